What follows belongs to an exercise in optimizing a design on an open flow for small area; a production flow would make more cautious choices. In this exercise RTL edits were held to simulation tests only and were not proved equivalent to the original. Order is by start time. A run may have started before the one above it ended, and the first run may already hold edits. The series may have gaps, and a smaller design here may also do less where the tests do not look. No activity file was given, so power comes from the tool's default toggle rates.

==> design/flow/design.v <==
`timescale 1ns / 1ps
module ALU_16(A, B, 	C, Opcode, Flags);
	input [15:0] A, B;	 
	input [7:0] Opcode;	 
	output reg [15:0]	C;		 
	output reg [4:0] Flags;  
	parameter ADD = 8'b00000101;
	parameter ADDI = 8'b01010000;
	parameter ADDU = 8'b00000110;
	parameter ADDUI = 8'b01100000;
	parameter ADDC = 8'b00000111;
	parameter ADDCU = 8'b00001110;   
	parameter ADDCUI = 8'b11100000; 
	parameter ADDCI = 8'b01110000;
	parameter SUB = 8'b00001001;
	parameter SUBI = 8'b10010000;
	parameter CMP = 8'b00001011;
	parameter CMPI = 8'b10110000;
	parameter CMPU = 8'b00001101;     
	parameter AND = 8'b00000001;
	parameter OR = 8'b00000010;
	parameter XOR = 8'b00000011;
	parameter NOT = 8'b00100000;	 	 
	parameter LSH = 8'b10000100;
	parameter LSHI = 8'b10000000;
	parameter RSH = 8'b00001010;      
	parameter RSHI = 8'b1010000;
	parameter ALSH = 8'b10000110;		 
	parameter ARSH = 8'b10000010;
	parameter WAIT = 8'b00000000;
	always @* 
	begin
			C = 16'b0;
			Flags = 5'b0;
			case(Opcode)
			ADD, ADDI:
				begin
					{Flags[4],C} = A + B;
					if (C	== 0) 
						Flags[1] = 1'b1;
					else 
						Flags[1] = 1'b0;
					if( (~A[15] & ~B[15] & 	C[15]) | (A[15] & B[15] & ~C[15]) )
						Flags[2] = 1'b1;
					else 
						Flags[2] = 1'b0;
					Flags[3] = 0; Flags[0] = 1'b0;
				end
			ADDU, ADDUI:
				begin
					{Flags[4], 	C} = A + B;
					if (C	== 0) 
						Flags[1] = 1'b1;
					else 
						Flags[1] = 1'b0;
					Flags[3:2] = 2'b00; Flags[0] = 1'b0;
				end
			ADDC	:
				begin
					{Flags[4], 	C} = (A + Flags[4]) + B;
					if (C == 0) 
						Flags[1] = 1'b1;
					else 
						Flags[1] = 1'b0;
					if( (~A[15] & ~B[15] & 	C[15]) | (A[15] & B[15] & ~C[15]) )
						Flags[4] = 1'b1;
					else 
						Flags[4] = 1'b0;
					Flags[3:2] = 2'b00; Flags[0] = 1'b0;
				end
			ADDCU, ADDCUI:
				begin
					{Flags[4], 	C} = (A + Flags[4]) + B;
					if (C	 == 0) 
						Flags[1] = 1'b1;
					else 
						Flags[1] = 1'b0;
					Flags[3:2] = 2'b00; Flags[0] = 1'b0;
				end
			SUB, SUBI:
				begin
					C	= A - B;
					if (C	 == 0)
						Flags[1] = 1'b1;
					else 
						Flags[1] = 1'b0;
					if( (~A[15] & B[15] & 	C[15]) | (A[15] & ~B[15] & ~C[15]) )
						Flags[2] = 1'b1;  
					else 
						Flags[2] = 1'b0;
					Flags[3:2] = 2'b00; Flags[0] = 1'b0;
				end
				CMP, 	CMPI:
				begin
					if (A == B)
						Flags[1] = 1'b1;  
					else
						Flags[1] = 1'b0;
					if( $signed(A) < $signed(B) )
						Flags[0] = 1'b1;  
					else 
						Flags[0] = 1'b0;
					if(A < B)
						Flags[3] = 1'b1;  
					else
						Flags[3] = 1'b0;
					Flags[4] = 1'b0; Flags[2] = 1'b0; 
					C	= 0;
				end
				CMPU:
				begin
					if (A == B)
						Flags[1] = 1'b1;  
						else
						Flags[1] = 1'b0;
					if(A < B)
						Flags[3] = 1'b1;  
						else
						Flags[3] = 1'b0;
					Flags[4] = 1'b0; Flags[2] = 1'b0; Flags[0] = 1'b0;  
					C	= 0;
				end
			LSH, LSHI:
				begin
				C	= A << B;
				Flags[4:0] = 5'b0000;
				end
			RSH, RSHI:
				begin
				C	= A >> B;
				Flags[4:0] = 5'b0000;
				end
			ALSH:
				begin
				C	= A <<< B;
				Flags[4:0] = 5'b0000;
				end
			ARSH:
				begin
				C	= A >>> B;
				Flags[4:0] = 5'b0000;
				end
			AND:
				begin
				C	= A & B;
				Flags[4:0] = 5'b0000;
				end
			OR:
				begin
				C	= A | B;
				Flags[4:0] = 5'b0000;
				end
			XOR:
				begin
				C	= A ^ B;
				Flags[4:0] = 5'b0000;
				end
			NOT:
				begin
				C	= ~A;
				Flags[4:0] = 5'b0000;
				end
			WAIT:
				begin
					C	= 4'b0000;
					Flags = 5'b00010;
				end
			default: 
				begin
				end
				endcase
	end
endmodule
`timescale 1ns / 1ps
module mux(imm, Rin, ctrl, enable, out);
	input [15:0] imm, Rin;
	input ctrl, enable;
	output reg [15:0] out;
	always@(imm, Rin, ctrl, enable)
	begin
		if(ctrl)
			out <= Rin;
		else
			out <= imm;
	end
endmodule
`timescale 1ns / 1ps
module register(clk, write, EnableWrite, read, rst);
	input [15:0] write;
	input clk, rst, EnableWrite;
	output wire [15:0] read;
	reg [15:0] register;
	assign read = register;
	always @(posedge clk, posedge rst)
	begin
		if(rst)
			register <= 0;
		else if(EnableWrite)
			register <= write;
	end
endmodule
`timescale 1ns / 1ps
module regfile(Rdest, Rsrc, EnableWrite, A, B, write, rst, clk);
	input [3:0] Rdest, Rsrc;
	input [15:0] write;
	input EnableWrite, rst, clk;
	wire[15:0] readReg [0:15];
	wire [15:0] writeEnable;
	output wire[15:0] A, B;
	assign A = readReg[Rdest];
	assign B = readReg[Rsrc];
	assign writeEnable[15:0] = (EnableWrite << Rdest);
		register R0(.clk(clk), .write(write), .EnableWrite(writeEnable[0]), .read(readReg[0]), .rst(rst));
		register R1(.clk(clk), .write(write), .EnableWrite(writeEnable[1]), .read(readReg[1]), .rst(rst));
		register R2(.clk(clk), .write(write), .EnableWrite(writeEnable[2]), .read(readReg[2]), .rst(rst));
		register R3(.clk(clk), .write(write), .EnableWrite(writeEnable[3]), .read(readReg[3]), .rst(rst));
		register R4(.clk(clk), .write(write), .EnableWrite(writeEnable[4]), .read(readReg[4]), .rst(rst));
		register R5(.clk(clk), .write(write), .EnableWrite(writeEnable[5]), .read(readReg[5]), .rst(rst));
		register R6(.clk(clk), .write(write), .EnableWrite(writeEnable[6]), .read(readReg[6]), .rst(rst));
		register R7(.clk(clk), .write(write), .EnableWrite(writeEnable[7]), .read(readReg[7]), .rst(rst));
		register R8(.clk(clk), .write(write), .EnableWrite(writeEnable[8]), .read(readReg[8]), .rst(rst));
		register R9(.clk(clk), .write(write), .EnableWrite(writeEnable[9]), .read(readReg[9]), .rst(rst));
		register R10(.clk(clk), .write(write), .EnableWrite(writeEnable[10]), .read(readReg[10]), .rst(rst));
		register R11(.clk(clk), .write(write), .EnableWrite(writeEnable[11]), .read(readReg[11]), .rst(rst));
		register R12(.clk(clk), .write(write), .EnableWrite(writeEnable[12]), .read(readReg[12]), .rst(rst));
		register R13(.clk(clk), .write(write), .EnableWrite(writeEnable[13]), .read(readReg[13]), .rst(rst));
		register R14(.clk(clk), .write(write), .EnableWrite(writeEnable[14]), .read(readReg[14]), .rst(rst));
		register R15(.clk(clk), .write(write), .EnableWrite(writeEnable[15]), .read(readReg[15]), .rst(rst));
endmodule
`timescale 1ns / 1ps
module CPU(clk, nextInstruction, rst, Flags, OUT, aluOutput, mem_rdata, mem_wdata, mem_we, REGA, REGB, ADDRA, FULLOP);
	reg [15:0] data_a, imm, NextIns, WRITEBACK, FullOp;
	reg [9:0] addr_a, ProgramCounter;
	output[9:0] nextInstruction;
	reg we_a, WriteReg;
	input clk, rst;
	wire [15:0] q_a;
	output [15:0] OUT, aluOutput;
	output wire [4:0] Flags;
	reg [3:0] Rsrc, Rdest;
	wire [15:0] MuxBout, regfileA, regfileB;
	reg ctrlMuxB;
	reg[1:0] TriCount;
	reg[4:0] JcondFlags;
	input [15:0] mem_rdata;
	output [15:0] mem_wdata;
	output mem_we;
	output [15:0] REGA, REGB, FULLOP;
	output [9:0] ADDRA;
	parameter ADD = 8'b00000101;
	parameter ADDI = 8'b01010000;
	parameter ADDU = 8'b00000110;
	parameter ADDUI = 8'b01100000;
	parameter ADDC = 8'b00000111;
	parameter ADDCU = 8'b00001110;   
	parameter ADDCUI = 8'b11100000; 
	parameter ADDCI = 8'b01110000;
	parameter SUB = 8'b00001001;
	parameter SUBI = 8'b10010000;
	parameter CMP = 8'b00001011;
	parameter CMPI = 8'b10110000;
	parameter CMPU = 8'b00001101;     
	parameter AND = 8'b00000001;
	parameter OR = 8'b00000010;
	parameter XOR = 8'b00000011;
	parameter NOT = 8'b00100000;	 	 
	parameter LSH = 8'b10000100;
	parameter LSHI = 8'b1000000x;
	parameter RSH = 8'b00001010;      
	parameter RSHI = 8'b1010000;
	parameter ALSH = 8'b10000110;		 
	parameter ARSH = 8'b10000010;
	parameter WAIT = 8'b00000000;
	parameter LOAD = 8'b01000000;
	parameter STORE = 8'b01000100;
	parameter JAL = 8'b01001000;
	parameter JCOND = 8'b01001100;
assign q_a = mem_rdata;
assign mem_wdata = data_a;
assign mem_we = we_a;
    ALU_16 ALU(
				  .A(regfileA), 
				  .B(MuxBout), 
				  .C(aluOutput),
				  .Opcode({FullOp[15:12], FullOp[7:4]}), 
				  .Flags(Flags)
				  );
	regfile RegFile(
						.Rdest(Rdest),
						.Rsrc(Rsrc),
						.EnableWrite(WriteReg),
						.A(regfileA),
						.B(regfileB),
						.write(WRITEBACK),
						.rst(rst),
						.clk(clk)
						);
	mux muxB(
		  .imm(imm), 
		  .Rin(regfileB), 
		  .ctrl(ctrlMuxB),
		  .enable(1'b1),
		  .out(MuxBout)
		  );
assign nextInstruction = ProgramCounter;
assign OUT = WRITEBACK;
assign ADDRA = addr_a;
assign REGA = regfileA;
assign REGB = MuxBout;
assign FULLOP = FullOp;
reg [15:0] imm_n;
reg [15:0] FullOp_n;
reg [9:0] addr_a_n;
reg [15:0] data_a_n;
reg  we_a_n;
reg [9:0] ProgramCounter_n;
reg  WriteReg_n;
reg [3:0] Rsrc_n;
reg [3:0] Rdest_n;
reg  ctrlMuxB_n;
reg [1:0] TriCount_n;
reg [15:0] NextIns_n;
reg [15:0] WRITEBACK_n;
reg [4:0] JcondFlags_n;
always@(posedge clk, posedge rst)
		begin
		if(rst) begin
		imm <= 0;
		FullOp <= 16'b0;
	   addr_a <= 10'b0;
		we_a <= 0;
		ProgramCounter <= -1;
		WriteReg <= 0;
	   Rsrc <= 4'b0;
		Rdest <= 4'b0;
	   ctrlMuxB <= 1;
	   TriCount <= -1;
		NextIns <= 16'b0;
		WRITEBACK <= 16'b0;
		JcondFlags <= 5'b0;
		end
		else begin
		imm_n = imm;
		FullOp_n = FullOp;
		addr_a_n = addr_a;
		data_a_n = data_a;
		we_a_n = we_a;
		ProgramCounter_n = ProgramCounter;
		WriteReg_n = WriteReg;
		Rsrc_n = Rsrc;
		Rdest_n = Rdest;
		ctrlMuxB_n = ctrlMuxB;
		TriCount_n = TriCount;
		NextIns_n = NextIns;
		WRITEBACK_n = WRITEBACK;
		JcondFlags_n = JcondFlags;
		TriCount_n = TriCount_n + 1;
			case(TriCount_n)
			0: begin  
			WriteReg_n = 0;
			FullOp_n = NextIns_n;
			Rdest_n = FullOp_n[11:8];
			Rsrc_n  = FullOp_n[3:0];
			case(FullOp_n[7:4])
			4'b0: begin
				imm_n = FullOp_n[3:0];
				ctrlMuxB_n = 0;
			end
			default: begin
				ctrlMuxB_n = 1;
			end
			endcase
			case({FullOp_n[15:12],FullOp_n[7:4]})
			JAL: begin
				addr_a_n = regfileB;
				we_a_n = 0;
			end
			JCOND: begin
				case(JcondFlags_n[3])
				0: begin
					addr_a_n = regfileB;
					we_a_n = 0;
				end
				1: begin
					ProgramCounter_n = ProgramCounter_n + 1;
					addr_a_n = ProgramCounter_n;
					we_a_n = 0;
				end
				endcase
			end
			default: begin
			ProgramCounter_n = ProgramCounter_n + 1;
			addr_a_n = ProgramCounter_n;
			we_a_n = 0;
			end
			endcase
			end
			1: begin
			case({FullOp_n[15:12],FullOp_n[7:4]})
				CMP, CMPI, CMPU: begin
					JcondFlags_n = Flags;
				end
				LOAD: begin
					addr_a_n = regfileB;
					we_a_n = 0;
				end
				JAL, JCOND: begin
					we_a_n = 0;
				end
				default: begin
			end
			endcase
			NextIns_n = q_a;
			end
			2: begin
			case({FullOp_n[15:12],FullOp_n[7:4]})
			STORE:
			begin
				data_a_n = regfileB;
				addr_a_n = regfileA;
		   	we_a_n = 1;
				WriteReg_n = 0;
				WRITEBACK_n = regfileB;
			end
			CMP, CMPI, CMPU, WAIT:
			begin
				WriteReg_n = 0;
				WRITEBACK_n = 0;
			end
			LOAD: begin
				WRITEBACK_n = q_a;
				WriteReg_n = 1;
				TriCount_n = TriCount_n - 1;
			end
			JAL: begin
				WRITEBACK_n = ProgramCounter_n;
				WriteReg_n = 1;
				ProgramCounter_n = regfileB;
			end
			JCOND: begin
				WRITEBACK_n = ProgramCounter_n;
				WriteReg_n = 0;
				ProgramCounter_n = regfileB;
			end
			default:
			begin
				WRITEBACK_n = aluOutput;
				WriteReg_n = 1;
			end
			endcase
			TriCount_n = -1;
			end
			default: begin
			end
			endcase
				imm <= imm_n;
		FullOp <= FullOp_n;
		addr_a <= addr_a_n;
		data_a <= data_a_n;
		we_a <= we_a_n;
		ProgramCounter <= ProgramCounter_n;
		WriteReg <= WriteReg_n;
		Rsrc <= Rsrc_n;
		Rdest <= Rdest_n;
		ctrlMuxB <= ctrlMuxB_n;
		TriCount <= TriCount_n;
		NextIns <= NextIns_n;
		WRITEBACK <= WRITEBACK_n;
		JcondFlags <= JcondFlags_n;
		end
	end
endmodule 
==> design/flow/run.sh <==
#!/bin/bash
# synth_recipe.tcl (not shown) runs the flow's synth.tcl, then flattens the netlist and writes it again
# the make line also repeats each setting of config.mk as NAME=value (left out here)
make -C /OpenROAD-flow-scripts/flow DESIGN_CONFIG=/design/flow/config.mk WORK_HOME=/design/flow/orfs CLKGATE_MAP_FILE= SYNTH_SCRIPT=/design/flow/synth_recipe.tcl finish
==> design/flow/config.mk <==
export PLATFORM = sky130hd
export DESIGN_NAME = CPU
export DESIGN_NICKNAME = CPU
export VERILOG_FILES = /design/flow/design.v
export SDC_FILE = /design/flow/constraint.sdc
export NUM_CORES = 4
export LEC_CHECK = 0
export ABC_AREA = 1
export CAP_MARGIN = 20
export CORE_MARGIN = 2
export CORE_UTILIZATION = 40
export PLACE_DENSITY = 0.6
export SLEW_MARGIN = 20
==> design/flow/constraint.sdc <==
create_clock -name core_clock -period 12.0 [get_ports {clk}]
set_input_delay 2.4000 -clock core_clock [delete_from_list [all_inputs] [get_ports {clk}]]
set_output_delay 2.4000 -clock core_clock [all_outputs]
set_load 0.01 [all_outputs]
==> notes.md, run 1 <==
- Register area share after synthesis: 40.3%
- Fmax: 0.104 GHz
- Power, Total: 0.00329 W
- Status: no timing/DRC/antenna violations
- Iteration-0 DRC Markers: 2,944
- Synth-to-Final Area Change: 16.8%
- Critical Path Source: FullOp[3]
- Setup repair bufs after CTS: 0
- Reg-to-reg critical path endpoint: WRITEBACK[11]
- Synth Area in Adders: 3.26%
- Hold-fix buffers, CTS: 0
- Slew @ Worst Pin: 1160 ps
- Met3 Wirelength: 11,500 microns
- Yosys warnings: 5
- CP delay by family, top: buffers and inverters
- Die Wd: 238 microns
- Routed WL: 108,000 microns
- P per Cell Area: 128 nW/um^2
- CP bufs+invs: 5
- Core ar.: 54,100 sq um
- Most common cell after layout, fill and taps aside: nand2_1
- Unique cell type count in the Yosys netlist: 56
- Final Max Tran Viols: 0
- CP Capture Type: output pin
- CTS max path bufs: 3
- Sw Pwr: 0.00104 W
- CTS tree: yes
- Setup slack at placement: 3100 ps
- Clk sinks: 350
- Leakage: 12.1 nW
- R2R Path Start: FullOp[3]
- Router iterations before antenna repair: 6
- Share of cells above drive strength 1: 6.39%
- Comb pwr share: 18.3%
- PortBufs: 139
- Row count: 85
- Synth Cell Area: 22,000 sq um
- IO Pins: 140
- Crit path required time: 9600 ps
- Crit Path Class: flop to output pin
- CP Launch Type: flop
- Worst setup path end: aluOutput[11]
- WHS: 478 ps
- Rel. slew slack: 22.2%
- Final period util: 80.3%
- Share of power burned in the clock network: 41.0%
- Vias in the first global route: 22,300
- Clock root buffer: clkbuf_16
- Peak supply drop: 0.135 mV
- Count of final hold-check violations: 0
- Syn_nets: 3,258
- Gr usage total: 37.6%
- FF+latch count, synth: 350
- Vias/cell: 5.93
- Total number of vias: 23,800
- Ys async rst share: 95.4%
- Fin Setup TNS: 0 ps
- R2r worst-path depth: 30
- Flop2flop setup slack: 5410 ps
- Clock slew seen by the registers of the worst setup and hold paths: 60 ps
- WP depth: 29
- DR DRC count: 0
- Most common cell on crit path: nand2_1
- Post-synthesis mux area share: 0%
- Top sig layer: met4
- Post-route cell area: 25,700 sq um
- Fillcell total: 5,556
- CTS buffer count: 42
- Final setup margin: 2360 ps
- MaxCap Viol Count: 0
- Largest family of logic cells by synthesized area: simple AND/OR/NAND/NOR gates
- Compound-gate portion of the synthesized area: 16.4%
- Sw Ratio: 31.5%
- Simple-gate share of the synthesized area: 30.8%
- GRT overflow: 0
- Max stage delay cell, worst path: o21ai_0
- Final Critical Period: 9640 ps
- First-pass GRT wire length: 156,000 microns
- Gpl congestion: 1.01
- Crit path max fanout: 39
- Placed Area: 24,300 sq um
- Worst hold path class: flop to flop
- Routed length on met2: 45,000 microns
- Cell Int Power: 0.00225 W
- Synth Area in XOR/XNOR: 1.20%
- Flop pwr share: 40.6%
- DIE AREA: 56,900 sq um
- Most used DFF post-synth: dfrtp_1
- Die Span Y: 238 microns
- Most frequent cells in the layout: nand2_1, o21ai_0, dfrtp_1
- Cells after synthesis: 3,184
- Setup violators final: 0
- DRT met1 WL: 46,200 microns
- Largest net degree at the start of global routing: 74
- ANT nets after route: 0
- DR WL/cell: 26.9 microns
- Number of synthesized flops with an enable pin: 16
- Starting Density: 40.6%
- Post_cts resized: 0
- Nets@finish: 3,364
- RSZ-0062 raised after global routing: no
- DPL Wire Length: 76,900 microns
- Slowest stage delay, CP: 660 ps
- Htree depth: 2
- CP arrival: 7240 ps
- Clock skew: 15.6 ps
- Initial antenna violation count: 3
- Syn_area_per_cell: 6.91 sq um
- Latest clock arrival within the worst-skew pair: 580 ps
cell type report:
type,instances,area (sq um),share of cell area [%]
diodes,1,2.50,0.00974
clock buffers,54,1170,4.55
clock inverters,20,250,0.974
inverters,303,1140,4.46
multi-input cells,2372,11400,44.3
flip-flops and latches,350,8850,34.5
well taps,696,871,3.39
repair buffers,221,2010,7.81
tightest hold or removal path, delay by kind of cell (launching register included):
family	cells	cell delay, ps
and+or+nand+nor	2	100
DFF	1	350
per-stage QoR:
stage	instances	utilization, %
6_report	4017	47.4
3_3_place_gp	3942	44.8
3_5_place_dp	3942	44.8
4_1_cts	4016	47.4
5_1_grt	4016	47.4
2_1_floorplan	3184	-
worst min path at each step:
stage,startpoint,end,slack [ps],cells after the start
final,NextIns[11],NextIns[11],480,2
after global routing,NextIns[9],NextIns[9],500,2
after CTS,NextIns[9],NextIns[9],480,2
after detailed placement,NextIns[9],NextIns[9],460,2
after global placement,NextIns[9],NextIns[9],460,2
after floorplan,NextIns[10],NextIns[10],440,2
power groups by stage:
stage	clock (W)	sequential [W]	combinational, W
after detailed placement	0	0.00135	0.000586
after CTS	0.00136	0.00133	0.000589
final	0.00135	0.00134	0.000601
after floorplan	0	0.00134	0.000328
after global placement	0	0.00135	0.000588
after global routing	0.00141	0.00134	0.000648
state kept, by name (all words and copies together), names as in the netlist, 16 cells and up:
name and cells:
FullOp 16, NextIns 16, RegFile.R0.register 16, RegFile.R1.register 16
RegFile.R10.register 16, RegFile.R11.register 16, RegFile.R12.register 16, RegFile.R13.register 16
RegFile.R14.register 16, RegFile.R15.register 16, RegFile.R2.register 16, RegFile.R3.register 16
RegFile.R4.register 16, RegFile.R5.register 16, RegFile.R6.register 16, RegFile.R7.register 16
RegFile.R8.register 16, RegFile.R9.register 16, WRITEBACK 16, data_a 16
cell usage after synthesis, types with 14 or more instances:
library cell     n  area [sq um]
a211oi_1        14           105
a21oi_1         98           490
a221oi_1        27           236
buf_2           27           135
clkbuf_1       126           473
dfrtp_1        321          8030
edfxtp_1        16           480
ha_1            54           676
inv_1          280          1050
inv_2           14          52.6
nand2_1       1088          4080
nand3_1        235          1180
nand4_1         37           231
nor2_1         231           867
nor3_1          18          90.1
nor4_1          14          87.6
o21ai_0        365          1830
o22ai_1         33           206
xor2_1          27           236
per-layer routing:
metal | up-vias | GRT usage, %
met2 | 1411 | 54.8
met4 | 0 | 16.7
met1 | 11500 | 53.3
met3 | 257 | 8.35
met5 | - | 0
li1 | 10600 | -
logic make-up after synthesis:
kind of cell,Yosys count
DFF,350
buffers and inverters,462
adders and majority gates,56
AOI/OAI and AO/OA,631
xor gates and xnor gates,30
and+or+nand+nor,1655
==> inputs of run 2 (changes only) <==
==> design/flow/design.v (replaced) <==
`timescale 1ns / 1ps
module ALU_16(A, B, C, Opcode, Flags);
	input [15:0] A, B;
	input [7:0] Opcode;
	output [15:0] C;
	output [4:0] Flags;    
	wire oADD  = (Opcode == 8'h05) | (Opcode == 8'h50);
	wire oADDC = (Opcode == 8'h07);
	wire oADDU = (Opcode == 8'h06) | (Opcode == 8'h60) | (Opcode == 8'h0E) | (Opcode == 8'hE0);
	wire oSUB  = (Opcode == 8'h09) | (Opcode == 8'h90);
	wire oCMPS = (Opcode == 8'h0B) | (Opcode == 8'hB0);
	wire oCMPU = (Opcode == 8'h0D);
	wire oSHL  = (Opcode == 8'h84) | (Opcode == 8'h80) | (Opcode == 8'h86);
	wire oSHR  = (Opcode == 8'h0A) | (Opcode == 8'h82);
	wire oAND  = (Opcode == 8'h01);
	wire oOR   = (Opcode == 8'h02);
	wire oXOR  = (Opcode == 8'h03);
	wire oNOT  = (Opcode == 8'h20);
	wire oWAIT = (Opcode == 8'h00);
	wire oCMP = oCMPS | oCMPU;
	wire sub = oSUB | oCMP;
	wire oSUM = oADD | oADDC | oADDU | oSUB;
	wire [15:0] b = B ^ {16{sub}};
	wire [16:0] c;
	wire [15:0] s;
	assign c[0] = sub;
	genvar i;
	generate
		for (i = 0; i < 16; i = i + 1) begin : add
			assign s[i] = A[i] ^ b[i] ^ c[i];
			assign c[i+1] = (A[i] & b[i]) | (A[i] & c[i]) | (b[i] & c[i]);
		end
	endgenerate
	wire ovf = c[15] ^ c[16];
	wire zero = (s == 16'b0);
	wire [15:0] x, xr, y, yr;
	generate
		for (i = 0; i < 16; i = i + 1) begin : rev
			assign xr[i] = A[15-i];
			assign yr[i] = y[15-i];
		end
	endgenerate
	assign x = oSHR ? xr : A;
	assign y = (B[15:4] != 12'b0) ? 16'b0 : (x << B[3:0]);
	wire [15:0] sh = oSHR ? yr : y;
	assign C = ({16{oSUM}} & s)
		| ({16{oSHL | oSHR}} & sh)
		| ({16{oAND}} & (A & B))
		| ({16{oOR}} & (A | B))
		| ({16{oXOR}} & (A ^ B))
		| ({16{oNOT}} & ~A);
	assign Flags[4] = ((oADD | oADDU) & c[16]) | (oADDC & ovf);
	assign Flags[3] = oCMP & ~c[16];
	assign Flags[2] = oADD & ovf;
	assign Flags[1] = ((oSUM | oCMP) & zero) | oWAIT;
	assign Flags[0] = oCMPS & (s[15] ^ ovf);
endmodule
`timescale 1ns / 1ps
module regfile(clk, rst, Rdest, Rsrc, EnableWrite, write, A, B);
	input clk, rst, EnableWrite;
	input [3:0] Rdest, Rsrc;
	input [15:0] write;
	output reg [15:0] A, B;
	reg [15:0] R [0:15];
	reg [15:0] valid;
	wire [15:0] decA = 16'b1 << Rdest;
	wire [15:0] decB = 16'b1 << Rsrc;
	wire [15:0] we = decA & {16{EnableWrite}};
	integer i;
	always @* begin
		A = 16'b0;
		B = 16'b0;
		for (i = 0; i < 16; i = i + 1) begin
			A = A | ({16{decA[i] & valid[i]}} & R[i]);
			B = B | ({16{decB[i] & valid[i]}} & R[i]);
		end
	end
	always @(posedge clk, posedge rst) begin
		if (rst)
			valid <= 16'b0;
		else
			valid <= valid | we;
	end
	genvar g;
	generate
		for (g = 0; g < 16; g = g + 1) begin : regs
			always @(posedge clk)
				if (we[g])
					R[g] <= write;
		end
	endgenerate
endmodule
`timescale 1ns / 1ps
module CPU(clk, nextInstruction, rst, Flags, OUT, aluOutput, mem_rdata, mem_wdata, mem_we, REGA, REGB, ADDRA, FULLOP);
	input clk, rst;
	input [15:0] mem_rdata;
	output [9:0] nextInstruction, ADDRA;
	output [4:0] Flags;
	output [15:0] OUT, aluOutput, mem_wdata, REGA, REGB, FULLOP;
	output mem_we;
	reg [15:0] FullOp, NextIns, WB;
	reg [9:0] PC, addr;
	reg s0, s1;      
	reg L;           
	wire sD = ~s0 & ~s1;     
	wire [7:0] op  = {FullOp[15:12], FullOp[7:4]};
	wire [7:0] nop = {NextIns[15:12], NextIns[7:4]};
	wire extz = (FullOp[7:4] == 4'b0);
	wire isSTORE = (op == 8'h44);
	wire isLOAD  = (op == 8'h40);
	wire isJ     = (op == 8'h48) | (op == 8'h4C);
	wire isCMP   = (op == 8'h0B) | (op == 8'hB0) | (op == 8'h0D);
	wire noWrite = isSTORE | isCMP | (op == 8'h00) | (op == 8'h4C);
	wire WriteReg = sD & ~noWrite;
	wire [15:0] ra, rb;
	wire [15:0] bop = extz ? {12'b0, FullOp[3:0]} : rb;
	regfile RegFile(.clk(clk), .rst(rst), .Rdest(FullOp[11:8]), .Rsrc(FullOp[3:0]),
		.EnableWrite(WriteReg), .write(WB), .A(ra), .B(rb));
	ALU_16 ALU(.A(ra), .B(bop), .C(aluOutput), .Opcode(op), .Flags(Flags));
	assign nextInstruction = PC;
	assign ADDRA = addr;
	assign OUT = WB;
	assign mem_wdata = WB;
	assign mem_we = sD & isSTORE;
	assign REGA = ra;
	assign REGB = bop;
	assign FULLOP = FullOp;
	wire njump = (nop == 8'h48) | ((nop == 8'h4C) & ~L);
	wire [9:0] pc1 = PC + 10'd1;
	always @(posedge clk, posedge rst) begin
		if (rst) begin
			s0 <= 1'b0;
			s1 <= 1'b0;
			FullOp <= 16'b0;
			NextIns <= 16'b0;
			WB <= 16'b0;
			PC <= 10'h3FF;
			addr <= 10'b0;
			L <= 1'b0;
		end else begin
			s0 <= sD;
			s1 <= s0;
			if (sD) begin
				FullOp <= NextIns;
				if (njump)
					addr <= rb[9:0];
				else begin
					PC <= pc1;
					addr <= pc1;
				end
			end
			if (s0) begin
				NextIns <= mem_rdata;
				if (isCMP)
					L <= Flags[3];
				if (isLOAD)
					addr <= rb[9:0];
			end
			if (s1) begin
				if (isSTORE) begin
					addr <= ra[9:0];
					WB <= rb;
				end else if (isLOAD)
					WB <= mem_rdata;
				else if (isJ) begin
					WB <= {6'b0, PC};
					PC <= rb[9:0];
				end else
					WB <= aluOutput;
			end
		end
	end
endmodule
==> notes.md, run 2 <==
- Inserted Diodes: 0 (-1)
- Largest net degree at the start of global routing: 73 (-1.4%)
- Most used DFF post-synth: edfxtp_1
- Yosys warnings: 3 (-2)
- Post-synth top area share: 38.5% (+1.9 points)
- Peak supply drop: 0.112 mV (-17%)
- Iteration-0 DRC Markers: 2,875 (-2.3%)
- Most numerous cell in the Yosys netlist: nand2_1
- Inst Count DP: 3,415 (-13%)
- Starting Density: 40.6% (about the same)
- Flop pwr share: 41.9% (+1.3 points)
- Vias in the first global route: 19,500 (-12%)
- Slew @ Worst Pin: 1230 ps (+66.0 ps)
- Rel. slew slack: 17.7% (-4.5 points)
- Fmax: 0.0856 GHz (-18%)
- Comb pwr share: 21.2% (+2.9 points)
- Router iterations before antenna repair: 8 (+2)
- PortBufs: 139 (unchanged)
- DPL Wire Length: 75,900 microns (-1.4%)
- Max reg flops: 256
- Synth cell count leaders: nand2_1, edfxtp_1, nor2_1
- Vias/cell: 5.85 (-1.4%)
- Latest clock arrival within the worst-skew pair: 590 ps (about the same)
- Slowest stage delay, CP: 450 ps (-210 ps)
- Clk sinks: 343 (-2.0%)
- Flop2flop setup slack: 3140 ps (-2270 ps)
- CTS tree: yes
- Crit path max fanout: 6 (-85%)
- Most common cell on crit path: fa_2
- Row count: 81 (-4.7%)
- CTS buffer count: 40 (-4.8%)
- CP Launch Type: flop
- Clock root buffer: clkbuf_16
- RSZ-0062 raised after global routing: no
- Routed WL: 103,000 microns (-4.8%)
- Setup violators final: 0 (unchanged)
- Synth Cell Area: 20,000 sq um (-9.1%)
- FF+latch count, synth: 343 (-2.0%)
- Cell Int Power: 0.00228 W (+1.2%)
- CP arrival: 9280 ps (+2040 ps)
- DR DRC count: 0 (unchanged)
- Post-synth top area cell: edfxtp_1
- Final period util: 97.4% (+17 points)
- Fin cells: 3,492 (-13%)
- Hold-fix buffers, CTS: 0 (unchanged)
- Leakage: 11.6 nW (-4.3%)
- CTS max path bufs: 3 (unchanged)
- Crit Path Class: flop to output pin
- Final Max Tran Viols: 0 (unchanged)
- Clock slew seen by the registers of the worst setup and hold paths: 50 ps (about the same)
- Htree depth: 2 (unchanged)
- Fin Setup TNS: 0 ps (unchanged)
- Die Span Y: 227 microns (-4.6%)
- Placed Area: 23,700 sq um (-2.5%)
- First-pass GRT wire length: 143,000 microns (-8.3%)
- Most common cell after layout, fill and taps aside: nand2_1
- Fillcell total: 4,733 (-15%)
- Nets@finish: 2,863 (-15%)
- DIE AREA: 51,700 sq um (-9.0%)
- CP delay by family, top: adder cells
- Initial antenna violation count: 3 (unchanged)
- Sw Ratio: 31.5% (about the same)
- DR WL/cell: 29.5 microns (+9.5%)
- Crit path required time: 9600 ps (about the same)
- Unique cell type count in the Yosys netlist: 50 (-11%)
- GRT overflow: 0 (unchanged)
- ANT nets after route: 0 (unchanged)
- CP Capture Type: output pin
- Register area share after synthesis: 49.4% (+9.2 points)
- Post-route cell area: 25,100 sq um (-2.2%)
- Count of final hold-check violations: 0 (unchanged)
- Clock skew: 33.4 ps (+17.8 ps)
- Sw Pwr: 0.00105 W (+1.2%)
- Final Critical Period: 11,680 ps (+2050 ps)
- Core ar.: 49,200 sq um (-9.2%)
- Share of cells above drive strength 1: 16.6% (+10 points)
- Most frequent cells in the layout: nand2_1, buf_4, edfxtp_1
- Syn_area_per_cell: 8.10 sq um (+17%)
- Gpl congestion: 1.08 (+7.3%)
- Die Wd: 227 microns (-4.6%)
- MaxCap Viol Count: 0 (unchanged)
- Max stage delay cell, worst path: dfrtp_2
- Syn_nets: 2,532 (-22%)
- Gr usage total: 39.7% (+2.1 points)
- Finished Core Util: 51.1% (+3.6 points)
- Synth-to-Final Area Change: 25.7%
- Total number of vias: 20,400 (-14%)
- Largest Register: RegFile.R
- CP bufs+invs: 7 (+2)
- IO Pins: 140 (unchanged)
- P per Cell Area: 132 nW/um^2 (+3.5%)
- Area contributors post-synth: edfxtp_1, nand2_1, dfrtp_1, nand3_1, nor2_1
- Share of power burned in the clock network: 36.9% (-4.1 points)
- Number of synthesized flops with an enable pin: 256 (+240)
- WHS: 483 ps (+5.27 ps)
- Ys async rst share: 25.4% (-70 points)
- Status: no timing/DRC/antenna violations
- Worst hold path class: flop to flop
- Cells after synthesis: 2,465 (-23%)
-- run 2: final timing paths --
kind / startpoint / end / cells past startpoint
setup / recovery: FullOp[0] / aluOutput[15] / 34
hold / removal: NextIns[11] / NextIns[11] / 2
setup reg to reg: FullOp[0] / WB[15] / 36
hold reg to reg: NextIns[11] / NextIns[11] / 2
max in group asynchronous: rst / FullOp[11] / 3
min in group asynchronous: rst / RegFile.valid[1] / 2
-- run 2: cell families after synthesis --
kind of cell             synth area share (%)
AND/OR/NAND/NOR                          32.8
flip-flops                               49.4
buffers and inverters                    6.86
AO/OA/AOI/OAI                            6.42
adder cells (fa/ha/maj)                  3.67
XOR/XNOR                                0.833
-- run 2: worst min-delay path, delay by kind of cell (launching register included) --
kind / cells / cell delay, ps
AND/OR/NAND/NOR: 2 / 110
flip-flops: 1 / 350
-- run 2: power by group through the flow --
stage	Sequential [W]	Clock, W	Combinational [W]
after floorplan	0.00141	0	0.000305
after global placement	0.00141	0	0.000671
after detailed placement	0.00141	0	0.000670
after CTS	0.00139	0.00123	0.000679
after global routing	0.00140	0.00128	0.000741
final	0.00139	0.00123	0.000704
-- run 2: through the flow --
step / power [W] / worst slack [ps]
floorplan: 0.00171 / 17.2
global placement: 0.00208 / -282
detailed placement: 0.00208 / -436
CTS: 0.00330 / 61.1
global route: 0.00342 / 50.9
finish: 0.00332 / 317
-- run 2: per-layer routing --
layer	vias up	GRT usage (%)	routed length (microns)
met4	4	20.1	5860
met1	9880	53.3	41000
met2	1335	57.7	43100
li1	8914	-	-
met3	288	12.6	12800
met5	-	0	27
-- run 2: area by class of cell --
cell class                 count  area [sq um]  share of cell area (%)
sequential                   343          9880                    39.4
multi-input combinational   1815          8930                    35.6
timing repair buffer         412          3470                    13.8
clock buffer                  47          1060                    4.22
tap                          664           831                    3.31
inverter                     184           693                    2.76
clock inverter                27           243                   0.967
-- run 2: timing repair --
item / in CTS / in global routing
endpoints found under the setup margin: 8 / 7
pin swaps: 3 / 10
resized for setup: 31 / 10
setup buffers: 1 / 2
==> inputs of run 3 (changes only) <==
==> design/flow/flow/run.sh (new file) <==
#!/bin/bash
# Own layout flow: the standard layout with three changes.
#  1. synthesis maps the logic with an area-oriented abc script (my_synth.tcl);
#     the registers are those of the standard synthesis.
#  2. port buffers are buf_1 cells instead of the default.
#  3. CTS uses clkbuf_8 buffers and no dummy loads.
# Each tool's output goes to a log file in this folder.
set -euo pipefail
W=$PWD
F=$W/flow
make -C "$FLOW_HOME" DESIGN_CONFIG=$W/config.mk WORK_HOME=$W/orfs CLKGATE_MAP_FILE= \
  SYNTH_SCRIPT=$F/my_synth.tcl MY_ABC_SCRIPT=$F/area.abc synth > $W/synth.log 2>&1
export BUFFER_PORTS_ARGS="-buffer_cell sky130_fd_sc_hd__buf_1"
export CTS_ARGS="-sink_clustering_enable -repair_clock_nets -buf_list sky130_fd_sc_hd__clkbuf_8 -dont_use_dummy_load"
bash $W/standard.sh > $W/layout.log 2>&1
==> design/flow/flow/area.abc (new file) <==
strash
&get -n
&st
&syn2
&dch -f
&nf -a -R 1000
&put
topo
==> design/flow/flow/my_synth.tcl (new file) <==
# The standard synthesis (synth_recipe.tcl: ORFS synth.tcl, then flatten and
# rename) with one change: abc maps the logic with flow/area.abc, an
# area-oriented script, instead of ORFS's abc_area.script.
proc synth {args} { yosys synth -nofsm -noshare {*}$args }
set f [open $::env(SCRIPTS_DIR)/synth.tcl]; set t [read $f]; close $f
set old {log_cmd abc {*}$abc_args}
if { [string first $old $t] < 0 } { error "abc call not found in synth.tcl" }
set t [string map [list $old {log_cmd abc {*}[lreplace $abc_args 1 1 $::env(MY_ABC_SCRIPT)]}] $t]
set p $::env(OBJECTS_DIR)/synth_patched.tcl
set f [open $p w]; puts -nonewline $f $t; close $f
source $p
# left out here: clear keep_hierarchy, flatten, clean up, hide names made inside functions, write 1_2_yosys.v
==> design/flow/standard.sh (new file) <==
#!/bin/bash
# synth_recipe.tcl (not shown) runs the flow's synth.tcl, then flattens the netlist and writes it again
# the make line also repeats each setting of config.mk as NAME=value (left out here)
make -C /OpenROAD-flow-scripts/flow DESIGN_CONFIG=/design/flow/config.mk WORK_HOME=/design/flow/orfs CLKGATE_MAP_FILE= SYNTH_SCRIPT=/design/flow/synth_recipe.tcl "${@:-finish}"
removed: design/flow/run.sh
==> notes.md, run 3 <==
- Status: no timing/DRC/antenna violations
- Most common cell after layout, fill and taps aside: edfxtp_1
- Synth Cell Area: 17,000 sq um (-15%)
- Finished Core Util: 48.2% (-2.8 points)
- Gpl congestion: 0.947 (-12%)
- Router iterations before antenna repair: 10 (+2)
- Latest clock arrival within the worst-skew pair: 670 ps (+80 ps)
- Final Critical Period: 11,710 ps (+28.6 ps)
- RSZ-0062 raised after global routing: no
- Most frequent cells in the layout: edfxtp_1, nand2_1, buf_4
- Row count: 75 (-7.4%)
- Clk sinks: 343 (unchanged)
- Vias in the first global route: 14,700 (-25%)
- Leakage: 7.45 nW (-36%)
- MaxCap Viol Count: 0 (unchanged)
- Core ar.: 41,900 sq um (-15%)
- Most common cell on crit path: fa_2
- Fin cells: 2,275 (-35%)
- Die Span Y: 210 microns (-7.6%)
- P per Cell Area: 132 nW/um^2 (-0.17%)
- Largest net degree at the start of global routing: 72 (-1.4%)
- CP bufs+invs: 3 (-4)
- Starting Density: 40.5% (-0.14 points)
- Final period util: 97.6% (+0.24 points)
- Slowest stage delay, CP: 440 ps (about the same)
- GRT overflow: 0 (unchanged)
- Iteration-0 DRC Markers: 2,678 (-6.9%)
- Htree depth: 2 (unchanged)
- Slew @ Worst Pin: 1110 ps (-123 ps)
- CTS tree: yes
- ANT nets after route: 0 (unchanged)
- Cells after synthesis: 1,407 (-43%)
- Largest Register: RegFile.R
- Rel. slew slack: 25.2% (+7.5 points)
- Peak supply drop: 0.0704 mV (-37%)
- Yosys warnings: 3 (unchanged)
- Nets@finish: 1,804 (-37%)
- Post-synth top area share: 45.3% (+6.8 points)
- CP Capture Type: output pin
- Die Wd: 210 microns (-7.6%)
- First-pass GRT wire length: 102,000 microns (-28%)
- Register area share after synthesis: 58.1% (+8.7 points)
- Worst hold path class: flop to flop
- DIE AREA: 44,100 sq um (-15%)
- Gr usage total: 32.0% (-7.7 points)
- Number of synthesized flops with an enable pin: 256 (unchanged)
- Crit path max fanout: 5 (-1)
- Share of cells above drive strength 1: 15.7% (-0.94 points)
- Initial antenna violation count: 2 (-1)
- Clock root buffer: clkbuf_8
- Max reg flops: 256 (unchanged)
- Vias/cell: 6.72 (+15%)
- Routed WL: 72,100 microns (-30%)
- Final Max Tran Viols: 0 (unchanged)
- Max stage delay cell, worst path: dfrtp_2
- CP Launch Type: flop
- Setup violators final: 0 (unchanged)
- IO Pins: 140 (unchanged)
- Hold-fix buffers, CTS: 0 (unchanged)
- Count of final hold-check violations: 0 (unchanged)
- Crit path required time: 9600 ps (about the same)
- Fillcell total: 3,808 (-20%)
- Fmax: 0.0854 GHz (-0.24%)
- Synth cell count leaders: edfxtp_1, nand2_1, nor2_1
- PortBufs: 139 (unchanged)
- Unique cell type count in the Yosys netlist: 50 (unchanged)
- Power, Total: 0.00268 W (-20%)
- Most used DFF post-synth: edfxtp_1
- Setup slack at placement: -326 ps (+110 ps)
- Inst Count DP: 2,213 (-35%)
- Post-synth top area cell: edfxtp_1
- Syn_nets: 1,474 (-42%)
- CTS max path bufs: 3 (unchanged)
- Clock slew seen by the registers of the worst setup and hold paths: 50 ps (about the same)
- Total number of vias: 15,300 (-25%)
- DR DRC count: 0 (unchanged)
- CP arrival: 9310 ps (+30 ps)
- Ys async rst share: 25.4% (unchanged)
- CP delay by family, top: adder cells
- Most numerous cell in the Yosys netlist: edfxtp_1
- CTS buffer count: 56 (+40%)
- Synth-to-Final Area Change: 19.1%
- DPL Wire Length: 48,200 microns (-37%)
- Crit Path Class: flop to output pin
- FF+latch count, synth: 343 (unchanged)
- Fin Setup TNS: 0 ps (unchanged)
- Area contributors post-synth: edfxtp_1, dfrtp_1, a222oi_1, nand2_1, a22oi_1
- Clock skew: 129 ps (+96.0 ps)
- DR WL/cell: 31.7 microns (+7.5%)
- Syn_area_per_cell: 12.1 sq um (+49%)
- Final setup margin: 288 ps (-28.6 ps)
-- run 3: changes by cell type in the layout (fill, tap and decap cells not counted), sizes merged, moves of 45 or more --
cell	before	now
a222oi	0	88
a22oi	4	62
clkdlybuf4s50	137	0
nand4	133	29
nand2	887	149
nand3	219	36
nor2	254	110
o21ai	107	62
inv	182	0
-- run 3: cells by family (layout without fill, tap and decap cells) --
| family | Yosys count | count (layout) | share of synthesized area, % |
|---|---|---|---|
| flops | 343 | 343 | 58.1 |
| fa+ha+maj | 49 | 49 | 4.32 |
| xor+xnor | 25 | 25 | 1.29 |
| compound gates | 441 | 441 | 19.6 |
| buf+inv | 59 | 387 | 1.66 |
| mux | 37 | 37 | 2.36 |
| other cells | 0 | 1 | 0 |
| simple gates | 453 | 453 | 12.7 |
-- run 3: metrics by stage --
step	cell area [sq um]	hold WS, ps
2_1_floorplan	17100	432
3_3_place_gp	19300	460
6_report	20200	469
5_1_grt	20200	507
4_1_cts	20200	475
3_5_place_dp	19300	457
-- run 3: path summary, 6_finish.rpt --
kind,cells past startpoint,slack [ps],end,startpoint
setup / recovery,30,290,Flags[1],FullOp[0]
hold / removal,2,470,FullOp[8],NextIns[8]
setup reg to reg,28,2980,WB[15],FullOp[0]
hold reg to reg,2,470,FullOp[8],NextIns[8]
max in group asynchronous,4,9210,PC[8],rst
min in group asynchronous,2,1770,s0,rst
-- run 3: worst register-to-register path, delay by kind of cell, from the launching register on --
kind	cells	cell delay, ps
AO/OA/AOI/OAI	5	1280
AND/OR/NAND/NOR	4	720
buffers and inverters	2	270
adder cells (fa/ha/maj)	15	5920
multiplexers	1	200
XOR/XNOR	1	120
flip-flops	1	440
-- run 3: where the power goes --
group	internal [W]	switching, W
logic	0.000157	0.000287
registers	0.00133	0.0000654
clock network	0.000408	0.000425
total	0.00190	0.000778
-- run 3: area by class of cell --
class / count / area (sq um) / area share, %
repair buffers: 288 / 1660 / 8.21
well taps: 539 / 674 / 3.33
flip-flops and latches: 343 / 9880 / 48.8
inverters: 43 / 163 / 0.804
clock buffers: 56 / 771 / 3.81
multi-input cells: 1005 / 7080 / 35.0
diodes: 1 / 2.50 / 0.0124
-- run 3: what timing repair did --
action	in CTS	in global routing
pin swaps	6	9
buffers inserted	1	3
gates resized for setup	16	7
setup endpoints to repair	8	2
gates cloned	0	0
-- run 3: routing by layer --
metal  vias to the layer above  share of wire [%]  GRT usage [%]
met3                       257                 12           6.94
li1                       6355                  -              -
met4                         0                5.6           15.3
met1                      7528                 37           41.9
met2                      1159                 45           50.9
met5                         -                  0              0
==> inputs of run 4 (changes only) <==
--- a/design/flow/config.mk
+++ b/design/flow/config.mk
@@ -9,5 +9,6 @@
 export CAP_MARGIN = 20
 export CORE_MARGIN = 2
 export CORE_UTILIZATION = 40
+export GPL_TIMING_DRIVEN = 0
 export PLACE_DENSITY = 0.6
 export SLEW_MARGIN = 20
==> notes.md, run 4 <==
- Peak supply drop: 0.0579 mV (-18%)
- Worst hold path class: flop to flop
- Share of cells above drive strength 1: 16.7% (+1.1 points)
- Clock slew seen by the registers of the worst setup and hold paths: 60 ps (about the same)
- Largest Register: RegFile.R
- ANT nets after route: 0 (unchanged)
- CTS buffer count: 52 (-7.1%)
- Most used DFF post-synth: edfxtp_1
- Core ar.: 41,900 sq um (unchanged)
- Starting Density: 40.5% (unchanged)
- Vias in the first global route: 14,600 (-0.35%)
- FF+latch count, synth: 343 (unchanged)
- Clock skew: 70.7 ps (-58.7 ps)
- Largest net degree at the start of global routing: 65 (-9.7%)
- Syn_nets: 1,474 (unchanged)
- Most common cell after layout, fill and taps aside: edfxtp_1
- Cells after synthesis: 1,407 (unchanged)
- RSZ-0062 raised after global routing: yes
- Inserted Diodes: 0 (-1)
- R2r worst-path depth: 28 (unchanged)
- Inst Count DP: 2,110 (-4.7%)
- CP bufs+invs: 3 (unchanged)
- Worst setup path end: Flags[1]
- Post-synth top area cell: edfxtp_1
- Slew @ Worst Pin: 1190 ps (+84.1 ps)
- CP Capture Type: output pin
- Most numerous cell in the Yosys netlist: edfxtp_1
- DR DRC count: 0 (unchanged)
- DIE AREA: 44,100 sq um (unchanged)
- CP delay by family, top: adder cells
- CP Launch Type: flop
- CTS tree: yes
- Number of synthesized flops with an enable pin: 256 (unchanged)
- Crit path max fanout: 16 (+11)
- Failing Checks: negative setup slack
- Rel. slew slack: 20.3% (-4.9 points)
- Clock root buffer: clkbuf_8
- Reg-to-reg critical path endpoint: WB[15]
- Row count: 75 (unchanged)
- Max stage delay cell, worst path: dfrtp_2
- First-pass GRT wire length: 101,000 microns (-0.87%)
- Area occupied by multi-input gates: 7370 sq um (+4.1%)
- Sw Pwr: 0.000778 W (about the same)
- Routed WL: 72,200 microns (+0.21%)
- Final setup margin: -102 ps (-390 ps)
- Area contributors post-synth: edfxtp_1, dfrtp_1, a222oi_1, nand2_1, a22oi_1
- Cell Int Power: 0.00186 W (-1.8%)
- Reg area: 9890 sq um (about the same)
- Final period util: 101% (+3.3 points)
- Count of final hold-check violations: 0 (unchanged)
- Finished Core Util: 48.4% (+0.17 points)
- WP depth: 30 (unchanged)
- DPL Wire Length: 43,500 microns (-9.6%)
- Crit Path Class: flop to output pin
- PortBufs: 139 (unchanged)
- P per Cell Area: 130 nW/um^2 (-1.6%)
- Initial antenna violation count: 2 (unchanged)
- Nets@finish: 1,766 (-2.1%)
- Slowest stage delay, CP: 590 ps (+150 ps)
- IO Pins: 140 (unchanged)
- Status: failed layout checks
- Most frequent cells in the layout: edfxtp_1, nand2_1, buf_1
- Unique cell type count in the Yosys netlist: 50 (unchanged)
- Sw Ratio: 29.4% (+0.36 points)
- GRT overflow: 0 (unchanged)
- Router iterations before antenna repair: 11 (+1)
- Synth Cell Area: 17,000 sq um (unchanged)
- MaxCap Viol Count: 0 (unchanged)
- Htree depth: 2 (unchanged)
- CTS max path bufs: 3 (unchanged)
- Most common cell on crit path: fa_2
- Max reg flops: 256 (unchanged)
- Crit path required time: 9600 ps (about the same)
- Vias/cell: 6.88 (+2.4%)
- Register area share after synthesis: 58.1% (unchanged)
- Latest clock arrival within the worst-skew pair: 620 ps (-50 ps)
- R2R Path Start: FullOp[11]
- Gpl congestion: 0.931 (-1.7%)
- Share of power burned in the clock network: 30.4% (-0.8 points)
- Fin cells: 2,236 (-1.7%)
- Fillcell total: 3,712 (-2.5%)
- Placed Area: 18,700 sq um (-3.3%)
- Post-synth top area share: 45.3% (unchanged)
- Synth-to-Final Area Change: 19.5%
- Flop pwr share: 53.0% (+0.8 points)
- Gr usage total: 32.1% (about the same)
- Setup violators final: 1 (+1)
- Syn_area_per_cell: 12.1 sq um (unchanged)
- Leakage: 7.27 nW (-2.4%)
- Iteration-0 DRC Markers: 2,663 (-0.56%)
- DR WL/cell: 32.3 microns (+2.0%)
- Fmax: 0.0826 GHz (-3.2%)
- Final Critical Period: 12,100 ps (+390 ps)
- Yosys warnings: 3 (unchanged)
- Total number of vias: 15,400 (+0.61%)
- Post-route cell area: 20,300 sq um (+0.36%)
- Die Span Y: 210 microns (unchanged)
- CP arrival: 9700 ps (+390 ps)
- Synth cell count leaders: edfxtp_1, nand2_1, nor2_1
- Critical Path Source: FullOp[11]
- Die Wd: 210 microns (unchanged)
- Clk sinks: 343 (unchanged)
- Final Max Tran Viols: 0 (unchanged)
- Flop2flop setup slack: 2800 ps (-180 ps)
- Ys async rst share: 25.4% (unchanged)
- Comb pwr share: 16.6% (about the same)
[run 4: cell counts after synthesis]
No cell type changed its count.
[run 4: power groups by stage]
stage,registers (W),logic [W],clock network [W]
final,0.00140,0.000438,0.000802
after CTS,0.00140,0.000427,0.000803
after floorplan,0.00141,0.000232,0
after global placement,0.00142,0.000382,0
after global routing,0.00141,0.000470,0.000846
after detailed placement,0.00142,0.000392,0
[run 4: cell families after synthesis]
kind of cell / Yosys count / share of synthesized area (%)
and+or+nand+nor: 453 / 12.7
AOI/OAI and AO/OA: 441 / 19.6
DFF: 343 / 58.1
buffers and inverters: 59 / 1.66
adders and majority gates: 49 / 4.32
muxes: 37 / 2.36
xor gates and xnor gates: 25 / 1.29
[run 4: stage by stage]
step	total power (W)	worst slack, ps	hold slack (ps)	setup TNS, ps
floorplan	0.00164	46.5	432	0
global placement	0.00180	-2240	441	-9880
detailed placement	0.00181	-2280	444	-9990
CTS	0.00263	26.8	459	0
global route	0.00272	-207	484	-207
finish	0.00264	-102	452	-102
[run 4: repair_timing]
item / 4_1_cts / 5_1_grt
buffers inserted: 73 / 0
hold buffers: 0 / 0
gates cloned: 1 / 0
pin swaps: 38 / 0
gates resized for setup: 103 / 3
endpoints found under the setup margin: 11 / 1
[run 4: worst min path at each step]
stage,from,slack [ps],end,cells after the start
CTS,NextIns[8],460,FullOp[8],2
floorplan,NextIns[10],430,FullOp[10],2
global route,NextIns[10],480,FullOp[10],2
finish,NextIns[8],450,FullOp[8],2
global placement,NextIns[8],440,FullOp[8],2
detailed placement,NextIns[8],440,FullOp[8],2
[run 4: worst min-delay path, stage by stage, from the launching register on]
cell     delay [ps]
dfrtp_1         330
nand2_1          50
nand2_1          50
[run 4: final cells by class]
class / instances / share of cell area [%]
multi-input combinational: 1006 / 36.3
sequential: 343 / 48.7
clock buffer: 52 / 3.52
buffer: 16 / 0.591
timing repair buffer: 237 / 6.74
tap: 539 / 3.32
inverter: 43 / 0.844
[run 4: per-layer routing]
layer	GRT usage (%)	vias to the layer above	share of wire (%)
li1	-	6302	-
met1	40.3	7435	36
met2	48.1	1301	43
met3	8.78	350	13
met4	22.5	4	8.1
met5	0	-	0.032
==> inputs of run 5 (changes only) <==
--- a/design/flow/design.v
+++ b/design/flow/design.v
@@ -41,14 +41,19 @@
 		end
 	endgenerate
 	assign x = oSHR ? xr : A;
-	assign y = (B[15:4] != 12'b0) ? 16'b0 : (x << B[3:0]);
-	wire [15:0] sh = oSHR ? yr : y;
+	assign y = (x << B[3:0]);
+	wire big = (B[15:4] != 12'b0);
+	wire [15:0] sh = ({16{oSHR & ~big}} & yr) | ({16{oSHL & ~big}} & y);
 	assign C = ({16{oSUM}} & s)
-		| ({16{oSHL | oSHR}} & sh)
-		| ({16{oAND}} & (A & B))
-		| ({16{oOR}} & (A | B))
-		| ({16{oXOR}} & (A ^ B))
-		| ({16{oNOT}} & ~A);
+		| sh
+		| lg;
+	wire t3 = oAND | oOR, t2 = oOR | oXOR, t1 = oOR | oXOR | oNOT, t0 = oNOT;
+	wire [15:0] lg;
+	generate
+		for (i = 0; i < 16; i = i + 1) begin : lgc
+			assign lg[i] = A[i] ? (B[i] ? t3 : t2) : (B[i] ? t1 : t0);
+		end
+	endgenerate
 	assign Flags[4] = ((oADD | oADDU) & c[16]) | (oADDC & ovf);
 	assign Flags[3] = oCMP & ~c[16];
 	assign Flags[2] = oADD & ovf;
@@ -100,9 +105,13 @@
 	output mem_we;
 	reg [15:0] FullOp, NextIns, WB;
 	reg [9:0] PC, addr;
-	reg s0, s1;      
+	reg s0, s1;
 	reg L;           
 	wire sD = ~s0 & ~s1;     
+	wire sR = s0 & s1;       
+	wire dec = sD | sR;
+	wire fet = s0 & ~s1;
+	wire exe = ~s0 & s1;
 	wire [7:0] op  = {FullOp[15:12], FullOp[7:4]};
 	wire [7:0] nop = {NextIns[15:12], NextIns[7:4]};
 	wire extz = (FullOp[7:4] == 4'b0);
@@ -125,23 +134,26 @@
 	assign REGA = ra;
 	assign REGB = bop;
 	assign FULLOP = FullOp;
-	wire njump = (nop == 8'h48) | ((nop == 8'h4C) & ~L);
+	wire njump = sD & ((nop == 8'h48) | ((nop == 8'h4C) & ~L));
 	wire [9:0] pc1 = PC + 10'd1;
+	always @(posedge clk)
+		if (fet)
+			NextIns <= mem_rdata;
 	always @(posedge clk, posedge rst) begin
 		if (rst) begin
-			s0 <= 1'b0;
-			s1 <= 1'b0;
+			s0 <= 1'b1;
+			s1 <= 1'b1;
 			FullOp <= 16'b0;
-			NextIns <= 16'b0;
 			WB <= 16'b0;
 			PC <= 10'h3FF;
 			addr <= 10'b0;
 			L <= 1'b0;
 		end else begin
-			s0 <= sD;
-			s1 <= s0;
-			if (sD) begin
+			s0 <= dec;
+			s1 <= fet;
+			if (sD)
 				FullOp <= NextIns;
+			if (dec) begin
 				if (njump)
 					addr <= rb[9:0];
 				else begin
@@ -149,14 +161,13 @@
 					addr <= pc1;
 				end
 			end
-			if (s0) begin
-				NextIns <= mem_rdata;
+			if (fet) begin
 				if (isCMP)
 					L <= Flags[3];
 				if (isLOAD)
 					addr <= rb[9:0];
 			end
-			if (s1) begin
+			if (exe) begin
 				if (isSTORE) begin
 					addr <= ra[9:0];
 					WB <= rb;
==> design/flow/flow/run.sh (replaced) <==
#!/bin/bash
# Own layout flow: the standard layout with these changes.
#  1. synthesis (my_synth.tcl) is the standard synthesis except that Yosys's
#     extract_fa step is skipped and abc maps the logic with flow/area.abc,
#     an area-oriented script; the registers are those of the standard synthesis.
#  2. port buffers are buf_1 cells instead of the default.
#  3. CTS uses clkbuf_8 buffers and no dummy loads.
# Each tool's output goes to a log file in this folder.
set -euo pipefail
W=$PWD
F=$W/flow
MY_NO_FA=1 make -C "$FLOW_HOME" DESIGN_CONFIG=$W/config.mk WORK_HOME=$W/orfs CLKGATE_MAP_FILE= \
  SYNTH_SCRIPT=$F/my_synth.tcl MY_ABC_SCRIPT=$F/area.abc synth > $W/synth.log 2>&1
export BUFFER_PORTS_ARGS="-buffer_cell sky130_fd_sc_hd__buf_1"
export CTS_ARGS="-sink_clustering_enable -repair_clock_nets -buf_list sky130_fd_sc_hd__clkbuf_8 -dont_use_dummy_load"
bash $W/standard.sh > $W/layout.log 2>&1
==> design/flow/flow/area.abc (replaced) <==
strash
dc2
&get -n
&st
&dch -f
&nf -a -p -R 1000
&put
topo
==> design/flow/flow/my_synth.tcl (replaced) <==
proc synth {args} { yosys synth -nofsm -noshare {*}$args }
set f [open $::env(SCRIPTS_DIR)/synth.tcl]; set t [read $f]; close $f
set old {log_cmd abc {*}$abc_args}
if { [string first $old $t] < 0 } { error "abc call not found in synth.tcl" }
set t [string map [list $old {log_cmd abc {*}[lreplace $abc_args 1 1 $::env(MY_ABC_SCRIPT)]}] $t]
if { [info exists ::env(MY_NO_FA)] && $::env(MY_NO_FA) } {
  set old2 {extract_fa {*}[dont_use_extract_fa_args]}
  if { [string first $old2 $t] < 0 } { error "extract_fa call not found in synth.tcl" }
  set t [string map [list $old2 {}] $t]
}
set p $::env(OBJECTS_DIR)/synth_patched.tcl
set f [open $p w]; puts -nonewline $f $t; close $f
source $p
# left out here: clear keep_hierarchy, flatten, clean up, hide names made inside functions, write 1_2_yosys.v
==> notes.md, run 5 <==
- Setup violators final: 0 (-1)
- Share of cells above drive strength 1: 12.8% (-3.9 points)
- Critical Path Source: FullOp[1]
- Syn_area_per_cell: 12.5 sq um (+3.6%)
- Syn_nets: 1,339 (-9.2%)
- Synth cell count leaders: edfxtp_1, nand2_1, a222oi_1
- Clock root buffer: clkbuf_8
- Reg area: 9960 sq um (+0.73%)
- Gpl congestion: 0.982 (+5.5%)
- Crit Path Class: flop to output pin
- ANT nets after route: 0 (unchanged)
- Most numerous cell in the Yosys netlist: edfxtp_1
- Synth-to-Final Area Change: 17.7%
- Cells after synthesis: 1,321 (-6.1%)
- Starting Density: 40.5% (about the same)
- CTS buffer count: 53 (+1.9%)
- Hold endpoint: FullOp[10]
- Latest clock arrival within the worst-skew pair: 620 ps (about the same)
- PortBufs: 139 (unchanged)
- Htree depth: 2 (unchanged)
- Clock skew: 38.0 ps (-32.7 ps)
- Crit path max fanout: 25 (+9)
- Hold Path Origin: NextIns[10]
- R2R Path Start: FullOp[1]
- CP Capture Type: output pin
- Routed WL: 66,900 microns (-7.3%)
- Inserted Diodes: 0 (unchanged)
- Hold-fix buffers, CTS: 0 (unchanged)
- CTS tree: yes
- CTS max path bufs: 3 (unchanged)
- Max reg flops: 256 (unchanged)
- Synth Cell Area: 16,500 sq um (-2.7%)
- Vias in the first global route: 13,900 (-4.9%)
- Clk sinks: 343 (unchanged)
- Crit path required time: 9600 ps (about the same)
- RSZ-0062 raised after global routing: no
- Flop2flop setup slack: 3040 ps (+240 ps)
- Iteration-0 DRC Markers: 2,651 (-0.45%)
- GRT overflow: 0 (unchanged)
- Setup repair bufs after CTS: 0 (-100%)
- Fillcell total: 3,632 (-2.2%)
- CP arrival: 9160 ps (-540 ps)
- Rel. slew slack: 17.3% (-3.1 points)
- Count of final hold-check violations: 0 (unchanged)
- Number of synthesized flops with an enable pin: 272 (+6.3%)
- DR DRC count: 0 (unchanged)
- DIE AREA: 43,000 sq um (-2.7%)
- Clock slew seen by the registers of the worst setup and hold paths: 70 ps (about the same)
- Gr usage total: 30.2% (-1.8 points)
- Initial antenna violation count: 0 (-2)
- Fmax: 0.0865 GHz (+4.7%)
- WHS: 464 ps (+12.7 ps)
- Status: no timing/DRC/antenna violations
- Register area share after synthesis: 60.3% (+2.1 points)
- Area occupied by multi-input gates: 6750 sq um (-8.5%)
- Final Max Tran Viols: 0 (unchanged)
- FF+latch count, synth: 343 (unchanged)
- Most common cell after layout, fill and taps aside: edfxtp_1
- Unique cell type count in the Yosys netlist: 53 (+6.0%)
- Post-synth top area share: 49.4% (+4.2 points)
- Slew @ Worst Pin: 1240 ps (+50.4 ps)
- Core ar.: 40,800 sq um (-2.7%)
- Total number of vias: 14,500 (-5.7%)
- Ys async rst share: 20.7% (-4.7 points)
- Post-synth top area cell: edfxtp_1
- Worst hold path class: flop to flop
- Most used DFF post-synth: edfxtp_1
- DR WL/cell: 31.8 microns (-1.6%)
- Area contributors post-synth: edfxtp_1, dfrtp_1, a222oi_1, nand2_1, mux2i_1
- Die Wd: 207 microns (-1.3%)
- Vias/cell: 6.89 (+0.14%)
- Most frequent cells in the layout: edfxtp_1, buf_1, nand2_1
- DPL Wire Length: 44,800 microns (+2.8%)
- Largest net degree at the start of global routing: 72 (+11%)
- Row count: 74 (-1.3%)
- Router iterations before antenna repair: 11 (unchanged)
- Largest Register: RegFile.R
- IO Pins: 140 (unchanged)
- Die Span Y: 207 microns (-1.3%)
- Yosys warnings: 3 (unchanged)
- MaxCap Viol Count: 0 (unchanged)
- Reg-to-reg critical path endpoint: WB[15]
- Hold Path Stages: 1 (-1)
- R2r worst-path depth: 26 (-7.1%)
- First-pass GRT wire length: 95,700 microns (-5.6%)
- Nets@finish: 1,594 (-9.7%)
- CP Launch Type: flop
- Final period util: 96.3% (-4.5 points)
- Final Critical Period: 11,560 ps (-544 ps)
run 5: cells by family after synthesis:
logic type	synth area share (%)
buffers and inverters	0.909
multiplexers	4.33
flip-flops	60.3
XOR/XNOR	2.17
AND/OR/NAND/NOR	13.4
AO/OA/AOI/OAI	18.5
adder cells (fa/ha/maj)	0.424
run 5: area by class of cell:
cell class                 count  area share (%)
multi-input combinational    954            34.7
buffer                        16           0.618
tap                          532            3.42
timing repair buffer         200            6.14
inverter                       8           0.187
clock buffer                  53            3.75
sequential                   343            51.2
run 5: worst max-delay path by stage:
stage / to / slack (ps) / cells after the start
finish: aluOutput[15] / 440 / 25
global route: aluOutput[15] / 30 / 25
global placement: aluOutput[15] / -4220 / 26
detailed placement: aluOutput[15] / 290 / 25
floorplan: aluOutput[15] / 180 / 25
CTS: aluOutput[15] / 160 / 24
run 5: worst max-delay path, cell delays in order (launching register included):
cell and delay, ps:
dfrtp_1 730, nor3b_1 150, and3_2 490, a222oi_1 400, nand4_1 150, a211o_1 430, mux2i_2 560, clkinv_2 490
xnor2_1 260, and2_0 180, o21bai_1 230, o21ai_0 190, maj3_1 420, maj3_1 400, a21oi_1 250, o21ai_0 170
maj3_1 440, maj3_1 460, a21o_1 180, o21ai_0 120, o21ai_0 220, maj3_1 460, maj3_1 430, xor2_1 200
o211ai_1 340, buf_1 200
run 5: metal layers:
metal | wire (microns) | global-route usage (%) | vias up
met4 | 3370 | 14.0 | 0
met5 | 0 | 0 | -
met1 | 25100 | 39.9 | 7140
li1 | - | - | 5986
met2 | 30300 | 47.4 | 1163
met3 | 8170 | 7.10 | 229
run 5: stage by stage:
stage	util, %	setup WS [ps]	cells	setup TNS, ps	cell area [sq um]
after floorplan	-	177	1321	0	16500
after global placement	43.4	-4220	1992	-59890	17700
after detailed placement	45.7	289	2052	0	18700
after CTS	47.5	160	2105	0	19400
after global routing	47.6	30.0	2106	0	19500
final	47.6	442	2106	0	19500
run 5: timing repair:
item / CTS / global route
gates resized for setup: 7 / 4
pin swaps: 0 / 0
setup endpoints to repair: 5 / 6
gates cloned: 0 / 0
Power of run 5 is not shown: the default activity estimate is doubtful for this run.
==> inputs of run 6 (changes only) <==
==> design/flow/flow/run.sh (replaced) <==
#!/bin/bash
# Own layout flow: the standard layout with these changes.
#  1. synthesis (my_synth.tcl) is the standard synthesis except that Yosys's
#     extract_fa step is skipped and abc maps the logic with flow/area.abc,
#     an area-oriented script; the registers are those of the standard synthesis.
#  2. port buffers are buf_1 cells instead of the default.
#  3. CTS uses clkbuf_8 buffers, clusters of up to 12 sinks and no dummy loads.
# Each tool's output goes to a log file in this folder.
set -euo pipefail
W=$PWD
F=$W/flow
MY_NO_FA=1 make -C "$FLOW_HOME" DESIGN_CONFIG=$W/config.mk WORK_HOME=$W/orfs CLKGATE_MAP_FILE= \
  SYNTH_SCRIPT=$F/my_synth.tcl MY_ABC_SCRIPT=$F/area.abc synth > $W/synth.log 2>&1
export BUFFER_PORTS_ARGS="-buffer_cell sky130_fd_sc_hd__buf_1"
export CTS_ARGS="-sink_clustering_enable -repair_clock_nets -buf_list sky130_fd_sc_hd__clkbuf_8 -dont_use_dummy_load -sink_clustering_size 12 -sink_clustering_max_diameter 60"
bash $W/standard.sh > $W/layout.log 2>&1
--- a/design/flow/config.mk
+++ b/design/flow/config.mk
@@ -6,9 +6,9 @@
 export NUM_CORES = 4
 export LEC_CHECK = 0
 export ABC_AREA = 1
-export CAP_MARGIN = 20
+export CAP_MARGIN = 0
 export CORE_MARGIN = 2
 export CORE_UTILIZATION = 40
 export GPL_TIMING_DRIVEN = 0
 export PLACE_DENSITY = 0.6
-export SLEW_MARGIN = 20
+export SLEW_MARGIN = 0
==> notes.md, run 6 <==
- Most used DFF post-synth: edfxtp_1
- Fillcell total: 3,628 (-0.11%)
- Rel. slew slack: 12.8% (-4.5 points)
- First-pass GRT wire length: 95,500 microns (-0.24%)
- CP arrival: 9080 ps (-80 ps)
- Finished Core Util: 47.4% (-0.28 points)
- Final Critical Period: 11,480 ps (-74.2 ps)
- Total number of vias: 14,400 (-1.1%)
- WHS: 451 ps (-13.7 ps)
- Gr usage total: 30.1% (-0.14 points)
- GRT overflow: 0 (unchanged)
- Worst hold path class: flop to flop
- Synth Cell Area: 16,500 sq um (unchanged)
- Max reg flops: 256 (unchanged)
- Most numerous cell in the Yosys netlist: edfxtp_1
- Gpl congestion: 0.982 (unchanged)
- Post-synth top area share: 49.4% (unchanged)
- Area contributors post-synth: edfxtp_1, dfrtp_1, a222oi_1, nand2_1, mux2i_1
- ANT nets after route: 0 (unchanged)
- DIE AREA: 43,000 sq um (unchanged)
- Crit path required time: 9600 ps (about the same)
- Crit Path Class: flop to output pin
- Cells after synthesis: 1,321 (unchanged)
- Count of final hold-check violations: 0 (unchanged)
- DPL Wire Length: 46,300 microns (+3.5%)
- Fmax: 0.0871 GHz (+0.65%)
- Status: no timing/DRC/antenna violations
- Synth-to-Final Area Change: 17.0%
- MaxCap Viol Count: 0 (unchanged)
- CP delay by family, top: adder cells
- Largest net degree at the start of global routing: 44 (-39%)
- Clk sinks: 343 (unchanged)
- Most common cell after layout, fill and taps aside: edfxtp_1
- Register area share after synthesis: 60.3% (unchanged)
- Iteration-0 DRC Markers: 2,955 (+11%)
- Share of cells above drive strength 1: 11.7% (-1.2 points)
- Slew @ Worst Pin: 1310 ps (+67.5 ps)
- Unique cell type count in the Yosys netlist: 53 (unchanged)
- CTS buffer count: 35 (-34%)
- Vias/cell: 6.87 (-0.35%)
- Yosys warnings: 3 (unchanged)
- Latest clock arrival within the worst-skew pair: 560 ps (-60 ps)
- RSZ-0062 raised after global routing: no
- Slowest stage delay, CP: 750 ps (+20 ps)
- Initial antenna violation count: 0 (unchanged)
- Clock slew seen by the registers of the worst setup and hold paths: 80 ps (about the same)
- Final Max Tran Viols: 0 (unchanged)
- CTS max path bufs: 3 (unchanged)
- Crit path max fanout: 30 (+20%)
- Hold-fix buffers, CTS: 0 (unchanged)
- Clock skew: 35.4 ps (-2.64 ps)
- Most frequent cells in the layout: edfxtp_1, buf_1, nand2_1
- Routed WL: 66,500 microns (-0.62%)
- DR DRC count: 0 (unchanged)
- CTS tree: yes
- Router iterations before antenna repair: 10 (-1)
- CP Capture Type: output pin
- Setup slack at placement: 414 ps (+124 ps)
- Starting Density: 40.5% (unchanged)
- Vias in the first global route: 13,500 (-2.9%)
- CP Launch Type: flop
- Core ar.: 40,800 sq um (unchanged)
- Inserted Diodes: 0 (unchanged)
- Syn_area_per_cell: 12.5 sq um (unchanged)
- FF+latch count, synth: 343 (unchanged)
- PortBufs: 139 (unchanged)
- Clock root buffer: clkbuf_8
- Synth cell count leaders: edfxtp_1, nand2_1, a222oi_1
- Number of synthesized flops with an enable pin: 272 (unchanged)
- Row count: 74 (unchanged)
- Nets@finish: 1,579 (-0.94%)
- Syn_nets: 1,339 (unchanged)
- Ys async rst share: 20.7% (unchanged)
- DR WL/cell: 31.8 microns (about the same)
- Post-synth top area cell: edfxtp_1
- Die Span Y: 207 microns (unchanged)
- Most common cell on crit path: maj3_1
- IO Pins: 140 (unchanged)
- Max stage delay cell, worst path: dfrtp_1
- Largest Register: RegFile.R
- Final setup margin: 516 ps (+74.2 ps)
- Setup violators final: 0 (unchanged)
- Final period util: 95.7% (-0.62 points)
- Die Wd: 207 microns (unchanged)
- Htree depth: 2 (unchanged)
- CP bufs+invs: 2 (unchanged)
run 6: timing repair:
item,in CTS,in global routing
setup buffers,0,6
setup endpoints to repair,4,7
resized for setup,2,13
pin swaps,0,2
cloned,0,0
run 6: path summary, 6_finish.rpt:
check | from | to | slack, ps | cells past startpoint
hold / removal | NextIns[10] | FullOp[10] | 450 | 1
setup reg to reg | FullOp[2] | WB[15] | 3010 | 29
setup / recovery | FullOp[2] | aluOutput[15] | 520 | 28
min in group asynchronous | rst | RegFile.valid[9] | 1870 | 2
hold reg to reg | NextIns[10] | FullOp[10] | 450 | 1
max in group asynchronous | rst | PC[9] | 9430 | 3
run 6: per-layer routing:
layer  part of all wire, %  GRT usage (%)  up-vias
li1                      -              -     5961
met1                    38           40.5     7023
met2                    44           46.1     1158
met3                    13           6.70      222
met4                   5.7           14.8        0
met5                     0              0        -
run 6: cell type report:
cell class,instances,area [sq um],share of cell area [%]
well taps,532,666,3.44
repair buffers,203,1430,7.39
plain buffers,16,120,0.621
flip-flops and latches,343,9960,51.5
multi-input cells,954,6650,34.4
inverters,8,32.5,0.168
clock buffers,35,482,2.49
run 6: per-stage QoR:
step / setup TNS (ps) / cell area, sq um / instances
floorplan: 0 / 16500 / 1321
global placement: -59890 / 17700 / 1992
detailed placement: 0 / 18700 / 2049
CTS: 0 / 19200 / 2084
global route: 0 / 19300 / 2091
finish: 0 / 19300 / 2091
run 6: kinds of logic after synthesis:
group,synth area share [%]
AOI/OAI and AO/OA,18.5
xor gates and xnor gates,2.17
buffers and inverters,0.909
muxes,4.33
DFF,60.3
and+or+nand+nor,13.4
adders and majority gates,0.424
Power of run 6 is not shown: the default activity estimate is doubtful for this run.
==> inputs of run 7 (changes only) <==
==> design/flow/flow/run.sh (replaced) <==
#!/bin/bash
# Own layout flow: the standard layout with these changes.
#  1. synthesis (my_synth.tcl) is the standard synthesis except that Yosys's
#     extract_fa step is skipped and abc maps the logic with flow/area.abc,
#     an area-oriented script; the registers are those of the standard synthesis.
#  2. port buffers are buf_1 cells instead of the default.
#  3. the resize step's repair uses only drive strengths 1 and 2 (pre_resize.tcl).
#  4. CTS uses clkbuf_8 buffers, clusters of up to 12 sinks and no dummy loads.
# Each tool's output goes to a log file in this folder.
set -euo pipefail
W=$PWD
F=$W/flow
MY_NO_FA=1 make -C "$FLOW_HOME" DESIGN_CONFIG=$W/config.mk WORK_HOME=$W/orfs CLKGATE_MAP_FILE= \
  SYNTH_SCRIPT=$F/my_synth.tcl MY_ABC_SCRIPT=$F/area.abc synth > $W/synth.log 2>&1
export PRE_RESIZE_TCL=$F/pre_resize.tcl
export BUFFER_PORTS_ARGS="-buffer_cell sky130_fd_sc_hd__buf_1"
export CTS_ARGS="-sink_clustering_enable -repair_clock_nets -buf_list sky130_fd_sc_hd__clkbuf_8 -dont_use_dummy_load -sink_clustering_size 12 -sink_clustering_max_diameter 60"
bash $W/standard.sh > $W/layout.log 2>&1
==> design/flow/flow/pre_resize.tcl (new file) <==
# Sourced before the resize step (3_4): repair_design may use only the
# smallest drive strengths, which mends slew and capacitance with less area.
set_dont_use {sky130_fd_sc_hd__*_4 sky130_fd_sc_hd__*_6 sky130_fd_sc_hd__*_8 sky130_fd_sc_hd__*_12 sky130_fd_sc_hd__*_16}
==> notes.md, run 7 <==
- Most frequent cells in the layout: edfxtp_1, buf_1, nand2_1
- DR DRC count: 0 (unchanged)
- Row count: 74 (unchanged)
- Crit path max fanout: 30 (unchanged)
- Cells after synthesis: 1,321 (unchanged)
- Reg-to-reg critical path endpoint: WB[15]
- Initial antenna violation count: 0 (unchanged)
- Yosys warnings: 3 (unchanged)
- Most numerous cell in the Yosys netlist: edfxtp_1
- Total number of vias: 14,200 (-0.93%)
- Vias/cell: 6.82 (-0.74%)
- Worst setup path end: aluOutput[15]
- Routed WL: 66,100 microns (-0.63%)
- Starting Density: 40.5% (unchanged)
- Slowest stage delay, CP: 620 ps (-130 ps)
- Clock slew seen by the registers of the worst setup and hold paths: 80 ps (about the same)
- MaxCap Viol Count: 0 (unchanged)
- DR WL/cell: 31.7 microns (-0.44%)
- Hold Path Stages: 1 (unchanged)
- Synth Cell Area: 16,500 sq um (unchanged)
- Clock root buffer: clkbuf_8
- Critical Path Source: FullOp[1]
- Latest clock arrival within the worst-skew pair: 570 ps (about the same)
- Die Span Y: 207 microns (unchanged)
- Setup violators final: 0 (unchanged)
- Die Wd: 207 microns (unchanged)
- DPL Wire Length: 46,400 microns (+0.23%)
- GRT overflow: 0 (unchanged)
- Finished Core Util: 45.8% (-1.6 points)
- Final period util: 96.5% (+0.83 points)
- Unique cell type count in the Yosys netlist: 53 (unchanged)
- Clock skew: 59.9 ps (+24.5 ps)
- CP Capture Type: output pin
- Slew @ Worst Pin: 1330 ps (+21.9 ps)
- Most common cell on crit path: maj3_1
- CTS max path bufs: 3 (unchanged)
- Max stage delay cell, worst path: dfrtp_1
- CP Launch Type: flop
- Router iterations before antenna repair: 9 (-1)
- CP arrival: 9180 ps (+100 ps)
- Largest net degree at the start of global routing: 39 (-11%)
- Core ar.: 40,800 sq um (unchanged)
- Synth cell count leaders: edfxtp_1, nand2_1, a222oi_1
- Post-synth top area cell: edfxtp_1
- Worst hold path class: flop to flop
- Syn_area_per_cell: 12.5 sq um (unchanged)
- First-pass GRT wire length: 94,900 microns (-0.64%)
- R2r worst-path depth: 29 (unchanged)
- Ys async rst share: 20.7% (unchanged)
- R2R Path Start: FullOp[1]
- ANT nets after route: 0 (unchanged)
- Register area share after synthesis: 60.3% (unchanged)
- Largest Register: RegFile.R
- Area contributors post-synth: edfxtp_1, dfrtp_1, a222oi_1, nand2_1, mux2i_1
- Iteration-0 DRC Markers: 2,925 (-1.0%)
- IO Pins: 140 (unchanged)
- Status: no timing/DRC/antenna violations
- Htree depth: 2 (unchanged)
- Vias in the first global route: 13,500 (+0.074%)
- Gpl congestion: 0.982 (unchanged)
- Hold-fix buffers, CTS: 0 (unchanged)
- Final Max Tran Viols: 0 (unchanged)
- Clk sinks: 343 (unchanged)
- Post-synth top area share: 49.4% (unchanged)
- Flop2flop setup slack: 2930 ps (-80 ps)
- Final Critical Period: 11,580 ps (+99.7 ps)
- Synth-to-Final Area Change: 13.2%
- Share of cells above drive strength 1: 11.4% (-0.23 points)
- Rel. slew slack: 11.3% (-1.5 points)
- Fmax: 0.0863 GHz (-0.86%)
- RSZ-0062 raised after global routing: no
- Most common cell after layout, fill and taps aside: edfxtp_1
- Number of synthesized flops with an enable pin: 272 (unchanged)
- PortBufs: 139 (unchanged)
- Most used DFF post-synth: edfxtp_1
- CTS buffer count: 34 (-2.9%)
- Inserted Diodes: 0 (unchanged)
- Crit Path Class: flop to output pin
- Count of final hold-check violations: 0 (unchanged)
- Max reg flops: 256 (unchanged)
- Gr usage total: 29.9% (-0.19 points)
- Syn_nets: 1,339 (unchanged)
- DIE AREA: 43,000 sq um (unchanged)
- Crit path required time: 9600 ps (about the same)
- CTS tree: yes
- FF+latch count, synth: 343 (unchanged)
- Nets@finish: 1,575 (-0.25%)
[run 7: critical path, delay by kind of cell, from the launching register on]
| family | cells | cell delay [ps] |
|---|---|---|
| DFF | 1 | 620 |
| adders and majority gates | 7 | 2990 |
| buffers and inverters | 2 | 630 |
| and+or+nand+nor | 6 | 1600 |
| xor gates and xnor gates | 2 | 350 |
| AOI/OAI and AO/OA | 10 | 1940 |
| muxes | 1 | 500 |
[run 7: worst min-delay path by stage]
stage / start / end / slack, ps
2_1_floorplan: NextIns[0] / FullOp[0] / 440
3_3_place_gp: NextIns[3] / FullOp[3] / 440
3_5_place_dp: NextIns[10] / FullOp[10] / 450
4_1_cts: NextIns[10] / FullOp[10] / 460
5_1_grt: NextIns[10] / FullOp[10] / 490
6_report: NextIns[10] / FullOp[10] / 460
[run 7: cells by family after synthesis]
| logic type | after synthesis | synth area share, % |
|---|---|---|
| xor+xnor | 41 | 2.17 |
| fa+ha+maj | 7 | 0.424 |
| mux | 68 | 4.33 |
| compound gates | 403 | 18.5 |
| simple gates | 435 | 13.4 |
| buf+inv | 24 | 0.909 |
| flops | 343 | 60.3 |
[run 7: layout make-up]
class                           instances  area, sq um
Fill cell                            3683        22100
Sequential cell                       343         9960
Multi-Input combinational cell        954         6620
Timing Repair Buffer                  200          827
Tap cell                              532          666
Clock buffer                           34          468
Buffer                                 16          120
Inverter                                8         33.8
[run 7: metrics by stage]
step	setup slack [ps]	cells	setup TNS [ps]	hold slack (ps)	area, sq um
finish	416	2087	0	459	18700
global route	34.1	2087	0	485	18700
CTS	21.7	2087	0	457	18700
detailed placement	432	2053	0	451	18200
global placement	-4220	1992	-59890	445	17700
floorplan	177	1321	0	439	16500
[run 7: per-layer routing]
layer	wire, microns	up-vias	GRT usage [%]
li1	-	5957	-
met1	24700	6886	40.5
met2	29100	1157	46.3
met3	8660	230	6.37
met4	3530	0	13.7
met5	0	-	0
[run 7: repair_timing]
item / CTS / global route
hold endpoints to repair: 0 / 0
endpoints found under the setup margin: 3 / 7
buffers inserted: 0 / 0
gates resized for setup: 3 / 15
Power of run 7 is not shown: the default activity estimate is doubtful for this run.
==> inputs of run 8 (changes only) <==
--- a/design/flow/design.v
+++ b/design/flow/design.v
@@ -139,6 +139,15 @@
 	always @(posedge clk)
 		if (fet)
 			NextIns <= mem_rdata;
+	wire aRB = njump | (fet & isLOAD);
+	wire aPC = dec & ~njump;
+	wire aRA = exe & isSTORE;
+	wire aEN = aRB | aPC | aRA;
+	wire [9:0] addr_n = ({10{aRB}} & rb[9:0]) | ({10{aPC}} & pc1) | ({10{aRA}} & ra[9:0]);
+	wire pJ = exe & isJ;
+	wire [9:0] PC_n = ({10{aPC}} & pc1) | ({10{pJ}} & rb[9:0]);
+	wire [15:0] WB_n = aluOutput | ({16{isSTORE}} & rb) | ({16{isLOAD}} & mem_rdata)
+		| ({16{isJ}} & {6'b0, PC});
 	always @(posedge clk, posedge rst) begin
 		if (rst) begin
 			s0 <= 1'b1;
@@ -153,32 +162,14 @@
 			s1 <= fet;
 			if (sD)
 				FullOp <= NextIns;
-			if (dec) begin
-				if (njump)
-					addr <= rb[9:0];
-				else begin
-					PC <= pc1;
-					addr <= pc1;
-				end
-			end
-			if (fet) begin
-				if (isCMP)
-					L <= Flags[3];
-				if (isLOAD)
-					addr <= rb[9:0];
-			end
-			if (exe) begin
-				if (isSTORE) begin
-					addr <= ra[9:0];
-					WB <= rb;
-				end else if (isLOAD)
-					WB <= mem_rdata;
-				else if (isJ) begin
-					WB <= {6'b0, PC};
-					PC <= rb[9:0];
-				end else
-					WB <= aluOutput;
-			end
+			if (aEN)
+				addr <= addr_n;
+			if (aPC | pJ)
+				PC <= PC_n;
+			if (fet & isCMP)
+				L <= Flags[3];
+			if (exe)
+				WB <= WB_n;
 		end
 	end
 endmodule
==> notes.md, run 8 <==
- Syn_area_per_cell: 12.5 sq um (+0.26%)
- Clock slew seen by the registers of the worst setup and hold paths: 80 ps (about the same)
- Clock skew: 75.1 ps (+15.2 ps)
- Slew @ Worst Pin: 1380 ps (+50.0 ps)
- Die Span Y: 206 microns (-0.51%)
- Unique cell type count in the Yosys netlist: 49 (-7.5%)
- MaxCap Viol Count: 0 (unchanged)
- CP arrival: 9190 ps (about the same)
- Register area share after synthesis: 60.9% (+0.63 points)
- Max stage delay cell, worst path: and3_1
- Fin Setup TNS: 0 ps (unchanged)
- First-pass GRT wire length: 93,300 microns (-1.6%)
- Area contributors post-synth: edfxtp_1, dfrtp_1, a222oi_1, nand2_1, mux2i_1
- Vias in the first global route: 13,400 (-0.58%)
- ANT nets after route: 0 (unchanged)
- Gr usage total: 30.6% (+0.74 points)
- PortBufs: 139 (unchanged)
- Synth Area in XOR/XNOR: 1.98% (-0.19 points)
- Yosys warnings: 3 (unchanged)
- Setup repair bufs after CTS: 0 (unchanged)
- DIE AREA: 42,500 sq um (-1.0%)
- Number of synthesized flops with an enable pin: 272 (unchanged)
- Routed WL: 65,500 microns (-0.91%)
- Vias/cell: 6.85 (+0.43%)
- Share of cells above drive strength 1: 11.0% (-0.50 points)
- Post-synth top area cell: edfxtp_1
- Crit path required time: 9600 ps (about the same)
- Final Critical Period: 11,590 ps (+9.97 ps)
- Rel. slew slack: 7.98% (-3.3 points)
- Cells after synthesis: 1,304 (-1.3%)
- Largest net degree at the start of global routing: 43 (+10%)
- CP Launch Type: flop
- Area occupied by multi-input gates: 6360 sq um (-4.0%)
- Most numerous cell in the Yosys netlist: edfxtp_1
- Synth cell count leaders: edfxtp_1, nand2_1, a222oi_1
- Post-synth top area share: 49.9% (+0.51 points)
- Die Wd: 206 microns (-0.51%)
- Synth-to-Final Area Change: 13.0%
- Syn_nets: 1,322 (-1.3%)
- Ys async rst share: 20.7% (unchanged)
- Worst hold path class: flop to flop
- Fin cells: 2,066 (-1.0%)
- Fillcell total: 3,735 (+1.4%)
- Simple-gate share of the synthesized area: 14.4% (+1.0 points)
- Gpl congestion: 0.929 (-5.5%)
- Htree depth: 2 (unchanged)
- Setup violators final: 0 (unchanged)
- FF+latch count, synth: 343 (unchanged)
- Iteration-0 DRC Markers: 2,815 (-3.8%)
- Crit Path Class: flop to output pin
- Router iterations before antenna repair: 8 (-1)
- GRT overflow: 0 (unchanged)
- Status: no timing/DRC/antenna violations
- Initial antenna violation count: 1 (+1)
- Largest family of logic cells by synthesized area: compound AO/OA/AOI/OAI gates
- DPL Wire Length: 45,100 microns (-2.8%)
- Crit path max fanout: 29 (-3.3%)
- Clock root buffer: clkbuf_8
- Reg area: 9960 sq um (about the same)
- Total number of vias: 14,100 (-0.58%)
- Inserted Diodes: 0 (unchanged)
- Hold-fix buffers, CTS: 0 (unchanged)
- RSZ-0062 raised after global routing: no
- DR DRC count: 0 (unchanged)
- Nets@finish: 1,554 (-1.3%)
- Final Max Tran Viols: 0 (unchanged)
- Core ar.: 40,600 sq um (-0.68%)
- DR WL/cell: 31.7 microns (about the same)
- Most common cell on crit path: o21ai_0
- Final period util: 96.6% (about the same)
- Latest clock arrival within the worst-skew pair: 570 ps (about the same)
- IO Pins: 140 (unchanged)
- Post_cts resized: 3 (unchanged)
- Synth Cell Area: 16,400 sq um (-1.0%)
- Most used DFF post-synth: edfxtp_1
- Count of final hold-check violations: 0 (unchanged)
- Inst Count DP: 2,029 (-1.2%)
- Starting Density: 40.3% (-0.14 points)
- Max reg flops: 256 (unchanged)
- Row count: 74 (unchanged)
- Most common cell after layout, fill and taps aside: edfxtp_1
- CTS buffer count: 36 (+5.9%)
- Clk sinks: 343 (unchanged)
- CP Capture Type: output pin
- CTS tree: yes
- Largest Register: RegFile.R
- Compound-gate portion of the synthesized area: 17.7% (-0.83 points)
- CTS max path bufs: 3 (unchanged)
- Fmax: 0.0863 GHz (about the same)
- Most frequent cells in the layout: edfxtp_1, buf_1, nand2_1
- Post-synthesis mux area share: 3.78% (-0.55 points)
- Synth Area in Adders: 0.0612% (-0.36 points)
- Slowest stage delay, CP: 1130 ps (+510 ps)
## run 8: changes by cell type after synthesis, sizes merged, moves of 6 or more
cell     before  now
a2111oi       9    2
mux2         28   22
a221oi       11   29
nand4        15   23
maj3          7    1
a222oi      123  132
and3         35   27
nor2         85   92
a211oi       11    5
o21ai        65   28
clkinv        8   20
nand2       125  138
a21oi        72   54
a22oi        34   42
## run 8: layout make-up
type	count	share of cell area, %
Sequential cell	343	53.9
Clock buffer	36	2.68
Multi-Input combinational cell	925	34.4
Tap cell	532	3.60
Inverter	20	0.420
Timing Repair Buffer	194	4.37
Buffer	16	0.650
## run 8: stage by stage
step | setup WS (ps) | hold slack [ps] | utilization [%] | area [sq um]
final | 407 | 454 | 45.6 | 18500
after detailed placement | 532 | 449 | 44.2 | 17900
after global routing | 4.83 | 476 | 45.6 | 18500
after CTS | 59.2 | 455 | 45.5 | 18400
after floorplan | 2030 | 439 | - | 16400
after global placement | -2020 | 441 | 43.3 | 17500
## run 8: logic make-up (layout without fill, tap and decap cells)
kind of cell | Yosys count | in the layout
XOR/XNOR | 37 | 37
AO/OA/AOI/OAI | 360 | 360
buffers and inverters | 36 | 266
AND/OR/NAND/NOR | 468 | 468
flip-flops | 343 | 343
adder cells (fa/ha/maj) | 1 | 1
multiplexers | 59 | 59
## run 8: critical path, delay by kind of cell (launching register included)
kind                     cells  cell delay (ps)
XOR/XNOR                     2              390
AO/OA/AOI/OAI               16             3360
multiplexers                 1              510
adder cells (fa/ha/maj)      1              280
flip-flops                   1              850
AND/OR/NAND/NOR              9             3040
buffers and inverters        1              190
## run 8: per-layer routing
layer	part of all wire [%]	global-route usage, %	up-vias	wire length [microns]
li1	-	-	5886	-
met1	37	39.7	6860	23900
met2	44	47.6	1153	28900
met3	13	8.04	248	8830
met4	5.8	15.2	0	3820
met5	0	0	-	0
## run 8: worst paths after layout
check                           start   endpoint  slack (ps)  cells after the start
max in group asynchronous         rst     WB[10]        8720                      3
setup / recovery            FullOp[3]   Flags[1]         410                     30
hold reg to reg            NextIns[8]  FullOp[8]         450                      1
min in group asynchronous         rst    addr[2]        1830                      2
setup reg to reg            FullOp[3]     WB[15]        3360                     30
hold / removal             NextIns[8]  FullOp[8]         450                      1
Power of run 8 is not shown: the default activity estimate is doubtful for this run.
==> inputs of run 9 (changes only) <==
==> design/flow/flow/run.sh (replaced) <==
#!/bin/bash
# Own layout flow: the standard layout with these changes.
#  1. synthesis (my_synth.tcl) is the standard synthesis except that Yosys's
#     extract_fa step is skipped and abc maps the logic with flow/area.abc,
#     an area-oriented script; the registers are those of the standard synthesis.
#  2. port buffers are buf_1 cells instead of the default.
#  3. the resize step's repair uses only drive strengths 1 and 2 (pre_resize.tcl).
#  4. CTS uses clkbuf_8 buffers, clusters of up to 16 sinks and no dummy loads.
# Each tool's output goes to a log file in this folder.
set -euo pipefail
W=$PWD
F=$W/flow
MY_NO_FA=1 make -C "$FLOW_HOME" DESIGN_CONFIG=$W/config.mk WORK_HOME=$W/orfs CLKGATE_MAP_FILE= \
  SYNTH_SCRIPT=$F/my_synth.tcl MY_ABC_SCRIPT=$F/area.abc synth > $W/synth.log 2>&1
export PRE_RESIZE_TCL=$F/pre_resize.tcl
export BUFFER_PORTS_ARGS="-buffer_cell sky130_fd_sc_hd__buf_1"
export CTS_ARGS="-sink_clustering_enable -repair_clock_nets -buf_list sky130_fd_sc_hd__clkbuf_8 -dont_use_dummy_load -sink_clustering_size 16 -sink_clustering_max_diameter 60"
bash $W/standard.sh > $W/layout.log 2>&1
==> notes.md, run 9 <==
- Row count: 74 (unchanged)
- RSZ-0062 raised after global routing: no
- Finished Core Util: 45.4% (-0.19 points)
- Final Max Tran Viols: 0 (unchanged)
- Starting Density: 40.3% (unchanged)
- Hold Path Origin: NextIns[10]
- CTS tree: yes
- FF+latch count, synth: 343 (unchanged)
- Number of synthesized flops with an enable pin: 272 (unchanged)
- Synth Cell Area: 16,400 sq um (unchanged)
- CP arrival: 9110 ps (-80 ps)
- Share of cells above drive strength 1: 10.7% (-0.28 points)
- Latest clock arrival within the worst-skew pair: 650 ps (+80 ps)
- Hold endpoint: FullOp[10]
- CTS max path bufs: 3 (unchanged)
- IO Pins: 140 (unchanged)
- CTS buffer count: 30 (-17%)
- Cells after synthesis: 1,304 (unchanged)
- Setup repair bufs after CTS: 0 (unchanged)
- Gpl congestion: 0.929 (unchanged)
- Register area share after synthesis: 60.9% (unchanged)
- Clock slew seen by the registers of the worst setup and hold paths: 90 ps (about the same)
- Max reg flops: 256 (unchanged)
- Most frequent cells in the layout: edfxtp_1, buf_1, nand2_1
- Router iterations before antenna repair: 13 (+5)
- Setup slack at placement: 532 ps (unchanged)
- Most common cell after layout, fill and taps aside: edfxtp_1
- DR DRC count: 0 (unchanged)
- Nets@finish: 1,548 (-0.39%)
- Slowest stage delay, CP: 710 ps (-420 ps)
- Fin Setup TNS: 0 ps (unchanged)
- Total number of vias: 14,200 (+0.078%)
- DR WL/cell: 31.8 microns (+0.23%)
- Core ar.: 40,600 sq um (unchanged)
- Hold-fix buffers, CTS: 0 (unchanged)
- Post-synth top area share: 49.9% (unchanged)
- Unique cell type count in the Yosys netlist: 49 (unchanged)
- Die Span Y: 206 microns (unchanged)
- Crit path max fanout: 26 (-10%)
- CP Launch Type: flop
- GRT overflow: 0 (unchanged)
- Count of final hold-check violations: 0 (unchanged)
- Final period util: 95.9% (-0.68 points)
- Status: no timing/DRC/antenna violations
- Gr usage total: 30.5% (-0.15 points)
- Routed WL: 65,400 microns (about the same)
- Crit path required time: 9600 ps (about the same)
- Initial antenna violation count: 0 (-1)
- Most common cell on crit path: o21ai_0
- Most numerous cell in the Yosys netlist: edfxtp_1
- Fillcell total: 3,757 (+0.59%)
- Crit Path Class: flop to output pin
- Clk sinks: 343 (unchanged)
- Max stage delay cell, worst path: dfrtp_1
- Rel. slew slack: 4.07% (-3.9 points)
- Flop2flop setup slack: 3480 ps (+120 ps)
- Final setup margin: 488 ps (+81.9 ps)
- Clock skew: 93.1 ps (+18.0 ps)
- MaxCap Viol Count: 0 (unchanged)
- Setup violators final: 0 (unchanged)
- Htree depth: 1 (-1)
- Largest Register: RegFile.R
- Yosys warnings: 3 (unchanged)
- Vias in the first global route: 13,400 (+0.015%)
- Fmax: 0.0869 GHz (+0.71%)
- R2R Path Start: FullOp[2]
- Placed Area: 17,900 sq um (unchanged)
- Die Wd: 206 microns (unchanged)
- Slew @ Worst Pin: 1440 ps (+58.6 ps)
- Ys async rst share: 20.7% (unchanged)
- Syn_area_per_cell: 12.5 sq um (unchanged)
- Most used DFF post-synth: edfxtp_1
- CP Capture Type: output pin
- Syn_nets: 1,322 (unchanged)
- Clock root buffer: clkbuf_8
- Post-synth top area cell: edfxtp_1
- Hold Path Stages: 1 (unchanged)
- Inserted Diodes: 0 (unchanged)
- First-pass GRT wire length: 93,000 microns (-0.35%)
- Iteration-0 DRC Markers: 2,737 (-2.8%)
- Largest net degree at the start of global routing: 43 (unchanged)
- R2r worst-path depth: 32 (+6.7%)
- Area contributors post-synth: edfxtp_1, dfrtp_1, a222oi_1, nand2_1, mux2i_1
- DIE AREA: 42,500 sq um (unchanged)
- Worst hold path class: flop to flop
- DPL Wire Length: 45,100 microns (unchanged)
- Synth-to-Final Area Change: 12.5%
- Synth cell count leaders: edfxtp_1, nand2_1, a222oi_1
- Vias/cell: 6.87 (+0.37%)
- Final Critical Period: 11,510 ps (-81.9 ps)
- Post-route cell area: 18,400 sq um (-0.41%)
- PortBufs: 139 (unchanged)
- ANT nets after route: 0 (unchanged)
- Reg-to-reg critical path endpoint: WB[15]
## run 9: repair_timing
action                                  4_1_cts  5_1_grt
cloned                                        0        0
gates resized for setup                       4       14
endpoints found under the setup margin        1        4
pin swaps                                     0        0
## run 9: critical path: cells and delay by family (launching register included)
family	cells	cell delay, ps
buffers and inverters	2	650
AOI/OAI and AO/OA	16	3150
muxes	2	910
adders and majority gates	1	280
xor gates and xnor gates	1	170
DFF	1	710
and+or+nand+nor	10	2550
## run 9: kinds of logic after synthesis
family | synth area share (%)
muxes | 3.78
buffers and inverters | 1.19
and+or+nand+nor | 14.4
AOI/OAI and AO/OA | 17.7
xor gates and xnor gates | 1.98
adders and majority gates | 0.0612
DFF | 60.9
## run 9: layout make-up
class | instances | area, sq um | share of cell area (%)
clock buffer | 30 | 413 | 2.24
timing repair buffer | 194 | 807 | 4.38
sequential | 343 | 9960 | 54.1
tap | 532 | 666 | 3.62
multi-input combinational | 925 | 6360 | 34.6
buffer | 16 | 120 | 0.653
inverter | 20 | 77.6 | 0.421
## run 9: per-layer routing
layer	global-route usage (%)	part of all wire [%]	vias to the layer above
met1	39.1	36	6859
met5	0	0	-
met4	15.3	6.1	0
met2	47.7	44	1178
met3	8.22	14	265
li1	-	-	5856
## run 9: worst max-delay path by stage
stage                          start  depth (start not counted)        to
after floorplan            FullOp[5]                         30  Flags[1]
after global placement    FullOp[11]                         28  Flags[1]
after detailed placement   FullOp[1]                         31  Flags[1]
after CTS                  FullOp[1]                         31  Flags[1]
after global routing       FullOp[3]                         30  Flags[1]
final                      FullOp[2]                         32  Flags[1]
## run 9: per-stage QoR
stage | cells | hold slack (ps)
finish | 2060 | 444
global route | 2060 | 457
CTS | 2059 | 440
detailed placement | 2029 | 449
global placement | 1975 | 441
floorplan | 1304 | 439
Power of run 9 is not shown: the default activity estimate is doubtful for this run.
==> inputs of run 10 (changes only) <==
--- a/design/flow/flow/run.sh
+++ b/design/flow/flow/run.sh
@@ -2,7 +2,7 @@
 # Own layout flow: the standard layout with these changes.
 #  1. synthesis (my_synth.tcl) is the standard synthesis except that Yosys's
 #     extract_fa step is skipped and abc maps the logic with flow/area.abc,
-#     an area-oriented script; the registers are those of the standard synthesis.
+#     an area-oriented script (AIG optimisation with &deepsyn for 60 s, then area mapping); the registers are those of the standard synthesis.
 #  2. port buffers are buf_1 cells instead of the default.
 #  3. the resize step's repair uses only drive strengths 1 and 2 (pre_resize.tcl).
 #  4. CTS uses clkbuf_8 buffers, clusters of up to 16 sinks and no dummy loads.
==> design/flow/flow/area.abc (replaced) <==
strash
&get -n
&deepsyn -T 60
&put
dc2
&get -n
&st
&dch -f
&nf -a -p -R 1000
&put
topo
==> notes.md, run 10 <==
- Max stage delay cell, worst path: dfrtp_1
- Gpl congestion: 0.946 (+1.9%)
- CP arrival: 9340 ps (+230 ps)
- Synth Cell Area: 16,200 sq um (-0.91%)
- Most common cell after layout, fill and taps aside: edfxtp_1
- Register area share after synthesis: 61.5% (+0.56 points)
- Synth-to-Final Area Change: 12.3%
- Slew @ Worst Pin: 1310 ps (-131 ps)
- Syn_nets: 1,293 (-2.2%)
- Vias/cell: 6.99 (+1.6%)
- Area occupied by multi-input gates: 6330 sq um (-0.51%)
- First-pass GRT wire length: 92,100 microns (-0.94%)
- Inserted Diodes: 0 (unchanged)
- Latest clock arrival within the worst-skew pair: 670 ps (+20 ps)
- Setup slack at placement: -66.4 ps (-599 ps)
- Hold endpoint: FullOp[10]
- Crit Path Class: flop to output pin
- Post-synth top area share: 50.4% (+0.46 points)
- Initial antenna violation count: 0 (unchanged)
- Status: no timing/DRC/antenna violations
- Post-synth top area cell: edfxtp_1
- CTS max path bufs: 3 (unchanged)
- Reg-to-reg critical path endpoint: WB[15]
- Yosys warnings: 3 (unchanged)
- Most frequent cells in the layout: edfxtp_1, buf_1, nand2_1
- Flop2flop setup slack: 3040 ps (-440 ps)
- Reg area: 9960 sq um (about the same)
- Die Span Y: 205 microns (-0.45%)
- Fmax: 0.0852 GHz (-1.9%)
- Clk sinks: 343 (unchanged)
- IO Pins: 140 (unchanged)
- Share of cells above drive strength 1: 10.4% (-0.29 points)
- CTS tree: yes
- Hold Path Stages: 1 (unchanged)
- Iteration-0 DRC Markers: 2,659 (-2.8%)
- Largest Register: RegFile.R
- Number of synthesized flops with an enable pin: 272 (unchanged)
- Routed WL: 66,000 microns (+0.81%)
- Fillcell total: 3,677 (-2.1%)
- WHS: 472 ps (+28.6 ps)
- Most numerous cell in the Yosys netlist: edfxtp_1
- R2r worst-path depth: 27 (-16%)
- DR DRC count: 0 (unchanged)
- Worst hold path class: flop to flop
- Htree depth: 1 (unchanged)
- Cells after synthesis: 1,275 (-2.2%)
- Core ar.: 39,800 sq um (-1.8%)
- Unique cell type count in the Yosys netlist: 46 (-6.1%)
- PortBufs: 139 (unchanged)
- Syn_area_per_cell: 12.7 sq um (+1.3%)
- Count of final hold-check violations: 0 (unchanged)
- Max reg flops: 256 (unchanged)
- Setup violators final: 0 (unchanged)
- Post-synthesis mux area share: 3.40% (-0.38 points)
- Starting Density: 40.7% (+0.37 points)
- ANT nets after route: 0 (unchanged)
- CP Launch Type: flop
- Area contributors post-synth: edfxtp_1, dfrtp_1, a222oi_1, nand2_1, a22oi_1
- Final period util: 97.8% (+1.9 points)
- Hold Path Origin: NextIns[10]
- Final setup margin: 264 ps (-224 ps)
- Fin Setup TNS: 0 ps (unchanged)
- Clock slew seen by the registers of the worst setup and hold paths: 100 ps (about the same)
- Synth Area in XOR/XNOR: 2.38% (+0.40 points)
- Most used DFF post-synth: edfxtp_1
- Synth Area in Adders: 0.556% (+0.49 points)
- Total number of vias: 14,000 (-1.4%)
- Router iterations before antenna repair: 9 (-4)
- Final Max Tran Viols: 0 (unchanged)
- Simple-gate share of the synthesized area: 12.9% (-1.5 points)
- Rel. slew slack: 12.1% (+8.1 points)
- Ys async rst share: 20.7% (unchanged)
- Clock root buffer: clkbuf_8
- Crit path required time: 9600 ps (about the same)
- Nets@finish: 1,494 (-3.5%)
- Vias in the first global route: 13,100 (-2.6%)
- Largest family of logic cells by synthesized area: compound AO/OA/AOI/OAI gates
- Crit path max fanout: 16 (-38%)
- MaxCap Viol Count: 0 (unchanged)
- CTS buffer count: 30 (unchanged)
- Slowest stage delay, CP: 720 ps (about the same)
- Largest net degree at the start of global routing: 47 (+9.3%)
- DR WL/cell: 33.0 microns (+3.9%)
- Compound-gate portion of the synthesized area: 18.4% (+0.70 points)
- Most common cell on crit path: maj3_1
- FF+latch count, synth: 343 (unchanged)
- R2R Path Start: FullOp[11]
- DPL Wire Length: 42,300 microns (-6.2%)
- Die Wd: 205 microns (-0.45%)
- CP Capture Type: output pin
- Gr usage total: 30.5% (about the same)
- Synth cell count leaders: edfxtp_1, nand2_1, a222oi_1
- Final Critical Period: 11,740 ps (+224 ps)
- GRT overflow: 0 (unchanged)
- Clock skew: 81.8 ps (-11.3 ps)
- DIE AREA: 42,100 sq um (-0.89%)
- Row count: 73 (-1.4%)
## run 10: changes by cell type in the layout (fill, tap and decap cells not counted), sizes merged, moves of 9 or more
cell    previous run  this run
buf              210       185
and3              27        48
nor2              92        71
o21ai             28        45
a222oi           132       116
nand2b            24         8
a22oi             42        57
clkinv            20         5
nand3             37        52
nand4             23        11
mux2i             37        28
nor3b              9         0
o22a               0         9
## run 10: area by class of cell
| class | count | area share [%] |
|---|---|---|
| well taps | 525 | 3.61 |
| plain buffers | 16 | 0.660 |
| multi-input cells | 909 | 34.8 |
| inverters | 7 | 0.199 |
| repair buffers | 169 | 3.72 |
| flip-flops and latches | 343 | 54.7 |
| clock buffers | 30 | 2.27 |
## run 10: worst max path at each step
| stage | end | cells after the start | startpoint | slack, ps |
|---|---|---|---|---|
| 4_1_cts | aluOutput[15] | 26 | FullOp[11] | 9 |
| 5_1_grt | aluOutput[15] | 25 | FullOp[2] | -40 |
| 3_5_place_dp | aluOutput[15] | 27 | FullOp[2] | -70 |
| 2_1_floorplan | Flags[4] | 26 | FullOp[5] | 830 |
| 6_report | aluOutput[15] | 26 | FullOp[11] | 260 |
| 3_3_place_gp | aluOutput[15] | 25 | FullOp[5] | -2820 |
## run 10: cell families (layout without fill, tap and decap cells)
logic type / count (synthesis) / in the layout
simple gates: 420 / 420
flops: 343 / 343
buf+inv: 23 / 222
fa+ha+maj: 9 / 9
xor+xnor: 44 / 44
compound gates: 384 / 384
mux: 52 / 52
## run 10: per-stage QoR
step                instance area [sq um]  instances  util (%)
finish                              18200       1999      45.7
global route                        18200       1999      45.7
CTS                                 18100       1997      45.3
detailed placement                  17600       1967      44.2
global placement                    17400       1939      43.7
floorplan                           16200       1275         -
## run 10: repair_timing
action	CTS	global route
resized for setup	22	39
cloned	0	0
buffers inserted	0	2
hold buffers	0	0
pin swaps	0	0
endpoints found under the setup margin	7	6
## run 10: critical path: cells and delay by family (launching register included)
family          cells  cell delay (ps)
fa+ha+maj           9             3610
simple gates        7             2040
compound gates      7             1750
flops               1              720
xor+xnor            2              370
buf+inv             1              220
## run 10: layer usage
metal | vias up | GRT usage (%) | wire length [microns]
li1 | 5714 | - | -
met1 | 6799 | 40.5 | 24300
met2 | 1208 | 46.3 | 28600
met3 | 243 | 9.12 | 9750
met4 | 0 | 13.7 | 3340
met5 | - | 0 | 0
Power of run 10 is not shown: the default activity estimate is doubtful for this run.

## re-timing with driven ports
The flow's constraints put no driver on any port. The routed layouts listed below were extracted and timed again, unchanged, in two steps.
Step 1, drivers: a clkbuf_16 drives clk and a buf_2 each remaining input, both assumed.
Step 2 also shifts input and output timing later by t, the mid clock arrival at the registers, as if the neighbouring blocks saw the same clock.
Slacks: no drivers / after step 1 / after step 2; pairs: no drivers / after step 1.
run	t, ns	slack for setup (ns)	worst data-port slew with drivers (ns)
run 1	0.634	2.365 / 2.301 / 2.935	0.06
run 2	0.623	0.317 / 0.263 / 0.886	0.07
run 3	0.652	0.288 / 0.240 / 0.892	0.03
run 4	0.631	-0.102 / -0.150 / 0.481	0.03
run 5	0.649	0.442 / 0.390 / 1.038	0.04
run 6	0.589	0.516 / 0.465 / 1.054	0.04
run 7	0.591	0.416 / 0.368 / 0.959	0.04
run 8	0.580	0.407 / 0.357 / 0.936	0.07
run 9	0.652	0.488 / 0.439 / 1.092	0.07
run 10	0.679	0.264 / 0.214 / 0.893	0.04
